What follows belongs to an exercise in optimizing a design on an open flow for a short achievable clock period and few clock cycles; a production flow would make more cautious choices. Function was checked by simulation only, so behaviour that the tests miss may differ from the original. The runs stand in the order in which they began. Some may have run side by side, so a run need not build on the results above it, and the first need not be the original design. Some runs may be left out. An edit can pass the tests and still lose a function that they never use. Power figures rest on the tool's default switching activity, not on a simulated workload.

[design/flow/design.v]
`timescale 1ns/1ns
module Adder(input [31:0]a, b, output [31:0] s, c);
	assign {c, s} = a + b;
endmodule
`timescale 1ns/1ns
module Mux5bit(input [4:0] a, b, input s, output [4:0] w);
	assign w = s == 1'b0 ? a : b;
endmodule
`timescale 1ns/1ns
module Mux32bit(input [31:0]a, b, input s, output [31:0] w);
	assign w = s == 1'b0 ? a : b;
endmodule
`timescale 1ns/1ns
module Shifter(input [31:0] a, output [31:0] w);
	assign w = {a[29:0], 2'b0};
endmodule
`timescale 1ns/1ns
module Signex16(input [15:0] a, output [31:0] w);
	assign w = a[15] == 1'b0 ? {16'b0000000000000000, a} : {16'b1111111111111111, a};
endmodule
`timescale 1ns/1ns
module Signex26(input[25:0] a, output [31:0] w);
	assign w = a[25] == 1'b0 ? {6'b000000, a} : {6'b111111, a};
endmodule
`timescale 1ns/1ns
module PC(input clk, rst, input[31:0] a, output reg[31:0] w);
	always@(posedge clk, posedge rst) begin
		if(rst)
			w <= 32'b00000000000000000000000000000000;
		else
			w <= a;
	end
endmodule
module Reg(input clk,input rst,input Regwf,input [4:0]r1,input [4:0]r2,input [4:0]Regwadd,input [31:0]Regwdata,output [31:0]R1,output [31:0]R2);
  wire [31:0]register[0:31];
  assign register[0]=32'b00000000000000000000000000000000;
  genvar i;
  generate
    for(i=1;i<32;i=i+1)begin:regs
      reg [31:0]q;
      if(i==29)begin:sp
        always@(posedge clk,posedge rst)begin
          if(rst==1)
            q<=32'b00000000000000011000011010100000;
          else if(Regwf==1 && Regwadd==i)
            q<=Regwdata;
        end
      end
      else begin:gp
        always@(posedge clk)begin
          if(rst==0 && Regwf==1 && Regwadd==i)
            q<=Regwdata;
        end
      end
      assign register[i]=q;
    end
  endgenerate
  assign R1=register[r1];
  assign R2=register[r2];
endmodule
module ALU(input [31:0]a,input [31:0]b,input [2:0]ctrl,output reg zero,output reg [31:0]ALUres);
  always@(a,b,ctrl)begin
    if(ctrl==3'b000)
      ALUres=a+b;
    else if(ctrl==3'b001)
      ALUres=a-b;
    else if(ctrl==3'b010)
      ALUres=a&b;
    else if(ctrl==3'b011)
      ALUres=a|b;
    else begin
      if(a<b)
        ALUres=32'b00000000000000000000000000000001;
      else
        ALUres=32'b00000000000000000000000000000000;
    end
    if(ALUres==32'b00000000000000000000000000000000)
      zero=1;
    else
      zero=0;
  end
endmodule
`timescale 1ns/1ns
module DataPath(input clk, rst, Regwf, Memwf, input[9:0] sel, input[2:0] ALUctrl, output[5:0] opcode, func, output zero,
	output [31:0] imem_addr, input [31:0] imem_rdata,
	output [31:0] dmem_addr, output [31:0] dmem_wdata, output dmem_we, input [31:0] dmem_rdata);
	wire [31:0] FOUR = 32'b00000000000000000000000000000100;
	wire [4:0] TWENTY_NINE = 5'b11101;
	wire c1, c2;
	wire [31:0] pcIn, pcOut, insOut, Regwdata, R1, R2, se16Out, se26Out;
	wire [31:0] AluInb, ALUres, m3Out, m4Out, m5Out, m6Out, adder1Out, ShifterOut, adder2Out, Memwdata, R;
	wire [4:0] r1, r2, Regwadd, m2Out;
	PC pc(clk, rst, pcIn, pcOut);
	Adder adder1(FOUR, pcOut, adder1Out, c1);
	assign imem_addr = pcOut;
	assign insOut = imem_rdata;
	assign opcode = insOut[31:26];
	assign func = insOut[5:0];
	Mux5bit m0(TWENTY_NINE, insOut[25:21], sel[0], r1);
	assign r2 = insOut[20:16];
	Mux5bit m1(r2, insOut[15:11], sel[1], m2Out);
	Mux5bit m2(r1, m2Out, sel[2], Regwadd);
	Signex16 signex16(insOut[15:0], se16Out);
	Signex26 signex26(insOut[25:0], se26Out);
	Mux32bit m3(se16Out, se26Out, sel[3], m3Out);
	Reg regg(clk, rst, Regwf, r1, r2, Regwadd, Regwdata, R1, R2);
	Mux32bit m4(R2, m3Out, sel[4], m4Out);
	Mux32bit m5(m4Out, FOUR, sel[5], AluInb);
	Mux32bit m6(R1, m3Out, sel[6], m6Out);
	Shifter shl2(m6Out, ShifterOut);
	Adder adder2(adder1Out, ShifterOut, adder2Out, c2);
	Mux32bit m7(adder1Out, adder2Out, sel[7], pcIn);
	ALU alu(R1, AluInb, ALUctrl, zero, ALUres);
	Mux32bit m8(R2, adder1Out, sel[8], Memwdata);
	assign dmem_addr = ALUres;
	assign dmem_wdata = Memwdata;
	assign dmem_we = Memwf & ~rst;
	assign R = dmem_rdata;
	Mux32bit m9(ALUres, R, sel[9], Regwdata); 
endmodule
module Controller(input [5:0]opcode,input [5:0]func,input zero,output reg Regwf,output reg Memwf,output reg [2:0]ALUctrl,output reg [9:0]sel);
  always@(opcode,func,zero)begin
    Regwf=0;
    Memwf=0;
    ALUctrl=3'b000;
    sel=10'b0000000000;
    if(opcode==6'b000000)begin
      Regwf=1;
      Memwf=0;
      ALUctrl=func[2:0];
      sel[0]=1;
      sel[1]=1;
      sel[2]=1;
      sel[4]=0;
      sel[5]=0;
      sel[7]=0;
      sel[9]=0;
    end
    else if(opcode[5:3]==3'b001)begin
      Regwf=1;
      Memwf=0;
      ALUctrl=opcode[2:0];
      sel[0]=1;
      sel[1]=0;
      sel[2]=1;
      sel[3]=0;
      sel[4]=1;
      sel[5]=0;
      sel[7]=0;
      sel[9]=0;
    end
    else if(opcode[5:3]==3'b010)begin
      ALUctrl=3'b000;
      if(opcode[2:0]==3'b000)begin
        Regwf=1;
        Memwf=0;
      end
      else begin
        Regwf=0;
        Memwf=1;
      end
      sel[0]=1;
      sel[1]=0;
      sel[2]=1;
      sel[3]=0;
      sel[4]=1;
      sel[5]=0;
      sel[7]=0;
      sel[8]=0;
      sel[9]=1;
    end
    else if(opcode[5:3]==3'b011)begin
      if(opcode[2:0]==3'b000)begin
        Regwf=0;
        Memwf=0;
        sel[3]=1;
        sel[6]=1;
        sel[7]=1;
      end
      else if(opcode[2:0]==3'b001)begin
        Regwf=0;
        Memwf=0;
        sel[0]=1;
        sel[6]=0;
        sel[7]=1;
      end
      else if(opcode[2:0]==3'b010)begin
        Regwf=1;
        Memwf=1;
        ALUctrl=3'b000;
        sel[0]=0;
        sel[2]=0;
        sel[3]=1;
        sel[5]=1;
        sel[6]=1;
        sel[7]=1;
        sel[8]=0;
        sel[9]=0;
      end
      else begin
        Regwf=0;
        Memwf=0;
        ALUctrl=3'b001;
        sel[0]=1;
        sel[3]=0;
        sel[4]=0;
        sel[5]=0;
        sel[6]=1;
        if((opcode[2:0]==3'b011 && zero==1) || (opcode[2:0]==3'b100 && zero==0))
          sel[7]=1;
        else
          sel[7]=0;
      end
    end
  end
endmodule
module MIPS(input clk,input rst,
  output [31:0] imem_addr,input [31:0] imem_rdata,
  output [31:0] dmem_addr,output [31:0] dmem_wdata,output dmem_we,input [31:0] dmem_rdata);
  wire Regwf,Memwf,zero;
  wire[2:0]ALUctrl;
  wire[5:0] opcode,func;
  wire[9:0] sel;
  DataPath datapath(clk,rst,Regwf,Memwf,sel,ALUctrl,opcode,func,zero,imem_addr,imem_rdata,dmem_addr,dmem_wdata,dmem_we,dmem_rdata);
  Controller controller(opcode,func,zero,Regwf,Memwf,ALUctrl,sel);
endmodule
[design/flow/run.sh]
#!/bin/bash
# synth_recipe.tcl (not shown) runs the flow's synth.tcl, then flattens the netlist and writes it again
# the make line also repeats each setting of config.mk as NAME=value (left out here)
make -C /OpenROAD-flow-scripts/flow DESIGN_CONFIG=/design/flow/config.mk WORK_HOME=/design/flow/orfs CLKGATE_MAP_FILE= SYNTH_SCRIPT=/design/flow/synth_recipe.tcl finish
[design/flow/config.mk]
export PLATFORM = sky130hd
export DESIGN_NAME = MIPS
export DESIGN_NICKNAME = MIPS
export VERILOG_FILES = /design/flow/design.v
export SDC_FILE = /design/flow/constraint.sdc
export NUM_CORES = 4
export LEC_CHECK = 0
export CAP_MARGIN = 20
export CORE_MARGIN = 2
export CORE_UTILIZATION = 40
export PLACE_DENSITY = 0.6
export SETUP_SLACK_MARGIN = 3.5
export SLEW_MARGIN = 20
[design/flow/constraint.sdc]
create_clock -name core_clock -period 11.5 [get_ports {clk}]
set_input_delay 2.3000 -clock core_clock [delete_from_list [all_inputs] [get_ports {clk}]]
set_output_delay 2.3000 -clock core_clock [all_outputs]
set_load 0.01 [all_outputs]
==> key figures, run 1 <==
Die
  • Die width: 359 um
  • Chip Height: 359 um
  • Num ports: 163
  • Starting Density: 40.3%
  • CORE AREA: 0.125 mm2
  • Die area: 0.129 mm2
  • Row cnt: 130

Timing
  • Minimum clock period: 9970 ps
  • Setup TNS: 0 ps
  • Worst Slack Setup Final: 1530 ps
  • Pins Over Slew Limit: 0
  • Slew @ Worst Pin: 1150 ps
  • Post-Route Skew: 57.5 ps
  • Hold Slack: 488 ps
  • Hold Vio Cnt, Final: 0
  • RSZ-0062 raised after global routing: yes
  • # setup viols final: 0
  • Crit share post-route: 86.7%
  • Relative slew slack: 23.1%
  • Highest Clock Rate: 100 MHz

Yosys
  • Avg Cell Area, Syn: 12.5 um2
  • Synth warn: 6
  • Number of synthesized flops with an enable pin: 960
  • Mapped Area: 0.0505 mm2
  • Async S/R FF share, synth: 6.07%
  • Synth top area share: 57.1%
  • Number of synthesized register bits: 1022
  • Post-synth top area cell: edfxtp_1
  • Synth area leaders: edfxtp_1, a22oi_1, a221oi_1, a22o_1, ha_1
  • Sequential share of the synthesized area: 60.2%
  • Unique cell type count in the Yosys netlist: 89
  • Mapped Cells: 4047
  • Synth Flop Type: edfxtp_1
  • Most common cell in the netlist: edfxtp_1
  • Commonest cells post-synth: edfxtp_1, a22oi_1, nor2_1, clkbuf_1, a221oi_1

Power
  • P_leak: 0.0237 uW
  • Worst VDD drop: 0.288 mV
  • Total power: 14600 uW
  • Power Density: 217 mW/mm2

Placement
  • # port buffers: 160
  • Placed Instances: 5942
  • Dpl ws: 141 ps
  • RePlAce Congestion: 1.00
  • Post-DP HPWL: 172000 um

Job
  • Max_cap viols: 0

Critical path
  • CP Capture Type: primary output
  • Reg2reg start: datapath.regg.regs[18].q[2]
  • Setup crit start: imem_rdata[28]
  • Crit Path Category: input pin to primary output
  • Critical path startpoint category: input pin
  • CP max FO: 5
  • Arrival @ worst endpoint: 7670 ps
  • Req. time, crit path: 9200 ps

Layout
  • Area growth syn-to-layout: 33.5%
  • Post-layout nets: 5005
  • Layout Cells excl Fill: 6571
  • Layout cells sized above 1: 31.1%
  • Fillers: 10300

Global route
  • Gr ovfl total: 0
  • First-pass GRT wire length: 375000 um
  • Gr usage total: 41.9%
  • Initial antenna violation count: 16
  • Pin count of the biggest net entering global routing: 59
  • Vias in the first global route: 45700

Clock network
  • Clk buf depth: 3
  • CTS Buf Count: 108
  • Hold-fix buffers at CTS: 0
  • Clk sinks: 1022
  • Clk latency of the worst-skew pair: 750 ps
  • Htree depth: 3
  • Worst-path clk slew: 60 ps
  • Clock tree from TritonCTS: built
  • Clock root buffer: clkbuf_16

Routing
  • Via/cell ratio: 7.51
  • Pre-antenna DRT Iters: 14
  • Routed Antenna Nets: 0
  • Vias: 49300
  • 1st-iter DRT viols: 10600
  • Drt drc: 0
  • Wirelength per Cell: 43.0 um
  • Total Wirelength: 283000 um

Worst hold path
  • Worst Hold Class: flip-flop to flip-flop
  • Hold_sp: datapath.regg.regs[29].q[9]

Outcome
  • Status: timing/DRC/antenna clean
-- power by group --
group | leakage, uW | internal, uW | switching (uW) | total [uW]
registers | 0.00937 | 5000 | 123 | 5130
logic | 0.0126 | 2230 | 3610 | 5840
clock network | 0.00176 | 2080 | 1580 | 3660
-- state kept, by name, indices dropped and copies added, names as in the netlist --
name and flops:
datapath.pc.w 30, datapath.regg.regs.q 992
-- per-stage QoR --
step / instance area, um2 / util (%)
floorplan: 51600 / -
global route: 67400 / 53.7
detailed placement: 57600 / 45.9
CTS: 65900 / 52.6
finish: 67400 / 53.7
global placement: 57500 / 45.8
-- cells by family after synthesis --
group           Yosys count  synth area share [%]
simple gates            938                  9.20
other cells               1               0.00743
buf+inv                 411                  3.19
compound gates         1416                  21.6
mux                      63                  1.38
fa+ha+maj               129                  3.24
flops                  1022                  60.2
xor+xnor                 67                  1.16
-- layer usage --
layer	wire, um	track usage, %	share of wire (%)	up-vias
met3	51900	21.3	18	1855
met2	111000	58.4	39	5625
met5	111	0.296	0.039	-
met4	28200	29.6	10	12
met1	91400	49.7	32	23700
li1	-	-	-	18200
-- path summary, 6_finish.rpt --
kind	depth (start not counted)	end	slack (ps)
worst max-delay path	27	dmem_addr[28]	1530
worst min-delay path	2	datapath.regg.regs[29].q[9]	490
worst max register to register	27	datapath.pc.w[4]	4630
worst min register to register	2	datapath.regg.regs[29].q[9]	490
max in group asynchronous	3	datapath.regg.regs[29].q[3]	7990
min in group asynchronous	2	datapath.pc.w[15]	2100
-- cells in the final DEF, fill, tap and decap left out, drive strengths merged, types with 13 or more instances in the layout --
cell type	netlist	routed
xor2	23	23
a211oi	19	19
nand2b	23	23
inv	130	136
clkdlybuf4s50	0	112
a21oi	141	141
nor2	255	256
dfrtp	56	56
o31ai	14	14
diode	0	19
edfxtp	960	960
clkinv	0	45
nand3	149	149
nand4	122	122
ha	126	126
bufinv	0	14
and3	18	18
a22o	210	210
o211ai	31	31
a31oi	15	15
o21ai	76	76
or3	53	53
xnor2	44	44
nor3	33	33
buf	52	807
or2	14	14
o22ai	22	22
a21o	16	16
o21a	18	18
mux2	54	54
o21bai	13	13
nand2	182	182
and2	13	13
nor2b	19	19
a221oi	215	215
a22oi	485	485
a222oi	64	64
clkbuf	229	131
or4	28	28
-- area by class of cell --
class	count	area, um2	area share [%]
diodes	19	47.5	0.0706
clock inverters	76	805	1.19
inverters	130	503	0.746
repair buffers	932	9070	13.5
multi-input cells	2616	21700	32.2
flip-flops and latches	1022	30400	45.1
well taps	1650	2060	3.06
clock buffers	126	2830	4.20
-- critical path, stage by stage --
cell and delay (ps):
buf_8 100, nor3_4 240, nor3_4 80, a311oi_4 340, buf_6 170, nor2b_4 320, nand2_4 170, nor2_4 310
buf_6 210, a22oi_1 80, nand4_1 100, or3_4 220, buf_6 130, ha_4 130, inv_2 30, fa_2 370
nor2b_4 160, o21ai_4 70, o21ai_2 210, nand4_1 280, nand3b_1 220, nand4_1 120, buf_6 170, a2111oi_4 310
nor4_1 80, or3b_4 540, buf_6 170
-- repair_timing --
item | CTS | global route
gates cloned | 4 | 6
setup buffers | 326 | 71
setup endpoints to repair | 647 | 92
pin swaps | 216 | 130
resized for setup | 572 | 165
endpoints found under the hold margin | 0 | 0
Testbench counts, summed over its fixed seeds: cycles 74,727.
==> run 2: changes to the inputs <==
==> design/flow/design.v (replaced) <==
module MIPS(input clk,input rst,
  output [31:0] imem_addr,input [31:0] imem_rdata,
  output [31:0] dmem_addr,output [31:0] dmem_wdata,output dmem_we,input [31:0] dmem_rdata);
  reg  [31:0] pcF;
  assign imem_addr = pcF;
  reg         bv0, bv1, bptr;
  reg  [31:0] bt0, bt1, bg0, bg1;
  wire        h0 = bv0 && (bt0 == pcF);
  wire        h1 = bv1 && (bt1 == pcF);
  wire        bhit = h0 | h1;
  wire [31:0] btgt = h0 ? bg0 : bg1;
  wire [31:0] pc4F = pcF + 32'd4;
  reg         vD, predD;
  reg  [31:0] irD, pcD;
  wire [5:0] opD = irD[31:26];
  wire [4:0] rsD = irD[25:21];
  wire [4:0] rtD = irD[20:16];
  wire [4:0] rdD = irD[15:11];
  wire isR   = (opD == 6'b000000);
  wire isI   = (opD[5:3] == 3'b001);
  wire isLd  = (opD == 6'b010000);
  wire isSt  = (opD[5:3] == 3'b010) && (opD[2:0] != 3'b000);
  wire isJ   = (opD == 6'b011000);
  wire isJr  = (opD == 6'b011001);
  wire isPj  = (opD == 6'b011010);
  wire isBeq = (opD == 6'b011011);
  wire isBne = (opD == 6'b011100);
  wire isBr  = isBeq | isBne;
  wire [4:0] srcA = isPj ? 5'd29 : rsD;
  wire [4:0] srcB = rtD;
  wire useA = isR | isI | isLd | isSt | isJr | isBr | isPj;
  wire useB = isR | isSt | isBr | isPj;
  wire [4:0] dstD = isR ? rdD : (isPj ? 5'd29 : rtD);
  wire wenD = (isR | isI | isLd | isPj) && (dstD != 5'd0);
  wire [2:0] fD = isR ? irD[2:0] : (isI ? opD[2:0] : 3'b000);
  wire [31:0] immD = {{16{irD[15]}}, irD[15:0]};
  wire [31:0] offD = {{6{irD[25]}}, irD[25:0]};
  wire [31:0] rf [0:31];
  assign rf[0] = 32'd0;
  genvar g;
  reg         wenW;
  reg  [4:0]  dstW;
  reg  [31:0] resW;
  wire [31:0] rfA = rf[srcA];
  wire [31:0] rfB = rf[srcB];
  wire [31:0] rdA = (wenW && dstW == srcA) ? resW : rfA;
  wire [31:0] rdB = (wenW && dstW == srcB) ? resW : rfB;
  reg         vE, wenE, ldE, stE, brE, beqE, jrE, predE, bhE;
  reg  [4:0]  dstE;
  reg  [2:0]  fE;
  reg  [31:0] aE, bE, sE, pc4E, tgtE;
  reg         fAM, fAW, fBM, fBW, fSM, fSW;
  reg         wenM, ldM, weM;
  reg  [4:0]  dstM;
  reg  [31:0] aluM, wdM;
  wire ldUse = vD && ldE && ((useA && srcA == dstE) || (useB && srcB == dstE));
  wire [31:0] pc4D = pcD + 32'd4;
  wire backBr = isBr && irD[15];
  wire jmpD = isJ | isPj;
  wire [31:0] tgtD = pc4D + {(jmpD ? offD[29:0] : immD[29:0]), 2'b00};
  wire redirD = vD && ((!predD && (jmpD || backBr)) || (predD && !isBr));
  wire [31:0] redirDtgt = (predD && !isBr) ? pc4D : tgtD;
  wire [31:0] a  = fAM ? aluM : (fAW ? resW : aE);
  wire [31:0] b  = fBM ? aluM : (fBW ? resW : bE);
  wire [31:0] sd = fSM ? aluM : (fSW ? resW : sE);
  wire [31:0] sum  = a + b;
  wire [32:0] diff = {1'b0, a} - {1'b0, b};
  reg  [31:0] alu;
  always @(*) begin
    case (fE)
      3'b000: alu = sum;
      3'b001: alu = diff[31:0];
      3'b010: alu = a & b;
      3'b011: alu = a | b;
      default: alu = {31'd0, diff[32]};
    endcase
  end
  wire eq = (a == sd);
  wire takenE = brE && (beqE ? eq : !eq);
  wire mispE = brE && (takenE != predE);
  wire redirE = mispE | jrE;
  wire [31:0] jrT = pc4E + {a[29:0], 2'b00};
  wire [31:0] redirEtgt = jrE ? jrT : (takenE ? tgtE : pc4E);
  integer i;
  always @(posedge clk or posedge rst) begin
    if (rst) begin
      pcF <= 32'd0;
      vD <= 1'b0;
      vE <= 1'b0; wenE <= 1'b0; ldE <= 1'b0; stE <= 1'b0; brE <= 1'b0; jrE <= 1'b0;
      wenM <= 1'b0; ldM <= 1'b0; weM <= 1'b0;
      wenW <= 1'b0;
      bv0 <= 1'b0; bv1 <= 1'b0; bptr <= 1'b0;
    end else begin
      if (redirE) begin
        pcF <= redirEtgt;
        vD <= 1'b0;
      end else if (ldUse) begin
      end else if (redirD) begin
        pcF <= redirDtgt;
        vD <= 1'b0;
      end else begin
        pcF <= bhit ? btgt : pc4F;
        vD <= 1'b1;
      end
      if (redirE || ldUse || !vD) begin
        vE <= 1'b0; wenE <= 1'b0; ldE <= 1'b0; stE <= 1'b0; brE <= 1'b0; jrE <= 1'b0;
      end else begin
        vE <= 1'b1; wenE <= wenD; ldE <= isLd && wenD; stE <= isSt | isPj; brE <= isBr; jrE <= isJr;
      end
      wenM <= wenE; ldM <= ldE; weM <= stE;
      wenW <= wenM;
      if (brE && takenE && !bhE) begin
        if (bptr) bv1 <= 1'b1; else bv0 <= 1'b1;
        bptr <= ~bptr;
      end
    end
  end
  always @(posedge clk) begin
    if (!redirE && !ldUse && !redirD) begin
      irD <= imem_rdata;
      pcD <= pcF;
      predD <= bhit;
    end
    beqE <= isBeq;
    predE <= predD | (backBr && !predD);
    bhE <= predD;
    dstE <= dstD;
    fE <= fD;
    aE <= rdA;
    bE <= isR ? rdB : (isPj ? 32'd4 : immD);
    sE <= rdB;
    pc4E <= pc4D;
    tgtE <= tgtD;
    fAM <= wenE && dstE == srcA;
    fAW <= !(wenE && dstE == srcA) && wenM && dstM == srcA;
    fBM <= isR && wenE && dstE == srcB;
    fBW <= isR && !(wenE && dstE == srcB) && wenM && dstM == srcB;
    fSM <= wenE && dstE == srcB;
    fSW <= !(wenE && dstE == srcB) && wenM && dstM == srcB;
    dstM <= dstE;
    aluM <= alu;
    wdM <= sd;
    dstW <= dstM;
    resW <= ldM ? dmem_rdata : aluM;
    if (brE && takenE && !bhE) begin
      if (bptr) begin bt1 <= pc4E - 32'd4; bg1 <= tgtE; end
      else      begin bt0 <= pc4E - 32'd4; bg0 <= tgtE; end
    end
  end
  generate
    for (g = 1; g < 32; g = g + 1) begin : regs
      reg [31:0] q;
      if (g == 29) begin : sp
        always @(posedge clk or posedge rst)
          if (rst) q <= 32'h000186A0;
          else if (wenW && dstW == g) q <= resW;
      end else begin : gp
        always @(posedge clk)
          if (wenW && dstW == g) q <= resW;
      end
      assign rf[g] = q;
    end
  endgenerate
  assign dmem_addr  = aluM;
  assign dmem_wdata = wdM;
  assign dmem_we    = weM;
endmodule
--- a/design/flow/config.mk
+++ b/design/flow/config.mk
@@ -7,2 +7,3 @@
 export LEC_CHECK = 0
+export ABC_CLOCK_PERIOD_IN_PS = 3000
 export CAP_MARGIN = 20
@@ -11,3 +12,3 @@
 export PLACE_DENSITY = 0.6
-export SETUP_SLACK_MARGIN = 3.5
+export SETUP_SLACK_MARGIN = 5
 export SLEW_MARGIN = 20
==> key figures, run 2 <==
Placement
  • # port buffers: 162
  • Post-DP HPWL: 188000 um
  • RePlAce Congestion: 0.980
  • Placement Cell Area: 0.0757 mm2

Global route
  • First-pass GRT wire length: 436000 um
  • Gr usage total: 34.5%
  • Pin count of the biggest net entering global routing: 65
  • Met1 Resource Use GR: 42.6%
  • Met2 Use GR: 50.3%
  • Vias in the first global route: 54700
  • Initial antenna violation count: 18
  • Busiest grt layer: met2
  • Met3 GRT Util: 13.9%
  • Gr ovfl total: 0

Yosys
  • Synth top area share: 48.9%
  • Mapped Area: 0.0705 mm2
  • Adder-Cell Fraction of Synth Area: 2.97%
  • Number of synthesized flops with an enable pin: 1149
  • Most common cell in the netlist: edfxtp_1
  • Synth Area in Simple Gates: 8.76%
  • Mux contribution to synthesized area: 3.89%
  • Mapped Cells: 5734
  • Commonest cells post-synth: edfxtp_1, a22oi_1, nor2_1, clkbuf_1, nand2_1
  • XOR/XNOR share of the synthesized area: 3.51%
  • Async S/R FF share, synth: 5.11%
  • Largest family of logic cells by synthesized area: compound AO/OA/AOI/OAI gates
  • Avg Cell Area, Syn: 12.3 um2
  • Synth Flop Type: edfxtp_1
  • Sequential share of the synthesized area: 59.6%
  • Number of synthesized register bits: 1507
  • Post-synth top area cell: edfxtp_1
  • Unique cell type count in the Yosys netlist: 92
  • Synth Area in Compound Gates: 18.4%
  • Synth area leaders: edfxtp_1, dfxtp_1, a22oi_1, a22o_1, a221oi_1
  • Synth warn: 1

Clock network
  • Htree depth: 4
  • Clk buf depth: 3
  • Clk sinks: 1507
  • # Post-CTS Setup Buffers: 0
  • Worst-path clk slew: 60 ps
  • Clock tree from TritonCTS: built
  • Hold-fix buffers at CTS: 0
  • Post-CTS Resized: 0
  • Clock root buffer: clkbuf_16
  • CTS Buf Count: 156
  • Clk latency of the worst-skew pair: 820 ps

Critical path
  • CP delay by family, top: simple AND/OR/NAND/NOR gates
  • Largest stage delay on the critical path: 880 ps
  • CP max FO: 33
  • Critical path startpoint category: flip-flop
  • Critical path buffers and inverters: 3
  • Crit Path Category: flip-flop to flip-flop
  • Crit-path cells: buf_4 > mux2i_1 > nor2_1 > a21oi_1 > xor2_1 > nand4_1 > nor3_2 > mux2i_4 > buf_4 > nor2_1 > nor3_2 > buf_4 > nand3_1 > a2111oi_0
  • Arrival @ worst endpoint: 6370 ps
  • CP dominant cell by count: buf_4
  • Req. time, crit path: 12160 ps
  • CP Capture Type: flip-flop
  • Crit-path slowest cell: a21oi_1

Timing
  • Pins Over Slew Limit: 0
  • Hold Vio Cnt, Final: 0
  • Post-Route Skew: 74.3 ps
  • Minimum clock period: 5710 ps
  • Setup TNS: 0 ps
  • Relative slew slack: 18.3%
  • RSZ-0062 raised after global routing: no
  • Highest Clock Rate: 175 MHz
  • Slew @ Worst Pin: 1220 ps
  • Crit share post-route: 49.7%
  • # setup viols final: 0

Die
  • Starting Density: 40.1%
  • Row cnt: 154
  • Chip Height: 424 um
  • CORE AREA: 0.176 mm2
  • Num ports: 163
  • Die area: 0.180 mm2
  • Die width: 424 um

Layout
  • Fin util: 46.2%
  • Most common cell after layout, fill and taps aside: edfxtp_1
  • Fillers: 15700
  • Layout cells sized above 1: 11.2%
  • Post-layout nets: 6080
  • Most frequent cells in the layout: edfxtp_1, a22oi_1, nand2_1
  • Largest register FFs: 992
  • Most flops, register: regs.q
  • Design Area, Final: 0.0811 mm2
  • Area growth syn-to-layout: 15.0%

Worst hold path
  • Worst Hold Class: flip-flop to flip-flop

Routing
  • Via/cell ratio: 7.04
  • Wirelength per Cell: 38.4 um
  • Vias: 58700
  • Total Wirelength: 320000 um
  • Pre-antenna DRT Iters: 14
  • 1st-iter DRT viols: 12900
  • Drt drc: 0
  • Routed Antenna Nets: 0

Power
  • P_leak: 0.0275 uW
  • Worst VDD drop: 0.157 mV
  • Power Density: 285 mW/mm2

Outcome
  • Status: timing/DRC/antenna clean

Job
  • Max_cap viols: 0
[run 2: changes by cell type after synthesis, sizes merged, moves of 78 or more]
| cell | change |
|---|---|
| a21oi | +78 |
| clkbuf | +85 |
| dfxtp | +281 |
| edfxtp | +189 |
| mux2i | +139 |
| nand2 | +109 |
| nor3 | +89 |
| o21ai | +124 |
| xnor2 | +89 |
| xor2 | +119 |
[run 2: metrics by stage]
| stage | power [uW] | hold slack [ps] | instances | setup slack [ps] |
|---|---|---|---|---|
| 3_3_place_gp | 17300 | 358 | 8030 | 5830 |
| 6_report | 23100 | 372 | 8338 | 5790 |
| 4_1_cts | 22600 | 374 | 8325 | 5740 |
| 3_5_place_dp | 17400 | 360 | 8031 | 5810 |
| 2_1_floorplan | 13400 | 331 | 5734 | 5390 |
| 5_1_grt | 23800 | 388 | 8326 | 5320 |
[run 2: cell families (layout without fill, tap and decap cells)]
logic type / after synthesis / after routing
AO/OA/AOI/OAI: 1752 / 1752
flip-flops: 1507 / 1507
AND/OR/NAND/NOR: 1269 / 1269
buffers and inverters: 511 / 762
XOR/XNOR: 278 / 278
multiplexers: 252 / 252
adder cells (fa/ha/maj): 165 / 165
other: 0 / 13
[run 2: final timing paths]
check,to,start,slack (ps),cells past startpoint
worst max-delay path,stE,fAW,5790,14
worst min register to register,tgtE[0],pcD[0],370,0
worst min-delay path,tgtE[0],pcD[0],370,0
min in group asynchronous,weM,rst,1980,2
worst max register to register,stE,fAW,5790,14
max in group asynchronous,regs[29].q[2],rst,7910,3
[run 2: routing by layer]
metal,up-vias,share of wire [%]
li1,23000,-
met1,28400,35
met2,5697,42
met3,1592,15
met4,24,7.8
met5,-,0.089
[run 2: final cells by class]
cell class / instances / area, um2 / area share (%)
sequential: 1507 / 42100 / 51.9
clock buffer: 200 / 4250 / 5.24
multi-input combinational: 3716 / 27300 / 33.7
tap: 2340 / 2930 / 3.61
clock inverter: 94 / 1070 / 1.32
timing repair buffer: 329 / 2880 / 3.54
antenna: 13 / 32.5 / 0.0401
inverter: 139 / 524 / 0.646
[run 2: report_power, final]
part	leakage (uW)	internal (uW)	total [uW]	switching [uW]
clock	0.00255	2950	5280	2320
combinational	0.0112	3150	9050	5900
sequential	0.0138	7360	8800	1440
total	0.0275	13500	23100	9660
Testbench counts for the RTL of run 2, summed over its fixed seeds: cycles 80,954.
==> run 3: changes to the inputs <==
==> design/flow/design.v (replaced) <==
module Adder(input [31:0] a, input [31:0] b, input cin, output [31:0] s, output cout);
  wire [31:0] g [0:5];
  wire [31:0] p [0:5];
  wire [31:0] p0 = a ^ b;
  assign g[0] = {a[31:1] & b[31:1], (a[0] & b[0]) | (p0[0] & cin)};
  assign p[0] = p0;
  genvar k, i;
  generate
    for (k = 1; k <= 5; k = k + 1) begin : lvl
      for (i = 0; i < 32; i = i + 1) begin : bt
        if (i >= (1 << (k - 1))) begin : op
          assign g[k][i] = g[k-1][i] | (p[k-1][i] & g[k-1][i - (1 << (k - 1))]);
          assign p[k][i] = p[k-1][i] & p[k-1][i - (1 << (k - 1))];
        end else begin : pass
          assign g[k][i] = g[k-1][i];
          assign p[k][i] = p[k-1][i];
        end
      end
    end
  endgenerate
  assign s = p0 ^ {g[5][30:0], cin};
  assign cout = g[5][31];
endmodule
module MIPS(input clk,input rst,
  output [31:0] imem_addr,input [31:0] imem_rdata,
  output [31:0] dmem_addr,output [31:0] dmem_wdata,output dmem_we,input [31:0] dmem_rdata);
  reg  [31:0] pcF;
  assign imem_addr = pcF;
  reg         bv0, bv1, bptr;
  reg  [31:0] bt0, bt1, bg0, bg1;
  wire        h0 = bv0 && (bt0 == pcF);
  wire        h1 = bv1 && (bt1 == pcF);
  wire        bhit = h0 | h1;
  wire [31:0] btgt = h0 ? bg0 : bg1;
  wire [31:0] pc4F = pcF + 32'd4;
  wire [31:0] ins = imem_rdata;
  wire [5:0] op = ins[31:26];
  wire [4:0] rs = ins[25:21];
  wire [4:0] rt = ins[20:16];
  wire [4:0] rd = ins[15:11];
  wire isR   = (op == 6'b000000);
  wire isI   = (op[5:3] == 3'b001);
  wire isLd  = (op == 6'b010000);
  wire isSt  = (op[5:3] == 3'b010) && (op[2:0] != 3'b000);
  wire isJ   = (op == 6'b011000);
  wire isJr  = (op == 6'b011001);
  wire isPj  = (op == 6'b011010);
  wire isBeq = (op == 6'b011011);
  wire isBne = (op == 6'b011100);
  wire isBr  = isBeq | isBne;
  wire [4:0] srcA = isPj ? 5'd29 : rs;
  wire useA = isR | isI | isLd | isSt | isJr | isBr | isPj;
  wire useB = isR | isSt | isBr | isPj;
  wire [4:0] dst = isR ? rd : (isPj ? 5'd29 : rt);
  wire wen = (isR | isI | isLd | isPj) && (dst != 5'd0);
  wire [2:0] fsel = isR ? ins[2:0] : (isI ? op[2:0] : 3'b000);
  wire [31:0] imm = {{16{ins[15]}}, ins[15:0]};
  wire [31:0] off = {{6{ins[25]}}, ins[25:0]};
  wire [31:0] rf [0:31];
  assign rf[0] = 32'd0;
  wire [31:0] rfA = rf[rs];
  wire [31:0] rfB = rf[rt];
  reg         wenE, ldE, stE, brE, beqE, jE, jrE, bhE;
  reg  [4:0]  dstE;
  reg  [4:0]  fE;
  reg  [31:0] aE, bE, sE, pcE, pc4E, tE;
  reg         fAM, fAW, fBM, fBW, fSM, fSW;
  reg         stallE;    
  reg         insV; reg [31:0] insT, insG;    
  reg         wenM, ldM, weM;
  reg  [4:0]  dstM;
  reg  [31:0] aluM, wdM, resW;
  wire ldDep = ldE && ((useA && srcA == dstE) || (useB && rt == dstE));
  wire [31:0] a  = fAM ? aluM : (fAW ? resW : aE);
  wire [31:0] b  = fBM ? aluM : (fBW ? resW : bE);
  wire [31:0] sd = fSM ? aluM : (fSW ? resW : sE);
  wire [31:0] sum, diff;
  wire        cSum, cDiff;
  Adder addE(a, b, 1'b0, sum, cSum);
  Adder subE(a, ~b, 1'b1, diff, cDiff);
  wire [31:0] alu = ({32{fE[0]}} & sum) | ({32{fE[1]}} & diff) | ({32{fE[2]}} & (a & b)) |
                    ({32{fE[3]}} & (a | b)) | {31'd0, fE[4] & !cDiff};
  wire eq = (a == sd);
  wire takenE = brE && (beqE ? eq : !eq);
  wire mispE = brE && (takenE != bhE);
  wire redirE = !stallE && (mispE | jE | jrE);
  wire [31:0] tgtE;
  wire        cTgt;
  Adder tgtA(pc4E, {tE[29:0], 2'b00}, 1'b0, tgtE, cTgt);
  wire [31:0] jrT;
  wire        cJr;
  Adder jrA(pc4E, {a[29:0], 2'b00}, 1'b0, jrT, cJr);
  wire [31:0] redirTgt = jrE ? jrT : ((takenE | jE) ? tgtE : pc4E);
  wire btbIns = !stallE && brE && takenE && !bhE;
  wire [31:0] wb = ldM ? dmem_rdata : aluM;
  always @(posedge clk or posedge rst) begin
    if (rst) begin
      pcF <= 32'd0;
      wenE <= 1'b0; ldE <= 1'b0; stE <= 1'b0; brE <= 1'b0; jE <= 1'b0; jrE <= 1'b0; stallE <= 1'b0;
      wenM <= 1'b0; ldM <= 1'b0; weM <= 1'b0;
      bv0 <= 1'b0; bv1 <= 1'b0; bptr <= 1'b0; insV <= 1'b0;
    end else begin
      if (redirE)
        pcF <= redirTgt;
      else if (!stallE)
        pcF <= bhit ? btgt : pc4F;
      if (stallE) begin
        stallE <= 1'b0;
      end else if (redirE) begin
        wenE <= 1'b0; ldE <= 1'b0; stE <= 1'b0; brE <= 1'b0; jE <= 1'b0; jrE <= 1'b0;
      end else begin
        wenE <= wen; ldE <= isLd && wen; stE <= isSt | isPj; brE <= isBr; jE <= isJ | isPj; jrE <= isJr;
        stallE <= ldDep;
      end
      wenM <= wenE && !stallE; ldM <= ldE && !stallE; weM <= stE && !stallE;
      insV <= btbIns;
      if (insV) begin
        if (bptr) bv1 <= 1'b1; else bv0 <= 1'b1;
        bptr <= ~bptr;
      end
    end
  end
  always @(posedge clk) begin
    if (stallE) begin
      aE  <= a;  fAM <= 1'b0; fAW <= fAM;
      bE  <= b;  fBM <= 1'b0; fBW <= fBM;
      sE  <= sd; fSM <= 1'b0; fSW <= fSM;
    end else begin
      beqE <= isBeq;
      bhE  <= bhit;
      dstE <= dst;
      fE   <= {fsel[2], fsel == 3'b011, fsel == 3'b010, fsel == 3'b001, fsel == 3'b000};
      aE   <= isPj ? rf[29] : rfA;
      bE   <= isR ? rfB : (isPj ? 32'd4 : imm);
      sE   <= rfB;
      pcE  <= pcF;
      pc4E <= pc4F;
      tE   <= (isJ | isPj) ? off : imm;
      fAM  <= wenE && dstE == srcA;
      fAW  <= !(wenE && dstE == srcA) && wenM && dstM == srcA;
      fBM  <= isR && wenE && dstE == rt;
      fBW  <= isR && !(wenE && dstE == rt) && wenM && dstM == rt;
      fSM  <= wenE && dstE == rt;
      fSW  <= !(wenE && dstE == rt) && wenM && dstM == rt;
    end
    dstM <= dstE;
    aluM <= alu;
    wdM  <= sd;
    resW <= wb;
    insT <= pcE;
    insG <= tgtE;
    if (insV) begin
      if (bptr) begin bt1 <= insT; bg1 <= insG; end
      else      begin bt0 <= insT; bg0 <= insG; end
    end
  end
  genvar g;
  generate
    for (g = 1; g < 32; g = g + 1) begin : regs
      reg [31:0] q;
      if (g == 29) begin : sp
        always @(posedge clk or posedge rst)
          if (rst) q <= 32'h000186A0;
          else if (wenM && dstM == g) q <= wb;
      end else begin : gp
        always @(posedge clk)
          if (wenM && dstM == g) q <= wb;
      end
      assign rf[g] = q;
    end
  endgenerate
  assign dmem_addr  = aluM;
  assign dmem_wdata = wdM;
  assign dmem_we    = weM;
endmodule
==> design/flow/flow/run.sh (new file) <==
#!/bin/bash
set -euo pipefail
work=$(pwd)
bash standard.sh SYNTH_SCRIPT="$work/flow/synth_fast.tcl" ADDER_MAP_FILE= SETUP_SLACK_MARGIN=8.5 finish > make_finish.log 2>&1
==> design/flow/flow/synth_fast.tcl (new file) <==
proc synth {args} { yosys synth -nofsm -noshare {*}$args }
# Map with a delay-driven ABC script in place of ORFS's abc_speed script.
proc abc {args} {
  set i [lsearch $args -script]
  set args [lreplace $args $i [expr {$i + 1}] -script "+strash;balance;rewrite;refactor;balance;rewrite,-z;refactor,-z;balance;dch,-f;map,-D,400;buffer,-c;topo;upsize,-c;dnsize,-c"]
  yosys abc {*}$args
}
source $::env(SCRIPTS_DIR)/synth.tcl
# left out here: clear keep_hierarchy, flatten, clean up, hide names made inside functions, write 1_2_yosys.v
==> design/flow/standard.sh (new file) <==
#!/bin/bash
# synth_recipe.tcl (not shown) runs the flow's synth.tcl, then flattens the netlist and writes it again
# the make line also repeats each setting of config.mk as NAME=value (left out here)
make -C /OpenROAD-flow-scripts/flow DESIGN_CONFIG=/design/flow/config.mk WORK_HOME=/design/flow/orfs CLKGATE_MAP_FILE= SYNTH_SCRIPT=/design/flow/synth_recipe.tcl "${@:-finish}"
--- a/design/flow/config.mk
+++ b/design/flow/config.mk
@@ -7,3 +7,2 @@
 export LEC_CHECK = 0
-export ABC_CLOCK_PERIOD_IN_PS = 3000
 export CAP_MARGIN = 20
removed: design/flow/run.sh
==> key figures, run 3 <==
Critical path
  • CP max FO: 8
  • Arrival @ worst endpoint: 4740 ps
  • Crit Path Category: input pin to flip-flop
  • CP Capture Type: flip-flop
  • Critical path startpoint category: input pin
  • Req. time, crit path: 12200 ps

Yosys
  • Sequential share of the synthesized area: 58.2%
  • Mapped Cells: 7381
  • Commonest cells post-synth: nand2_1, edfxtp_1, a22oi_1, inv_1, nor2_1
  • Synth top area share: 48.4%
  • Synth Flop Type: edfxtp_1
  • Post-synth top area cell: edfxtp_1
  • Mapped Area: 0.0735 mm2
  • Synth area leaders: edfxtp_1, a22oi_1, dfxtp_1, nand2_1, inv_1
  • Number of synthesized flops with an enable pin: 1184
  • Synth warn: 2
  • Async S/R FF share, synth: 5.11%
  • Number of synthesized register bits: 1527
  • Unique cell type count in the Yosys netlist: 81
  • Avg Cell Area, Syn: 9.96 um2
  • Most common cell in the netlist: nand2_1

Layout
  • Design Area, Final: 0.100 mm2
  • Fin util: 54.8%
  • Largest register FFs: 992
  • Most common cell after layout, fill and taps aside: nand2_1
  • Area growth syn-to-layout: 36.4%
  • Most flops, register: regs.q
  • Post-layout nets: 8340
  • Most frequent cells in the layout: nand2_1, edfxtp_1, a22oi_1
  • Layout Cells excl Fill: 10900
  • Layout cells sized above 1: 29.0%

Worst hold path
  • Worst Hold Class: flip-flop to flip-flop

Clock network
  • Clk sinks: 1527
  • Clk buf depth: 3
  • Clock tree from TritonCTS: built
  • Clock root buffer: clkbuf_16
  • Htree depth: 4
  • CTS Buf Count: 165
  • Worst-path clk slew: 60 ps
  • Clk latency of the worst-skew pair: 900 ps

Die
  • Die width: 433 um
  • Starting Density: 40.2%
  • Num ports: 163
  • Chip Height: 433 um
  • Row cnt: 157
  • CORE AREA: 0.183 mm2
  • Die area: 0.187 mm2

Routing
  • Total Wirelength: 414000 um
  • Routed Antenna Nets: 0
  • Vias: 75700
  • 1st-iter DRT viols: 15200
  • Pre-antenna DRT Iters: 15
  • Drt drc: 0
  • Via/cell ratio: 6.94
  • Wirelength per Cell: 38.0 um

Power
  • Sw Ratio: 36.3%
  • Clock power frac: 29.8%
  • Power Density: 184 mW/mm2
  • Combinational share of power: 29.8%
  • Worst VDD drop: 0.126 mV
  • Part of the power in registers: 40.4%
  • Pint: 11800 uW
  • Total power: 18500 uW
  • Total net switching power: 6700 uW
  • P_leak: 0.0373 uW

Global route
  • Pin count of the biggest net entering global routing: 135
  • First-pass GRT wire length: 540000 um
  • Initial antenna violation count: 36
  • Vias in the first global route: 68000
  • Gr usage total: 41.7%
  • Gr ovfl total: 0

Timing
  • Setup TNS: 0 ps
  • # setup viols final: 0
  • Post-Route Skew: 81.4 ps
  • Highest Clock Rate: 247 MHz
  • Minimum clock period: 4040 ps
  • Hold Vio Cnt, Final: 0
  • RSZ-0062 raised after global routing: yes
  • Crit share post-route: 35.1%
  • Slew @ Worst Pin: 1160 ps
  • Pins Over Slew Limit: 0
  • Relative slew slack: 22.9%

Placement
  • Placement Cell Area: 0.0786 mm2
  • Placed Instances: 9779
  • Post-DP HPWL: 236000 um
  • RePlAce Congestion: 1.02
  • # port buffers: 162

Outcome
  • Status: timing/DRC/antenna clean

Job
  • Max_cap viols: 0
[run 3: cell types whose count changed after synthesis, moves of 189 or more]
cell / delta
a22oi_1: +320
inv_1: +484
a22o_1: -230
nor2_1: +193
nand2_1: +1097
nand4_1: +189
[run 3: metrics by stage]
step                      worst slack (ps)  hold WS (ps)
after global routing                  7490           347
after global placement                4830           325
final                                 7460           339
after detailed placement              4890           327
after CTS                             7700           340
after floorplan                       7440           323
[run 3: final timing paths]
check	from	to	slack [ps]	depth (start not counted)
worst max-delay path	imem_rdata[20]	sE[31]	7460	13
max in group asynchronous	rst	regs[29].q[7]	8660	3
worst max register to register	fAW	pcF[5]	7840	23
min in group asynchronous	rst	pcF[10]	2030	2
worst min-delay path	pcE[19]	insT[19]	340	0
worst min register to register	pcE[19]	insT[19]	340	0
[run 3: kinds of logic (layout without fill, tap and decap cells)]
family,count (synthesis),in the layout,share of synthesized area (%)
AO/OA/AOI/OAI,2102,2104,19.5
XOR/XNOR,55,55,0.655
buffers and inverters,996,2025,5.46
flip-flops,1527,1527,58.2
other,0,28,0
AND/OR/NAND/NOR,2701,2703,16.1
[run 3: critical path: stages]
cell	delay, ps
buf_12	120
buf_16	180
inv_12	70
nand2_4	90
nor3_2	60
buf_12	170
buf_16	190
a22oi_1	210
nand4_1	140
a2111oi_2	320
nand4_1	480
nand2_1	240
o21ai_1	90
[run 3: layer usage]
| metal | part of all wire, % | track usage [%] | wire length [um] |
|---|---|---|---|
| met1 | 32 | 48.2 | 133000 |
| met2 | 40 | 59.0 | 166000 |
| met3 | 16 | 19.0 | 67600 |
| met4 | 11 | 34.1 | 45700 |
| met5 | 0.39 | 1.56 | 1600 |
[run 3: layout make-up]
class | count | area, um2
tap | 2464 | 3080
timing repair buffer | 1067 | 12500
fill | 15300 | 82600
timing repair inverter | 12 | 153
clock inverter | 98 | 1130
sequential | 1527 | 43000
multi-input combinational | 4862 | 33000
inverter | 639 | 2950
antenna | 28 | 70.1
clock buffer | 209 | 4370
[run 3: power by group through the flow]
stage / registers, uW / clock network [uW] / logic (uW)
2_1_floorplan: 7270 / 0 / 2210
3_5_place_dp: 7640 / 0 / 3800
4_1_cts: 7420 / 5470 / 4900
6_report: 7460 / 5510 / 5510
5_1_grt: 7460 / 5690 / 5690
3_3_place_gp: 7640 / 0 / 3780
[run 3: timing repair]
| item | CTS | global route |
|---|---|---|
| hold buffers | 0 | 0 |
| pin swaps | 365 | 354 |
| gates resized for setup | 1990 | 530 |
| buffers inserted | 566 | 152 |
| gates cloned | 66 | 8 |
| setup endpoints to repair | 711 | 783 |
Testbench counts for the RTL of run 3, summed over its fixed seeds: cycles 78,462.
==> run 4: changes to the inputs <==
==> design/flow/design.v (replaced) <==
module Adder(input [31:0] a, input [31:0] b, input cin, output [31:0] s, output cout);
  wire [31:0] g [0:5];
  wire [31:0] p [0:5];
  wire [31:0] p0 = a ^ b;
  assign g[0] = {a[31:1] & b[31:1], (a[0] & b[0]) | (p0[0] & cin)};
  assign p[0] = p0;
  genvar k, i;
  generate
    for (k = 1; k <= 5; k = k + 1) begin : lvl
      for (i = 0; i < 32; i = i + 1) begin : bt
        if (i >= (1 << (k - 1))) begin : op
          assign g[k][i] = g[k-1][i] | (p[k-1][i] & g[k-1][i - (1 << (k - 1))]);
          assign p[k][i] = p[k-1][i] & p[k-1][i - (1 << (k - 1))];
        end else begin : pass
          assign g[k][i] = g[k-1][i];
          assign p[k][i] = p[k-1][i];
        end
      end
    end
  endgenerate
  assign s = p0 ^ {g[5][30:0], cin};
  assign cout = g[5][31];
endmodule
module MIPS(input clk,input rst,
  output [31:0] imem_addr,input [31:0] imem_rdata,
  output [31:0] dmem_addr,output [31:0] dmem_wdata,output dmem_we,input [31:0] dmem_rdata);
  reg  [31:0] pcF;
  reg  [31:0] pcO;
  assign imem_addr = pcO;
  reg         bv0, bv1, bptr;
  reg  [31:0] bt0, bt1, bg0, bg1;
  wire        h0 = bv0 && (bt0 == pcF);
  wire        h1 = bv1 && (bt1 == pcF);
  wire        bhit = h0 | h1;
  wire [31:0] btgt = h0 ? bg0 : bg1;
  wire [31:0] pc4F = pcF + 32'd4;
  reg         vD, predD;
  reg  [31:0] irD, pcD;
  wire [5:0] op = irD[31:26];
  wire [4:0] rs = irD[25:21];
  wire [4:0] rt = irD[20:16];
  wire [4:0] rd = irD[15:11];
  wire isR   = (op == 6'b000000);
  wire isI   = (op[5:3] == 3'b001);
  wire isLd  = (op == 6'b010000);
  wire isSt  = (op[5:3] == 3'b010) && (op[2:0] != 3'b000);
  wire isJ   = (op == 6'b011000);
  wire isJr  = (op == 6'b011001);
  wire isPj  = (op == 6'b011010);
  wire isBeq = (op == 6'b011011);
  wire isBne = (op == 6'b011100);
  wire isBr  = isBeq | isBne;
  wire jmp   = isJ | isPj;
  wire [4:0] srcA = isPj ? 5'd29 : rs;
  wire useA = isR | isI | isLd | isSt | isJr | isBr | isPj;
  wire useB = isR | isSt | isBr | isPj;
  wire [4:0] dst = isR ? rd : (isPj ? 5'd29 : rt);
  wire wen = (isR | isI | isLd | isPj) && (dst != 5'd0);
  wire [2:0] fsel = isR ? irD[2:0] : (isI ? op[2:0] : 3'b000);
  wire [31:0] imm = {{16{irD[15]}}, irD[15:0]};
  wire [31:0] off = {{6{irD[25]}}, irD[25:0]};
  wire [31:0] rf [0:31];
  assign rf[0] = 32'd0;
  wire [31:0] rzf;
  assign rzf[0] = 1'b1;
  wire [31:0] rfA = rf[rs];
  wire [31:0] rfB = rf[rt];
  wire [31:0] pc4D = pcD + 32'd4;
  wire [31:0] tgtD;
  wire        cTgt;
  Adder tgtA(pc4D, {(jmp ? off[29:0] : imm[29:0]), 2'b00}, 1'b0, tgtD, cTgt);
  wire backBr = isBr && irD[15];
  reg         wenE, ldE, stE, brE, beqE, jrE, predE, bhE;
  reg         addIE;     
  reg         addIM, zSumM;    
  reg  [4:0]  dstE;
  reg  [4:0]  fE;
  reg  [31:0] aE, bE, sE, pcE, pc4E, tgtE;
  reg         fAM, fAW, fBM, fBW, fSM, fSW;
  reg         stallE;    
  reg         insV; reg [31:0] insT, insG;    
  reg         wenM, ldM, weM;
  reg  [4:0]  dstM;
  reg  [31:0] aluO, wdM, resW;
  reg  [31:0] aluMn;
  wire [31:0] aluM = ~aluMn;
  wire ldDep = vD && ldE && ((useA && srcA == dstE) || (useB && rt == dstE));
  wire [31:0] a  = fAM ? aluM : (fAW ? resW : aE);
  wire [31:0] b  = fBM ? aluM : (fBW ? resW : bE);
  wire [31:0] sd = fSM ? aluM : (fSW ? resW : sE);
  wire [31:0] sum, diff;
  wire        cSum, cDiff;
  Adder addE(a, b, 1'b0, sum, cSum);
  Adder subE(a, ~b, 1'b1, diff, cDiff);
  wire [31:0] alu = ({32{fE[0]}} & sum) | ({32{fE[1]}} & diff) | ({32{fE[2]}} & (a & b)) |
                    ({32{fE[3]}} & (a | b)) | {31'd0, fE[4] & !cDiff};
  wire eqEE = (aE == sE),   eqEM = (aE == aluM),   eqEW = (aE == resW);
  wire eqME = (aluM == sE), eqMW = (aluM == resW), eqWE = (resW == sE);
  wire eqA_E = fSM ? eqEM : (fSW ? eqEW : eqEE);
  wire eqA_M = fSM ? 1'b1 : (fSW ? eqMW : eqME);
  wire eqA_W = fSM ? eqMW : (fSW ? 1'b1 : eqWE);
  wire eq = fAM ? eqA_M : (fAW ? eqA_W : eqA_E);
  wire takenE = brE && (beqE ? eq : !eq);
  wire mispE = brE && (takenE != predE);
  wire redirE = !stallE && (mispE | jrE);
  wire [31:0] jrTE, jrTM, jrTW;
  wire        cJrE, cJrM, cJrW;
  Adder jrAE(pc4E, {aE[29:0], 2'b00}, 1'b0, jrTE, cJrE);
  Adder jrAM(pc4E, {aluM[29:0], 2'b00}, 1'b0, jrTM, cJrM);
  Adder jrAW(pc4E, {resW[29:0], 2'b00}, 1'b0, jrTW, cJrW);
  wire [31:0] jrT = fAM ? jrTM : (fAW ? jrTW : jrTE);
  wire btbIns = !stallE && brE && takenE && !bhE;
  wire [31:0] wb = ldM ? dmem_rdata : aluM;
  wire [4:0]  rz   = (rs == 5'd0) ? rt : rs;
  wire        zCmp = isBr && (rs == 5'd0 || rt == 5'd0);
  wire        hitE = wenE && dstE == rz;
  wire        hitM = wenM && dstM == rz;
  wire        sumZE = &((aE ^ bE) ~^ {aE[30:0] | bE[30:0], 1'b0});
  wire        sumZM = &((aluM ^ bE) ~^ {aluM[30:0] | bE[30:0], 1'b0});
  wire        sumZW = &((resW ^ bE) ~^ {resW[30:0] | bE[30:0], 1'b0});
  wire        sumZ = fAM ? sumZM : (fAW ? sumZW : sumZE);
  wire        zRF  = rzf[rz];
  wire        zVal = (rz == 5'd0) | (hitE ? sumZ : (hitM ? zSumM : zRF));
  wire        resD = zCmp && (rz == 5'd0 || (hitE ? addIE : (hitM ? addIM : 1'b1)));
  wire        takenD = isBeq ? zVal : !zVal;
  wire        wantT = jmp | (isBr && (resD ? takenD : (predD | backBr)));
  wire redirD = vD && (wantT != predD);
  wire [31:0] seqPC = bhit ? btgt : pc4F;
  wire [31:0] xT = (vD && !predD) ? tgtD : seqPC;    
  wire [31:0] xN = (vD && predD) ? pc4D : seqPC;     
  wire        brR = brE && !stallE;
  wire        jrR = jrE && !stallE;
  wire [31:0] tTT = predE ? xT : tgtE;
  wire [31:0] tTN = predE ? xN : tgtE;
  wire [31:0] tNT = predE ? pc4E : xT;
  wire [31:0] tNN = predE ? pc4E : xN;
  wire [31:0] oT  = jrR ? jrT : (stallE ? pcF : xT);
  wire [31:0] oN  = jrR ? jrT : (stallE ? pcF : xN);
  wire [31:0] nextPC = brR ? (takenE ? (wantT ? tTT : tTN) : (wantT ? tNT : tNN))
                           : (wantT ? oT : oN);
  always @(posedge clk)
    pcO <= rst ? 32'd0 : nextPC;
  always @(posedge clk or posedge rst) begin
    if (rst) begin
      pcF <= 32'd0;
      vD <= 1'b0;
      wenE <= 1'b0; ldE <= 1'b0; stE <= 1'b0; brE <= 1'b0; jrE <= 1'b0; stallE <= 1'b0;
      wenM <= 1'b0; ldM <= 1'b0; weM <= 1'b0; addIM <= 1'b0;
      bv0 <= 1'b0; bv1 <= 1'b0; bptr <= 1'b0; insV <= 1'b0;
    end else begin
      pcF <= nextPC;
      if (redirE)
        vD <= 1'b0;
      else if (!stallE)
        vD <= !redirD;
      if (stallE) begin
        stallE <= 1'b0;
      end else if (redirE || !vD) begin
        wenE <= 1'b0; ldE <= 1'b0; stE <= 1'b0; brE <= 1'b0; jrE <= 1'b0;
      end else begin
        wenE <= wen; ldE <= isLd && wen; stE <= isSt | isPj; brE <= isBr; jrE <= isJr;
        stallE <= ldDep;
      end
      wenM <= wenE && !stallE; ldM <= ldE && !stallE; weM <= stE && !stallE;
      addIM <= addIE && !stallE;
      insV <= btbIns;
      if (insV) begin
        if (bptr) bv1 <= 1'b1; else bv0 <= 1'b1;
        bptr <= ~bptr;
      end
    end
  end
  always @(posedge clk) begin
    if (!stallE) begin
      irD   <= imem_rdata;
      pcD   <= pcF;
      predD <= bhit;
    end
    if (stallE) begin
      aE  <= a;  fAM <= 1'b0; fAW <= fAM;
      bE  <= b;  fBM <= 1'b0; fBW <= fBM;
      sE  <= sd; fSM <= 1'b0; fSW <= fSM;
    end else begin
      beqE  <= isBeq;
      addIE <= (isI && op[2:0] == 3'b000) || isPj;
      predE <= wantT;
      bhE   <= predD;
      dstE  <= dst;
      fE    <= {fsel[2], fsel == 3'b011, fsel == 3'b010, fsel == 3'b001, fsel == 3'b000};
      aE    <= isPj ? rf[29] : rfA;
      bE    <= isR ? rfB : (isPj ? 32'd4 : imm);
      sE    <= rfB;
      pcE   <= pcD;
      pc4E  <= pc4D;
      tgtE  <= tgtD;
      fAM   <= wenE && dstE == srcA;
      fAW   <= !(wenE && dstE == srcA) && wenM && dstM == srcA;
      fBM   <= isR && wenE && dstE == rt;
      fBW   <= isR && !(wenE && dstE == rt) && wenM && dstM == rt;
      fSM   <= wenE && dstE == rt;
      fSW   <= !(wenE && dstE == rt) && wenM && dstM == rt;
    end
    dstM <= dstE;
    zSumM <= sumZ;
    aluO  <= alu;
    aluMn <= ~alu;
    wdM  <= sd;
    resW <= wb;
    insT <= pcE;
    insG <= tgtE;
    if (insV) begin
      if (bptr) begin bt1 <= insT; bg1 <= insG; end
      else      begin bt0 <= insT; bg0 <= insG; end
    end
  end
  genvar g;
  generate
    for (g = 1; g < 32; g = g + 1) begin : regs
      reg [31:0] q;
      reg        z;
      if (g == 29) begin : sp
        always @(posedge clk or posedge rst)
          if (rst) begin
            q <= 32'h000186A0;
            z <= 1'b0;
          end else if (wenM && dstM == g) begin
            q <= wb;
            z <= ~|wb;
          end
      end else begin : gp
        always @(posedge clk)
          if (wenM && dstM == g) begin
            q <= wb;
            z <= ~|wb;
          end
      end
      assign rf[g] = q;
      assign rzf[g] = z;
    end
  endgenerate
  assign dmem_addr  = aluO;
  assign dmem_wdata = wdM;
  assign dmem_we    = weM;
endmodule
==> design/flow/flow/run.sh (replaced) <==
#!/bin/bash
set -euo pipefail
work=$(pwd)
bash standard.sh SYNTH_SCRIPT="$work/flow/synth_fast.tcl" ADDER_MAP_FILE= SETUP_SLACK_MARGIN=8.5 MATCH_CELL_FOOTPRINT=0 finish > make_finish.log 2>&1
==> key figures, run 4 <==
Yosys
  • Avg Cell Area, Syn: 9.18 um2
  • Commonest cells post-synth: nand2_1, edfxtp_1, inv_1, nor2_1, a22oi_1
  • Synth area leaders: edfxtp_1, dfxtp_1, nand2_1, a22oi_1, inv_1
  • Unique cell type count in the Yosys netlist: 99
  • Number of synthesized register bits: 1695
  • Number of synthesized flops with an enable pin: 1285
  • Sequential share of the synthesized area: 53.0%
  • Post-synth top area cell: edfxtp_1
  • Mapped Cells: 9698
  • Synth Flop Type: edfxtp_1
  • Most common cell in the netlist: nand2_1
  • Mapped Area: 0.0890 mm2
  • Synth top area share: 43.3%
  • Synth warn: 2
  • Async S/R FF share, synth: 4.72%

Layout
  • Area growth syn-to-layout: 37.3%
  • Most common cell after layout, fill and taps aside: nand2_1
  • Layout cells sized above 1: 31.1%
  • Fin util: 55.2%
  • Largest register FFs: 992
  • Most frequent cells in the layout: nand2_1, edfxtp_1, inv_1
  • Design Area, Final: 0.122 mm2
  • Most flops, register: regs.q
  • Post-layout nets: 10900

Timing
  • # setup viols final: 0
  • Minimum clock period: 3750 ps
  • Highest Clock Rate: 266 MHz
  • Pins Over Slew Limit: 0
  • Slew @ Worst Pin: 1280 ps
  • Hold Vio Cnt, Final: 0
  • Crit share post-route: 32.6%
  • RSZ-0062 raised after global routing: yes
  • Post-Route Skew: 111 ps
  • Setup TNS: 0 ps
  • Relative slew slack: 14.7%

Global route
  • Gr ovfl total: 0
  • Initial antenna violation count: 52
  • Gr usage total: 47.1%
  • First-pass GRT wire length: 728000 um
  • Vias in the first global route: 87100
  • Pin count of the biggest net entering global routing: 69

Clock network
  • Clock tree from TritonCTS: built
  • Clk buf depth: 3
  • Clk latency of the worst-skew pair: 910 ps
  • CTS Buf Count: 185
  • Hold-fix buffers at CTS: 0
  • Clock root buffer: clkbuf_16
  • Htree depth: 4
  • Worst-path clk slew: 70 ps
  • Clk sinks: 1695

Power
  • Worst VDD drop: 0.184 mV
  • P_leak: 0.0470 uW
  • Power Density: 208 mW/mm2
  • Total net switching power: 10800 uW
  • Part of the power in registers: 35.3%
  • Pint: 14700 uW
  • Combinational share of power: 40.1%
  • Clock power frac: 24.6%
  • Sw Ratio: 42.4%

Routing
  • 1st-iter DRT viols: 18800
  • Routed Antenna Nets: 0
  • Pre-antenna DRT Iters: 14
  • Vias: 97100
  • Total Wirelength: 567000 um
  • Drt drc: 0
  • Wirelength per Cell: 40.4 um
  • Via/cell ratio: 6.91

Die
  • CORE AREA: 0.222 mm2
  • Chip Height: 476 um
  • Num ports: 163
  • Die width: 476 um
  • Row cnt: 173
  • Die area: 0.226 mm2
  • Starting Density: 40.2%

Critical path
  • Arrival @ worst endpoint: 1450 ps
  • Largest stage delay on the critical path: 420 ps
  • CP max FO: 1
  • CP delay by family, top: flip-flops
  • Crit Path Category: flip-flop to primary output
  • Critical path buffers and inverters: 1
  • Req. time, crit path: 9200 ps
  • CP Capture Type: primary output
  • Crit-path cells: buf_6
  • Critical path startpoint category: flip-flop
  • Crit-path slowest cell: dfxtp_4

Placement
  • Post-DP HPWL: 353000 um
  • Placement Cell Area: 0.0953 mm2
  • RePlAce Congestion: 1.06
  • # port buffers: 162

Worst hold path
  • Worst Hold Class: flip-flop to flip-flop

Job
  • Max_cap viols: 0

Outcome
  • Status: timing/DRC/antenna clean
## run 4: cell types whose count changed after synthesis, sizes merged, moves of 81 or more
cell    previous run  this run
o21ai            352       531
clkbuf           229       310
nand3            261       456
o22ai             81       184
a21oi            312       463
nand2           1392      1687
edfxtp          1184      1285
nor2             513       926
inv              630      1003
## run 4: metal layers
| layer | GRT usage [%] | up-vias | routed length, um |
|---|---|---|---|
| met5 | 1.26 | - | 636 |
| met4 | 38.9 | 42 | 62500 |
| met3 | 18.4 | 2936 | 85800 |
| met2 | 66.4 | 9318 | 225000 |
| met1 | 56.5 | 46800 | 193000 |
| li1 | - | 37900 | - |
## run 4: final cells by class
cell class,instances,area [um2]
antenna,39,97.6
clock buffer,231,4950
clock inverter,114,1340
fill,19200,99400
inverter,1015,4120
multi-input combinational,6558,44600
sequential,1695,47700
tap,2975,3720
timing repair buffer,1414,15800
timing repair inverter,2,22.5
## run 4: final timing paths
kind	to	slack, ps	depth (start not counted)	from
max	dmem_addr[7]	7750	1	aluO[7]
min	insT[14]	320	0	pcE[14]
max reg2reg	pcO[14]	7800	18	resW[13]
min reg2reg	insT[14]	320	0	pcE[14]
max in group asynchronous	regs[29].q[15]	8460	4	rst
min in group asynchronous	pcF[1]	2080	3	rst
## run 4: metrics by stage
stage          hold WS [ps]  cells  setup slack, ps  total power (uW)
6_report                318  14000             7750             25500
3_3_place_gp            325  12600             6070             16200
3_5_place_dp            327  12600             6080             16200
4_1_cts                 302  13700             7740             24100
5_1_grt                 313  14000             7720             26000
2_1_floorplan           323   9698             7900             12500
## run 4: cell families (layout without fill, tap and decap cells)
logic type | count (synthesis) | in the layout | share of synthesized area [%]
simple gates | 3699 | 3706 | 18.2
flops | 1695 | 1695 | 53.0
other cells | 0 | 39 | 0
compound gates | 2695 | 2702 | 20.5
buf+inv | 1459 | 2776 | 6.48
mux | 19 | 19 | 0.235
xor+xnor | 131 | 131 | 1.55
## run 4: repair_timing
| action | 4_1_cts | 5_1_grt |
|---|---|---|
| gates cloned | 76 | 19 |
| endpoints found under the setup margin | 598 | 460 |
| resized for setup | 2377 | 891 |
| pin swaps | 374 | 383 |
| setup buffers | 640 | 300 |
## run 4: power by group through the flow
stage	clock network, uW	logic (uW)	registers, uW
floorplan	0	4280	8230
global placement	0	7130	9050
detailed placement	0	7100	9060
CTS	6220	9010	8900
global route	6470	10600	8970
finish	6260	10200	9000
Testbench counts for the RTL of run 4, summed over its fixed seeds: cycles 78,946.
==> run 5: changes to the inputs <==
==> design/flow/flow/run.sh (replaced) <==
#!/bin/bash
set -euo pipefail
work=$(pwd)
bash standard.sh SYNTH_SCRIPT="$work/flow/synth_fast.tcl" ADDER_MAP_FILE= SETUP_SLACK_MARGIN=9 MATCH_CELL_FOOTPRINT=0 finish > make_finish.log 2>&1
==> key figures, run 5 <==
Timing
  • Slew @ Worst Pin: 1840 ps
  • Relative slew slack: -23.0%
  • # setup viols final: 0
  • Crit share post-route: 32.9%
  • RSZ-0062 raised after global routing: yes
  • Setup TNS: 0 ps
  • Pins Over Slew Limit: 2
  • Hold Vio Cnt, Final: 0
  • Minimum clock period: 3780 ps
  • Post-Route Skew: 101 ps
  • Highest Clock Rate: 264 MHz

Clock network
  • Htree depth: 4
  • Clock root buffer: clkbuf_16
  • Hold-fix buffers at CTS: 0
  • Clk buf depth: 3
  • CTS Buf Count: 185
  • Clk latency of the worst-skew pair: 920 ps
  • Worst-path clk slew: 70 ps
  • Clk sinks: 1695
  • Clock tree from TritonCTS: built

Yosys
  • Post-synth top area cell: edfxtp_1
  • Avg Cell Area, Syn: 9.18 um2
  • Largest family of logic cells by synthesized area: compound AO/OA/AOI/OAI gates
  • Synth area leaders: edfxtp_1, dfxtp_1, nand2_1, a22oi_1, inv_1
  • Synth Area in Simple Gates: 18.2%
  • Mapped Area: 0.0890 mm2
  • Async S/R FF share, synth: 4.72%
  • Number of synthesized register bits: 1695
  • Number of synthesized flops with an enable pin: 1285
  • Synth Area in Compound Gates: 20.5%
  • XOR/XNOR share of the synthesized area: 1.55%
  • Synth Flop Type: edfxtp_1
  • Synth top area share: 43.3%
  • Adder-Cell Fraction of Synth Area: 0%
  • Mux contribution to synthesized area: 0.235%
  • Mapped Cells: 9698
  • Sequential share of the synthesized area: 53.0%
  • Most common cell in the netlist: nand2_1
  • Commonest cells post-synth: nand2_1, edfxtp_1, inv_1, nor2_1, a22oi_1
  • Unique cell type count in the Yosys netlist: 99
  • Synth warn: 2

Critical path
  • Largest stage delay on the critical path: 430 ps
  • CP max FO: 1
  • Crit-path slowest cell: dfrtp_1
  • Req. time, crit path: 9200 ps
  • Critical path startpoint category: flip-flop
  • R2R Setup Slk: 7830 ps
  • Arrival @ worst endpoint: 1480 ps
  • Crit Path Category: flip-flop to primary output
  • Critical path buffers and inverters: 1
  • CP Capture Type: primary output
  • CP delay by family, top: flip-flops
  • Crit-path cells: buf_2

Power
  • Power Density: 205 mW/mm2
  • Part of the power in registers: 33.9%
  • Worst VDD drop: 0.159 mV
  • Combinational share of power: 42.4%
  • Pint: 15400 uW
  • Clock power frac: 23.8%
  • Sw Ratio: 42.5%
  • Total net switching power: 11300 uW
  • P_leak: 0.0499 uW

Routing
  • Routed Antenna Nets: 0
  • Wirelength per Cell: 40.6 um
  • Drt drc: 0
  • Vias: 99700
  • Pre-antenna DRT Iters: 15
  • Total Wirelength: 583000 um
  • Via/cell ratio: 6.95
  • 1st-iter DRT viols: 18700

Die
  • CORE AREA: 0.222 mm2
  • Row cnt: 173
  • Die width: 476 um
  • Die area: 0.226 mm2
  • Num ports: 163
  • Starting Density: 40.2%
  • Chip Height: 476 um

Layout
  • Most flops, register: regs.q
  • Post-layout nets: 11200
  • Largest register FFs: 992
  • Area growth syn-to-layout: 46.2%
  • Layout cells sized above 1: 37.3%
  • Fin util: 58.7%
  • Most frequent cells in the layout: nand2_1, edfxtp_1, buf_4
  • Layout Cells excl Fill: 14400
  • Fillers: 18200
  • Most common cell after layout, fill and taps aside: nand2_1

Outcome
  • Status: complete, but fails checks
  • Violated layout checks: capacitance limit, slew limit

Global route
  • Gr usage total: 49.0%
  • First-pass GRT wire length: 756000 um
  • Vias in the first global route: 90700
  • Gr ovfl total: 0
  • Initial antenna violation count: 55
  • Pin count of the biggest net entering global routing: 117

Placement
  • # port buffers: 162
  • Placed Instances: 12600
  • RePlAce Congestion: 1.05
  • Post-DP HPWL: 351000 um

Job
  • Max_cap viols: 1

Worst hold path
  • Worst Hold Class: flip-flop to flip-flop
## run 5: cell counts after synthesis
Identical to the previous run, type by type.
## run 5: layout make-up
| cell class | instances | area, um2 | area share [%] |
|---|---|---|---|
| timing repair inverter | 4 | 72.6 | 0.0558 |
| tap | 2975 | 3720 | 2.86 |
| clock inverter | 84 | 1140 | 0.873 |
| inverter | 1015 | 4310 | 3.31 |
| clock buffer | 267 | 5220 | 4.01 |
| multi-input combinational | 6553 | 48300 | 37.1 |
| antenna | 36 | 90.1 | 0.0692 |
| sequential | 1695 | 47700 | 36.7 |
| timing repair buffer | 1724 | 19600 | 15.0 |
## run 5: cells by family (layout without fill, tap and decap cells)
group,Yosys count,count (layout)
AO/OA/AOI/OAI,2695,2697
XOR/XNOR,131,131
buffers and inverters,1459,3094
flip-flops,1695,1695
multiplexers,19,19
other,0,36
AND/OR/NAND/NOR,3699,3706
## run 5: routing by layer
layer	vias to the layer above	share of wire (%)	global-route usage (%)
li1	38600	-	-
met1	47900	33	57.9
met2	9785	39	68.0
met3	3372	15	20.0
met4	43	12	43.8
met5	-	0.16	1.02
## run 5: final timing paths
| check | start | cells past startpoint | endpoint |
|---|---|---|---|
| max in group asynchronous | rst | 3 | pcF[15] |
| min reg2reg | pcE[30] | 0 | insT[30] |
| min | pcE[30] | 0 | insT[30] |
| max reg2reg | pcD[17] | 20 | pcO[28] |
| max | weM | 1 | dmem_we |
| min in group asynchronous | rst | 3 | pcF[7] |
## run 5: per-stage QoR
stage	worst slack [ps]	hold slack, ps	cell area, um2	total power (uW)
global route	7680	289	130000	27200
finish	7720	295	130000	26700
floorplan	7930	323	90400	12600
detailed placement	5860	327	96100	16200
global placement	5680	324	96100	16200
CTS	7690	272	122000	25000
## run 5: power by group through the flow
stage                     Combinational, uW  Sequential (uW)  Clock, uW
final                                 11300             9040       6350
after CTS                              9760             8910       6290
after detailed placement               7170             9070          0
after global placement                 7190             9060          0
after global routing                  11600             9000       6560
after floorplan                        4340             8250          0
## run 5: timing repair
item	CTS	global route
gates cloned	89	16
buffers inserted	910	324
pin swaps	626	682
gates resized for setup	3068	1072
setup endpoints to repair	2112	1071
==> run 6: changes to the inputs <==
==> design/flow/flow/run.sh (replaced) <==
#!/bin/bash
set -euo pipefail
work=$(pwd)
args=(SYNTH_SCRIPT="$work/flow/synth_fast.tcl" ADDER_MAP_FILE= SETUP_SLACK_MARGIN=8.5 MATCH_CELL_FOOTPRINT=0)
bash standard.sh "${args[@]}" place > make_place.log 2>&1
res="$work/orfs/results/$FLOW_PLATFORM/MIPS/base"
cp "$res/3_place.odb" "$res/3_place_unmoved.odb"
ODB_IN="$res/3_place_unmoved.odb" ODB_OUT="$res/3_place.odb" openroad -no_init -exit "$work/flow/move_out_ffs.tcl" > move_out_ffs.log 2>&1
touch "$res/3_place.odb" "$res/3_place.sdc"
bash standard.sh "${args[@]}" finish > make_finish.log 2>&1
==> design/flow/flow/move_out_ffs.tcl (new file) <==
# Move each flip-flop that drives an output port's buffer next to that buffer,
# then legalize. Reads ODB_IN, writes ODB_OUT.
read_db $::env(ODB_IN)
set block [ord::get_db_block]
set moved 0
foreach bterm [$block getBTerms] {
  if {[$bterm getIoType] != "OUTPUT"} { continue }
  set net [$bterm getNet]
  set buf ""
  foreach it [$net getITerms] { if {[$it isOutputSignal]} { set buf [$it getInst] } }
  if {$buf == ""} { continue }
  set ff ""
  foreach it [$buf getITerms] {
    if {[$it isInputSignal]} {
      set n2 [$it getNet]
      if {$n2 == "NULL" || $n2 == ""} { continue }
      foreach it2 [$n2 getITerms] { if {[$it2 isOutputSignal]} { set ff [$it2 getInst] } }
    }
  }
  if {$ff == ""} { continue }
  set m [[$ff getMaster] getName]
  if {![string match "*df*" $m]} { continue }
  set loc [$buf getLocation]
  $ff setLocation [lindex $loc 0] [lindex $loc 1]
  incr moved
}
puts "moved $moved flip-flops"
detailed_placement
check_placement
write_db $::env(ODB_OUT)
==> key figures, run 6 <==
Outcome
  • Status: timing/DRC/antenna clean

Timing
  • RSZ-0062 raised after global routing: yes
  • Crit share post-route: 32.6%
  • Pins Over Slew Limit: 0
  • Hold Vio Cnt, Final: 0
  • Slew @ Worst Pin: 1270 ps
  • Minimum clock period: 3750 ps
  • # setup viols final: 0
  • Post-Route Skew: 48.0 ps
  • Setup TNS: 0 ps
  • Highest Clock Rate: 266 MHz
  • Relative slew slack: 15.6%

Yosys
  • Avg Cell Area, Syn: 9.18 um2
  • Number of synthesized flops with an enable pin: 1285
  • Sequential share of the synthesized area: 53.0%
  • Unique cell type count in the Yosys netlist: 99
  • Async S/R FF share, synth: 4.72%
  • Mapped Area: 0.0890 mm2
  • Post-synth top area cell: edfxtp_1
  • Synth Flop Type: edfxtp_1
  • Most common cell in the netlist: nand2_1
  • Number of synthesized register bits: 1695
  • Synth area leaders: edfxtp_1, dfxtp_1, nand2_1, a22oi_1, inv_1
  • Commonest cells post-synth: nand2_1, edfxtp_1, inv_1, nor2_1, a22oi_1
  • Mapped Cells: 9698
  • Synth warn: 2
  • Synth top area share: 43.3%

Die
  • Row cnt: 173
  • Chip Height: 476 um
  • Die area: 0.226 mm2
  • Num ports: 163
  • Starting Density: 40.2%
  • CORE AREA: 0.222 mm2
  • Die width: 476 um

Routing
  • Drt drc: 0
  • 1st-iter DRT viols: 18100
  • Pre-antenna DRT Iters: 12
  • Wirelength per Cell: 40.3 um
  • Via/cell ratio: 6.87
  • Total Wirelength: 566000 um
  • Vias: 96500
  • Routed Antenna Nets: 0

Layout
  • Layout Cells excl Fill: 14000
  • Design Area, Final: 0.123 mm2
  • Register area: 0.0476 mm2
  • Most flops, register: regs.q
  • Multi-input logic area: 0.0449 mm2
  • Layout cells sized above 1: 31.4%
  • Most frequent cells in the layout: nand2_1, edfxtp_1, inv_1
  • Most common cell after layout, fill and taps aside: nand2_1
  • Largest register FFs: 992
  • Post-layout nets: 10900
  • Fillers: 19200
  • Area growth syn-to-layout: 38.0%

Power
  • Power Density: 210 mW/mm2
  • P_leak: 0.0472 uW
  • Worst VDD drop: 0.168 mV

Clock network
  • Clock root buffer: clkbuf_16
  • CTS Buf Count: 183
  • Clock tree from TritonCTS: built
  • Clk buf depth: 3
  • Worst-path clk slew: 70 ps
  • Htree depth: 4
  • Clk sinks: 1695
  • Clk latency of the worst-skew pair: 950 ps

Global route
  • Pin count of the biggest net entering global routing: 69
  • Gr usage total: 47.1%
  • First-pass GRT wire length: 727000 um
  • Vias in the first global route: 87200
  • Initial antenna violation count: 56
  • Gr ovfl total: 0

Critical path
  • Critical path startpoint category: flip-flop
  • Req. time, crit path: 12270 ps
  • CP Capture Type: flip-flop
  • CP max FO: 23
  • Arrival @ worst endpoint: 4530 ps
  • Crit Path Category: flip-flop to flip-flop

Placement
  • Post-DP HPWL: 353000 um
  • # port buffers: 162
  • Placement Cell Area: 0.0953 mm2
  • Placed Instances: 12600
  • RePlAce Congestion: 1.06

Job
  • Max_cap viols: 0

Worst hold path
  • Worst Hold Class: flip-flop to flip-flop
[run 6: cell count changes in the layout (fill, tap and decap cells not counted), sizes merged]
cell	change
nand2	-3
and2	+2
a41oi	-1
inv	+17
buf	-284
bufinv	+6
nand3	+1
clkinv	+13
dlymetal6s2s	-1
clkinvlp	-11
diode	-3
clkbuf	-49
o21ai	+6
[run 6: path summary, 6_finish.rpt]
| kind | startpoint | endpoint | slack, ps | cells after the start |
|---|---|---|---|---|
| max in group asynchronous | rst | regs[29].q[25] | 8470 | 4 |
| setup reg to reg | fAW | pcO[20] | 7750 | 18 |
| min in group asynchronous | rst | weM | 2100 | 3 |
| hold reg to reg | pcE[2] | insT[2] | 340 | 0 |
| setup / recovery | fAW | pcO[20] | 7750 | 18 |
| hold / removal | pcE[2] | insT[2] | 340 | 0 |
[run 6: stage by stage]
| stage | hold WS (ps) | utilization [%] | power (uW) | setup WS (ps) |
|---|---|---|---|---|
| CTS | 338 | 52.1 | 24400 | 7790 |
| global route | 339 | 55.4 | 26300 | 7680 |
| global placement | 325 | 43.0 | 16200 | 6070 |
| detailed placement | 327 | 43.0 | 16200 | 6080 |
| finish | 338 | 55.4 | 25800 | 7750 |
| floorplan | 323 | - | 12500 | 7900 |
[run 6: worst max-delay path, stage by stage, from the launching register on]
cell and delay [ps]:
dfxtp_4 460, inv_2 140, buf_4 260, a31oi_2 300
nand4_1 150, nor2_1 130, nand4_1 140, a21oi_2 190
buf_6 220, o21ai_4 90, nand4_1 100, nand2_2 90
o21ai_4 190, buf_12 160, nand2_8 110, buf_12 180
o21ai_2 50, o211ai_1 160, a211oi_4 440
[run 6: what timing repair did]
| action | 4_1_cts | 5_1_grt |
|---|---|---|
| gates cloned | 74 | 20 |
| hold buffers | 0 | 0 |
| setup endpoints to repair | 594 | 420 |
| resized for setup | 2303 | 984 |
| buffers inserted | 647 | 305 |
| pin swaps | 348 | 443 |
| endpoints found under the hold margin | 0 | 0 |
[run 6: kinds of logic after synthesis]
group / synth area share (%)
XOR/XNOR: 1.55
multiplexers: 0.235
flip-flops: 53.0
buffers and inverters: 6.48
AND/OR/NAND/NOR: 18.2
AO/OA/AOI/OAI: 20.5
[run 6: power by group]
| part | switching (uW) | leakage (uW) | total [uW] | internal (uW) |
|---|---|---|---|---|
| clock | 2740 | 0.00319 | 6430 | 3690 |
| combinational | 6950 | 0.0283 | 10400 | 3470 |
| sequential | 1170 | 0.0157 | 8920 | 7760 |
[run 6: layer usage]
| layer | vias to the layer above | global-route usage (%) | wire length [um] |
|---|---|---|---|
| li1 | 37900 | - | - |
| met1 | 46600 | 57.1 | 194000 |
| met2 | 9124 | 67.0 | 227000 |
| met3 | 2806 | 17.7 | 85200 |
| met4 | 36 | 37.2 | 59700 |
| met5 | - | 0.426 | 799 |
[run 6: area by class of cell]
cell class,count,area share (%)
flip-flops and latches,1695,38.8
multi-input cells,6558,36.5
repair buffers,1422,12.8
clock buffers,235,4.15
inverters,1015,3.42
well taps,2975,3.03
clock inverters,109,1.13
diodes,33,0.0672
repair inverters,4,0.0479

-- re-timing with driven ports --
In the flow no input, the clock included, has a driving cell. The finished layouts below were timed again as built, in two steps.
Step 1 sets driving cells, clkbuf_16 on the clock port and buf_2 on the other inputs (assumed; they add their load-dependent delay and slew).
Step 2, shift: input delay + t, output delay - t, t = (earliest + latest rising clock arrival at the registers) / 2. This alone moves slack from input paths to output paths.
Three values: no drivers, after step 1, after step 2; two values: the first two.
run | t (ns) | setup slack, ns | pins driven straight from the clock port
run 1 | 0.794 | 1.527 / 1.483 / 1.483 | 1
run 2 | 0.885 | 5.787 / 5.787 / 5.787 | 1
run 3 | 0.943 | 7.458 / 7.367 / 6.424 | 1
run 4 | 0.961 | 7.747 / 7.642 / 7.268 | 1
run 5 | 0.972 | 7.716 / 7.611 / 7.353 | 1
run 6 | 1.024 | 7.745 / 7.688 / 7.023 | 1
The setup slack of run 3, which loses most, moves by -0.091 ns with the drivers and by -1.034 ns with both steps.
